What follows belongs to an exercise in optimizing a design on an open flow for small area, a short achievable clock period and few clock cycles; a production flow would make more cautious choices. RTL that was checked went through simulation tests only; none was proved equivalent to the original. The runs stand in the order in which they began. Some may have run side by side, so a run need not build on the results above it, and the first need not be the original design. The series may have gaps, and a smaller design here may also do less where the tests do not look. Function not checked in run 2: the RTL went through the layout flow alone. No driver is modelled on the clock port, so clocking that relies on it looks cheaper here than on a real chip. Power and IR drop assume default switching activity.

==> design.v <==
`timescale 100ps / 100ps
`default_nettype none
module BESDPB #(
    parameter DATA_FILE = "",
    parameter ADDRESS_BITWIDTH = 16,
    parameter DATA_BITWIDTH = 32,
    parameter COLUMN_BITWIDTH = 8,
    parameter COLUMN_COUNT = DATA_BITWIDTH / COLUMN_BITWIDTH
) (
    input wire clk,
    input wire [COLUMN_COUNT-1:0] write_enable,
    input wire [ADDRESS_BITWIDTH-1:0] address,
    output wire [DATA_BITWIDTH-1:0] data_out,
    input wire [DATA_BITWIDTH-1:0] data_in
);
  reg [DATA_BITWIDTH-1:0] data[2**ADDRESS_BITWIDTH-1:0];
  assign data_out = data[address];
  always @(posedge clk) begin
    for (int i = 0; i < COLUMN_COUNT; i++) begin
      if (write_enable[i]) begin
        data[address][(i+1)*COLUMN_BITWIDTH-1-:COLUMN_BITWIDTH] <= data_in[(i+1)*COLUMN_BITWIDTH-1-:COLUMN_BITWIDTH];
      end
    end
  end
endmodule
`default_nettype wire
`timescale 100ps / 100ps
`default_nettype none
module Cache #(
    parameter LINE_IX_BITWIDTH = 4,
    parameter BURST_RAM_DEPTH_BITWIDTH = 21,
    parameter COMMAND_DELAY_INTERVAL = 13,
    parameter RAM_ADDRESSING = 3
) (
    input wire clk,
    input wire rst,
    input wire [31:0] address,
    output reg [31:0] data_out,
    output reg data_out_ready,
    input wire [31:0] data_in,
    input wire [3:0] write_enable,
    output wire busy,
    output reg br_cmd,   
    output reg br_cmd_en,   
    output reg [BURST_RAM_DEPTH_BITWIDTH-1:0] br_addr,   
    output reg [63:0] br_wr_data,   
    output reg [7:0] br_data_mask,   
    input wire [63:0] br_rd_data,   
    input wire br_rd_data_valid   
);
  localparam ZEROS_BITWIDTH = 2;   
  localparam COLUMN_IX_BITWIDTH = 3;   
  localparam COLUMN_COUNT = 2 ** COLUMN_IX_BITWIDTH;
  localparam LINE_COUNT = 2 ** LINE_IX_BITWIDTH;
  localparam TAG_BITWIDTH = 32 - LINE_IX_BITWIDTH - COLUMN_IX_BITWIDTH - ZEROS_BITWIDTH;
  localparam LINE_VALID_BIT = TAG_BITWIDTH;
  localparam LINE_DIRTY_BIT = TAG_BITWIDTH + 1;
  localparam LINE_TO_RAM_ADDRESS_LEFT_SHIFT = COLUMN_IX_BITWIDTH+ZEROS_BITWIDTH-RAM_ADDRESSING;
  wire [COLUMN_IX_BITWIDTH-1:0] column_ix = address[
    COLUMN_IX_BITWIDTH+ZEROS_BITWIDTH-1
    -:COLUMN_IX_BITWIDTH
  ];
  wire [LINE_IX_BITWIDTH-1:0] line_ix =  address[
    LINE_IX_BITWIDTH+COLUMN_IX_BITWIDTH+ZEROS_BITWIDTH-1
    -:LINE_IX_BITWIDTH
  ];
  wire [TAG_BITWIDTH-1:0] address_tag = address[
    TAG_BITWIDTH+LINE_IX_BITWIDTH+COLUMN_IX_BITWIDTH+ZEROS_BITWIDTH-1
    -:TAG_BITWIDTH
  ];
  wire [BURST_RAM_DEPTH_BITWIDTH-1:0] burst_line_address = {
    address[31:COLUMN_IX_BITWIDTH+ZEROS_BITWIDTH], {LINE_TO_RAM_ADDRESS_LEFT_SHIFT{1'b0}}
  };
  reg burst_is_reading;   
  reg [31:0] burst_data_in[COLUMN_COUNT];
  reg burst_is_writing;   
  reg [3:0] burst_tag_write_enable;
  reg [3:0] burst_write_enable[COLUMN_COUNT];
  wire [31:0] cached_tag_and_flags;
  reg [3:0] tag_write_enable;
  reg [31:0] tag_data_in;
  BESDPB #(
      .ADDRESS_BITWIDTH(LINE_IX_BITWIDTH)
  ) tag (
      .clk(clk),
      .write_enable(tag_write_enable),
      .address(line_ix),
      .data_in(tag_data_in),
      .data_out(cached_tag_and_flags)
  );
  reg [LINE_COUNT-1:0] lines_valid;
  reg [LINE_COUNT-1:0] lines_dirty;
  always_ff @(posedge clk) begin
    if (rst) begin
      lines_valid <= 0;
      lines_dirty <= 0;
    end else if (tag_write_enable[3]) begin
      lines_valid[line_ix] <= tag_data_in[LINE_VALID_BIT];
      lines_dirty[line_ix] <= tag_data_in[LINE_DIRTY_BIT];
    end
  end
  wire line_valid = lines_valid[line_ix];
  wire line_dirty = lines_dirty[line_ix];
  wire [TAG_BITWIDTH-1:0] cached_tag = cached_tag_and_flags[TAG_BITWIDTH-1:0];
  wire [BURST_RAM_DEPTH_BITWIDTH-1:0] cached_line_address = {
    {cached_tag,line_ix}, {LINE_TO_RAM_ADDRESS_LEFT_SHIFT{1'b0}}
  };
  wire cache_line_hit = line_valid && address_tag == cached_tag;
  reg [5:0] command_delay_interval_counter;
  assign busy = !cache_line_hit;
  reg [31:0] column_data_in[COLUMN_COUNT];
  reg [3:0] column_write_enable[COLUMN_COUNT];
  wire [31:0] column_data_out[COLUMN_COUNT];
  generate
    for (genvar i = 0; i < COLUMN_COUNT; i = i + 1) begin: column
      BESDPB #(
          .ADDRESS_BITWIDTH(LINE_IX_BITWIDTH)
      ) column (
          .clk(clk),
          .write_enable(column_write_enable[i]),
          .address(line_ix),
          .data_in(burst_is_reading ? burst_data_in[i] : column_data_in[i]),
          .data_out(column_data_out[i])
      );
    end
  endgenerate
  always_comb begin
    data_out = column_data_out[column_ix];
    data_out_ready = write_enable ? 0 : cache_line_hit;
    for (int i = 0; i < COLUMN_COUNT; i++) begin
      column_write_enable[i] = 0;
      column_data_in[i] = 0;
    end
    tag_write_enable = 0;
    tag_data_in = 0;
    if (burst_is_reading) begin
      for (int i = 0; i < COLUMN_COUNT; i++) begin
        column_write_enable[i] = burst_write_enable[i];
      end
      tag_write_enable = burst_tag_write_enable;
      tag_data_in = {1'b0, 1'b1, address_tag};
    end else if (burst_is_writing) begin
    end else if (write_enable) begin
      if (cache_line_hit) begin
        tag_write_enable = 4'b1111;
        tag_data_in = {1'b1, 1'b1, address_tag};
        column_write_enable[column_ix] = write_enable;
        column_data_in[column_ix] = data_in;
      end else begin   
      end
    end else begin
    end
  end
  reg [10:0] state;
  localparam STATE_IDLE = 11'b000_0000_0001;
  localparam STATE_READ_WAIT_FOR_DATA_READY = 11'b000_0000_0010;
  localparam STATE_READ_1 = 11'b000_0000_0100;
  localparam STATE_READ_2 = 11'b000_0000_1000;
  localparam STATE_READ_3 = 11'b000_0001_0000;
  localparam STATE_READ_UPDATE_TAG = 11'b000_0010_0000;
  localparam STATE_READ_FINISH = 11'b000_0100_0000;
  localparam STATE_WRITE_1 = 11'b000_1000_0000;
  localparam STATE_WRITE_2 = 11'b001_0000_0000;
  localparam STATE_WRITE_3 = 11'b010_0000_0000;
  localparam STATE_WRITE_FINISH = 11'b100_0000_0000;
  always_ff @(posedge clk) begin
    if (rst) begin
      burst_tag_write_enable <= 0;
      for (int i = 0; i < COLUMN_COUNT; i++) begin
        burst_write_enable[i] <= 0;
      end
      br_data_mask <= 4'b1111;
      br_cmd_en <= 0;
      burst_is_reading <= 0;
      burst_is_writing <= 0;
      command_delay_interval_counter <= 0;
      state <= STATE_IDLE;
    end else begin
      if (command_delay_interval_counter != 0) begin
        command_delay_interval_counter <= command_delay_interval_counter - 1;
      end
      case (state)
        STATE_IDLE: begin
          if (!cache_line_hit && command_delay_interval_counter == 0) begin
            if (line_dirty) begin
              br_cmd <= 1;   
              br_addr <= cached_line_address;
              br_wr_data[31:0] <= column_data_out[0];
              br_wr_data[63:32] <= column_data_out[1];
              br_cmd_en <= 1;
              command_delay_interval_counter <= COMMAND_DELAY_INTERVAL;
              burst_is_writing <= 1;
              state <= STATE_WRITE_1;
            end else begin   
              br_cmd <= 0;   
              br_addr <= burst_line_address;
              br_cmd_en <= 1;
              command_delay_interval_counter <= COMMAND_DELAY_INTERVAL;
              burst_is_reading <= 1;
              state <= STATE_READ_WAIT_FOR_DATA_READY;
            end
          end
        end
        STATE_READ_WAIT_FOR_DATA_READY: begin
          br_cmd_en <= 0;
          if (br_rd_data_valid) begin
            burst_write_enable[0] <= 4'b1111;
            burst_data_in[0] <= br_rd_data[31:0];
            burst_write_enable[1] <= 4'b1111;
            burst_data_in[1] <= br_rd_data[63:32];
            state <= STATE_READ_1;
          end
        end
        STATE_READ_1: begin
          burst_write_enable[0] <= 0;
          burst_write_enable[1] <= 0;
          burst_write_enable[2] <= 4'b1111;
          burst_data_in[2] <= br_rd_data[31:0];
          burst_write_enable[3] <= 4'b1111;
          burst_data_in[3] <= br_rd_data[63:32];
          state <= STATE_READ_2;
        end
        STATE_READ_2: begin
          burst_write_enable[2] <= 0;
          burst_write_enable[3] <= 0;
          burst_write_enable[4] <= 4'b1111;
          burst_data_in[4] <= br_rd_data[31:0];
          burst_write_enable[5] <= 4'b1111;
          burst_data_in[5] <= br_rd_data[63:32];
          state <= STATE_READ_3;
        end
        STATE_READ_3: begin
          burst_write_enable[4] <= 0;
          burst_write_enable[5] <= 0;
          burst_write_enable[6] <= 4'b1111;
          burst_data_in[6] <= br_rd_data[31:0];
          burst_write_enable[7] <= 4'b1111;
          burst_data_in[7] <= br_rd_data[63:32];
          state <= STATE_READ_UPDATE_TAG;
        end
        STATE_READ_UPDATE_TAG: begin
          burst_write_enable[6] <= 0;
          burst_write_enable[7] <= 0;
          burst_tag_write_enable <= 4'b1111;
          state <= STATE_READ_FINISH;
        end
        STATE_READ_FINISH: begin
          burst_is_reading <= 0;
          burst_tag_write_enable <= 0;
          state <= STATE_IDLE;
        end
        STATE_WRITE_1: begin
          br_cmd_en <= 0;
          br_wr_data[31:0] <= column_data_out[2];
          br_wr_data[63:32] <= column_data_out[3];
          state <= STATE_WRITE_2;
        end
        STATE_WRITE_2: begin
          br_wr_data[31:0] <= column_data_out[4];
          br_wr_data[63:32] <= column_data_out[5];
          state <= STATE_WRITE_3;
        end
        STATE_WRITE_3: begin
          br_wr_data[31:0] <= column_data_out[6];
          br_wr_data[63:32] <= column_data_out[7];
          state <= STATE_WRITE_FINISH;
        end
        STATE_WRITE_FINISH: begin
          if (command_delay_interval_counter == 0) begin
            br_cmd <= 0;   
            br_addr <= burst_line_address;
            br_cmd_en <= 1;
            command_delay_interval_counter <= COMMAND_DELAY_INTERVAL;
            burst_is_writing <= 0;
            burst_is_reading <= 1;
            state <= STATE_READ_WAIT_FOR_DATA_READY;
          end else begin
          end
        end
      endcase
    end
  end
endmodule
`default_nettype wire
==> run.sh <==
#!/bin/bash
# synth_recipe.tcl (not shown) runs the flow's synth.tcl, then flattens the netlist and writes it again
# the make line also repeats each setting of config.mk as NAME=value (left out here)
make -C /OpenROAD-flow-scripts/flow DESIGN_CONFIG=/design/flow/config.mk WORK_HOME=/design/flow/orfs CLKGATE_MAP_FILE= SYNTH_SCRIPT=/design/flow/synth_recipe.tcl finish
==> config.mk <==
export PLATFORM = sky130hd
export DESIGN_NAME = Cache
export DESIGN_NICKNAME = Cache
export VERILOG_FILES = /design/flow/design.v
export SDC_FILE = /design/flow/constraint.sdc
export NUM_CORES = 4
export LEC_CHECK = 0
export CAP_MARGIN = 20
export CORE_MARGIN = 2
export CORE_UTILIZATION = 45
export PLACE_DENSITY = 0.6
export SLEW_MARGIN = 20
==> constraint.sdc <==
create_clock -name core_clock -period 9.0 [get_ports {clk}]
set_input_delay 1.8000 -clock core_clock [delete_from_list [all_inputs] [get_ports {clk}]]
set_output_delay 1.8000 -clock core_clock [all_outputs]
set_load 0.01 [all_outputs]
==> results of run 1 <==
## final timing paths
| check | startpoint | cells past startpoint | slack (ns) | endpoint |
|---|---|---|---|---|
| worst max register to register | tag.data[13][14] | 11 | 3.69 | column[1].column.data[6][9] |
| worst max-delay path | address[5] | 8 | 0.99 | data_out[6] |
| worst min register to register | lines_valid[8] | 2 | 0.45 | lines_valid[8] |
| worst min-delay path | lines_valid[8] | 2 | 0.45 | lines_valid[8] |
## layout by cell type (no fill, tap or decap), types with 17 or more instances in the layout
cell type,netlist,layout
a21oi_1,59,58
a221o_1,47,47
a22o_1,306,306
a22oi_1,101,101
a31oi_1,18,17
and2_1,26,23
buf_12,0,36
buf_4,21,647
bufinv_16,0,55
clkbuf_1,373,102
clkbuf_16,0,490
clkdlybuf4s50_1,0,236
clkinv_1,0,106
clkinv_2,0,91
clkinvlp_4,0,24
dfxtp_1,57,56
diode_2,0,167
edfxtp_1,4804,4804
inv_1,41,38
mux2_2,51,51
mux2i_1,87,87
mux4_2,1353,1353
nand2_1,384,384
nor2_1,75,65
nor2b_1,49,34
nor3_1,29,26
o21ai_0,491,157
o21ai_1,60,393
o22ai_1,54,54
xnor2_1,18,18
## stage by stage
stage / cells / hold WS [ns]
2_1_floorplan: 8946 / 0.4204
3_3_place_gp: 14910 / 0.4292
3_5_place_dp: 14910 / 0.4435
4_1_cts: 15820 / 0.4542
5_1_grt: 15960 / 0.4697
6_report: 15980 / 0.4545
## state kept, by name, indices dropped and copies added (netlist names), 11 cells and up
register / cells
tag.data: 368
state: 11
burst_data_in: 256
br_addr: 19
lines_dirty: 16
br_wr_data: 64
lines_valid: 16
column.column.data: 4096
## power by group
part | switching [mW] | internal, mW
Combinational | 2.39 | 1.10
Clock | 8.55 | 11.5
Sequential | 0.0351 | 25.5
## cell type report
cell class	count	area (sq um)	share of cell area [%]
Sequential cell	4861	145400	65.91
Multi-Input combinational cell	3419	43760	19.84
Clock buffer	593	12660	5.738
Timing Repair Buffer	929	8033	3.641
Tap cell	5663	7086	3.212
Clock inverter	309	3103	1.406
Antenna cell	167	417.9	0.1894
Inverter	41	161.4	0.07316
## synthesized netlist by cell type (19+ instances only)
| cell type | count | area (sq um) |
|---|---|---|
| a21oi_1 | 59 | 295.3 |
| a221o_1 | 47 | 470.5 |
| a22o_1 | 306 | 2680 |
| a22oi_1 | 101 | 758.2 |
| and2_1 | 26 | 162.7 |
| buf_1 | 130 | 488.0 |
| buf_2 | 91 | 455.4 |
| buf_4 | 21 | 157.7 |
| clkbuf_1 | 373 | 1400 |
| dfxtp_1 | 57 | 1141 |
| edfxtp_1 | 4804 | 144300 |
| inv_1 | 41 | 153.9 |
| mux2_2 | 51 | 574.3 |
| mux2i_1 | 87 | 870.8 |
| mux4_2 | 1353 | 30470 |
| nand2_1 | 384 | 1441 |
| nand3_1 | 19 | 95.09 |
| nor2_1 | 75 | 281.5 |
| nor2b_1 | 49 | 306.5 |
| nor3_1 | 29 | 145.1 |
| o21ai_0 | 491 | 2457 |
| o21ai_1 | 60 | 300.3 |
| o22ai_1 | 54 | 337.8 |
## cells by family after synthesis
family / after synthesis / share of synthesized area, %
compound gates: 1223 / 4.266
xor+xnor: 28 / 0.1280
fa+ha+maj: 8 / 0.05225
buf+inv: 666 / 1.445
flops: 4861 / 75.89
mux: 1491 / 16.66
other cells: 2 / 0.003920
simple gates: 659 / 1.553
## worst max-delay path, stage by stage
cell             delay (ns)
buf_16                 0.50
buf_4                  0.54
buf_4                  0.58
mux4_2                 0.59
mux4_2                 0.54
mux4_2                 0.47
mux2_2                 0.30
clkdlybuf4s50_1        0.48
## per-layer routing
metal | up-vias | GRT usage [%] | part of all wire, % | wire length (um)
met5 | - | 0.03324 | 0.019 | 112
met2 | 5704 | 42.50 | 48 | 279600
li1 | 39750 | - | - | -
met3 | 1104 | 5.858 | 9.7 | 56660
met4 | 14 | 13.72 | 5.7 | 33320
met1 | 53590 | 34.47 | 37 | 213800
==> summary.md, run 1 <==
| Metric | Value |
|---|---|
| Synth Cell Area | around 190,000 sq um |
| Synth unique cells | between 70 and 80 |
| Fmax | around 0.12 GHz |
| Setup_tns | 0 ns |
| CP Data Arrival Time | between 6 and 7 ns |
| IO buf count | around 250 |
| Fin crit period | 8.008 ns |
| Antenna violations before repair | about 100 |
| Global-route wire length before repair | between 700,000 and 800,000 um |
| Final setup margin | a little under 1 ns |
| Worst-path fanout max | between 100 and 150 |
| P_leak | ~70 nW |
| Mapped Cells | 8,938 |
| FILL cells | around 33k |
| Number of global-route vias before repair | about 100k |
| Post-CTS Setup Inserts | 0 |
| # nets final | just under 10k |
| Yosys reg bits | between 4k and 5k |
| Synth Flop Type | edfxtp_1 |
| Worst EP required | between 7 and 8 ns |
| Status | complete, no violations |
| Worst-Margin Slew | ~1.3 ns |
| Synthesized area per cell | ~21 sq um |
| Routed WL | slightly below 600,000 um |
| Pre-antenna DRT Iters | 8 |
| Worst vdd ir | 0.1888 mV |
| Crit Path Class | in -> out |
| Post-synthesis sequential area ratio | 75.89% |
| I/O pins | between 200 and 300 |
| Final hold vios | 0 |
| Syn. warnings | 10 |
| RSZ-0062 raised after global routing | false |
| Cts hold-fix bufs | 0 |
| CTS tree | built |
| DRT antenna net count | 0 |
| GRT overflow | 0 |
| Dpl hpwl | between 400,000 and 500,000 um |
| Setup crit start kind | input port |
| Fin Clk Skew | around 0.065 ns |
| Drc violations | 0 |
| Number of enable flip-flop cells after synthesis | just under 5k |
| Post-synth ARST share | 0% |
| Root Driver | clkbuf_16 |
| Power per cell area | approximately 220 nW/um^2 |
| Die area | 431,000 sq um |
| Routed vias/inst | 6.267 |
| Worst skew pair latency | around 1.0 ns |
| Max cap viols | 0 |
| Core ar. | about 420,000 sq um |
| Finished Core Util | between 50 and 60% |
| Routability cong. | 0.9598 |
| Relative slew slack | roughly 14% |
| DR vias | about 100k |
| Hold WC Path Type | reg -> reg |
| Pin count of the biggest net entering global routing | ~140 |
| Final non-filler cell area | ~220,000 sq um |
| Cell row count | roughly 240 |
| Crit end category | output pin |
| H-tree Lvls | 5 |
| WL/cell | approximately 37 um |
| Proportion of layout cells with a drive suffix above 1 | 28.15% |
| Die Ht | roughly 660 um |
| DRT iter0 DRCs | between 10k and 15k |
| Clk pin slew, worst setup/hold paths | roughly 0.060 ns |
| Clock buffer depth | 4 |
| Total track usage | between 20% and 30% |
| Initial core utilization | between 40% and 50% |
| Setup WS pre-CTS | 1.027 ns |
| Post-CTS sizing | 0 |
| Final period util | 88.97% |
| Num Clock Sinks | approximately 5k |
| Area after DPL | approximately 200,000 sq um |
| Area growth syn-to-layout | 15.16% |
| Chip width | about 660 um |
| Setup violators final | 0 |
| Fin. max-slew vios | 0 |
| Total Power | 49.09 mW |
| Total CTS buffers | slightly below 500 |
Testbench counts, summed over its fixed seeds: cycles 393,976.
==> run 2, diff against run 1 <==
==> design.v (replaced) <==
`timescale 100ps / 100ps
`default_nettype none
module BESDPB #(
    parameter DATA_FILE = "",
    parameter ADDRESS_BITWIDTH = 16,
    parameter DATA_BITWIDTH = 32,
    parameter COLUMN_BITWIDTH = 8,
    parameter COLUMN_COUNT = DATA_BITWIDTH / COLUMN_BITWIDTH
) (
    input wire clk,
    input wire [COLUMN_COUNT-1:0] write_enable,
    input wire [ADDRESS_BITWIDTH-1:0] address,
    output wire [DATA_BITWIDTH-1:0] data_out,
    input wire [DATA_BITWIDTH-1:0] data_in
);
  reg [DATA_BITWIDTH-1:0] data[2**ADDRESS_BITWIDTH-1:0];
  assign data_out = data[address];
  always @(posedge clk) begin
    for (int i = 0; i < COLUMN_COUNT; i++) begin
      if (write_enable[i]) begin
        data[address][(i+1)*COLUMN_BITWIDTH-1-:COLUMN_BITWIDTH] <= data_in[(i+1)*COLUMN_BITWIDTH-1-:COLUMN_BITWIDTH];
      end
    end
  end
endmodule
`default_nettype wire
`timescale 100ps / 100ps
`default_nettype none
module Cache #(
    parameter LINE_IX_BITWIDTH = 4,
    parameter BURST_RAM_DEPTH_BITWIDTH = 21,
    parameter COMMAND_DELAY_INTERVAL = 14,
    parameter RAM_ADDRESSING = 3
) (
    input wire clk,
    input wire rst,
    input wire [31:0] address,
    output reg [31:0] data_out,
    output reg data_out_ready,
    input wire [31:0] data_in,
    input wire [3:0] write_enable,
    output reg busy,
    output reg br_cmd,   
    output reg br_cmd_en,
    output reg [BURST_RAM_DEPTH_BITWIDTH-1:0] br_addr,
    output reg [63:0] br_wr_data,
    output wire [7:0] br_data_mask,
    input wire [63:0] br_rd_data,
    input wire br_rd_data_valid
);
  localparam LINE_COUNT = 2 ** LINE_IX_BITWIDTH;
  localparam TAG_BITWIDTH = 32 - LINE_IX_BITWIDTH - 3 - 2 - 8;   
  assign br_data_mask = 8'h0F;
  reg [31:0] data[LINE_COUNT][8];
  reg [TAG_BITWIDTH-1:0] tags[LINE_COUNT];
  reg [LINE_COUNT-1:0] lines_valid;
  reg [LINE_COUNT-1:0] lines_dirty;
  wire [TAG_BITWIDTH-1:0] in_tag = address[23:9];
  wire [LINE_IX_BITWIDTH-1:0] in_idx = address[8:5];
  reg [TAG_BITWIDTH-1:0] a_tag;
  reg [LINE_IX_BITWIDTH-1:0] a_idx;
  reg [2:0] a_col;
  reg [3:0] a_we;
  reg [31:0] a_din;
  always_ff @(posedge clk) begin
    a_tag <= in_tag;
    a_idx <= in_idx;
    a_col <= address[4:2];
    a_we  <= write_enable;
    a_din <= data_in;
  end
  localparam S_REQ = 3'd0;
  localparam S_LOOK = 3'd1;
  localparam S_MISS = 3'd2;
  localparam S_WB = 3'd3;
  localparam S_FILL = 3'd4;
  localparam S_DONE = 3'd5;
  reg [2:0] state;
  reg hit_r;   
  reg dirty_r;   
  reg [TAG_BITWIDTH-1:0] old_tag;
  reg [3:0] cnt;   
  reg [1:0] beat;   
  wire [63:0] pair = {data[a_idx][{beat, 1'b1}], data[a_idx][{beat, 1'b0}]};
  wire in_hit = lines_valid[in_idx] && tags[in_idx] == in_tag;
  wire fill_beat = state == S_FILL && br_rd_data_valid;
  wire cpu_write = state == S_DONE && a_we != 0;
  reg [31:0] wdata[8];
  reg [3:0] wen[LINE_COUNT][8];
  always_comb begin
    for (int c = 0; c < 8; c++) begin
      wdata[c] = state == S_FILL ? (c % 2 ? br_rd_data[63:32] : br_rd_data[31:0]) : a_din;
      for (int l = 0; l < LINE_COUNT; l++) begin
        for (int b = 0; b < 4; b++) begin
          wen[l][c][b] = a_idx == l && ((fill_beat && beat == c / 2) ||
                                        (cpu_write && a_col == c && a_we[b]));
        end
      end
    end
  end
  always_ff @(posedge clk) begin
    for (int l = 0; l < LINE_COUNT; l++) begin
      for (int c = 0; c < 8; c++) begin
        for (int b = 0; b < 4; b++) begin
          if (wen[l][c][b]) data[l][c][8*b+:8] <= wdata[c][8*b+:8];
        end
      end
    end
  end
  always_ff @(posedge clk) begin
    if (fill_beat && beat == 3) tags[a_idx] <= a_tag;
  end
  always_ff @(posedge clk) begin
    if (rst) begin
      lines_valid <= 0;
      lines_dirty <= 0;
    end else if (fill_beat && beat == 3) begin
      lines_valid[a_idx] <= 1;
      lines_dirty[a_idx] <= 0;
    end else if (cpu_write) begin
      lines_dirty[a_idx] <= 1;
    end
  end
  always_ff @(posedge clk) begin
    if (rst) begin
      state <= S_REQ;
      busy <= 1;
      data_out_ready <= 0;
      br_cmd_en <= 0;
      cnt <= 0;
    end else begin
      br_cmd_en <= 0;
      if (cnt != 0) cnt <= cnt - 1;
      case (state)
        S_REQ: begin
          hit_r <= in_hit;
          dirty_r <= lines_valid[in_idx] && lines_dirty[in_idx];
          old_tag <= tags[in_idx];
          beat <= in_hit ? address[4:3] : 2'd0;
          state <= S_LOOK;
        end
        S_LOOK, S_MISS: begin
          if (state == S_LOOK && hit_r) begin
            data_out <= a_col[0] ? pair[63:32] : pair[31:0];
            busy <= 0;
            data_out_ready <= a_we == 0;
            state <= S_DONE;
          end else if (cnt == 0) begin
            cnt <= 4'(COMMAND_DELAY_INTERVAL - 1);
            br_cmd_en <= 1;
            if (dirty_r) begin
              br_cmd <= 1;
              br_addr <= {old_tag, a_idx, 2'b00};
              br_wr_data <= pair;
              dirty_r <= 0;
              beat <= 1;
              state <= S_WB;
            end else begin
              br_cmd <= 0;
              br_addr <= {a_tag, a_idx, 2'b00};
              beat <= 0;
              state <= S_FILL;
            end
          end else begin
            beat <= 0;
            state <= S_MISS;
          end
        end
        S_WB: begin
          br_wr_data <= pair;
          beat <= beat + 1;
          if (beat == 3) state <= S_MISS;
        end
        S_FILL: begin
          if (br_rd_data_valid) begin
            if (beat == a_col[2:1]) data_out <= a_col[0] ? br_rd_data[63:32] : br_rd_data[31:0];
            beat <= beat + 1;
            if (beat == 3) begin
              busy <= 0;
              data_out_ready <= a_we == 0;
              state <= S_DONE;
            end
          end
        end
        S_DONE: begin
          busy <= 1;
          data_out_ready <= 0;
          state <= S_REQ;
        end
        default: state <= S_REQ;
      endcase
    end
  end
endmodule
`default_nettype wire
--- a/config.mk
+++ b/config.mk
@@ -9,4 +9,7 @@
 export CORE_MARGIN = 2
 export CORE_UTILIZATION = 45
+export CTS_CLUSTER_DIAMETER = 60
+export CTS_CLUSTER_SIZE = 30
 export PLACE_DENSITY = 0.6
+export SETUP_SLACK_MARGIN = 5
 export SLEW_MARGIN = 20
==> run 2 against run 1 <==
Compared with the run above:
- still clean on timing, DRC and antenna
- first-iteration DRC count increased by 69%
- wire length increased by 23%
- synthesized area decreased by 13%
- flip-flop and latch count decreased by 290
- synthesized cell count increased by 2.6%
- sequential share of layout area increased by 2.6 points
- clock-buffer cell count decreased by 274
- clock power decreased by 22%
- sequential power about the same
- critical endpoint is now data_out[31]
- largest cell class unchanged
- largest power group unchanged
==> summary.md, run 2 <==
| Metric | Value |
|---|---|
| Status | complete, no violations |
| Total CTS buffers | 296 |
| Total track usage | 36.63% |
| Most area-consuming cells after synthesis | edfxtp_1, a22oi_1, a22o_1, a221oi_1, nor2_1 |
| Internal power | about 34 mW |
| Cell with the most instances after synthesis | edfxtp_1 |
| Worst path cell trace | buf_4 -> inv_2 -> ha_4 -> buf_12 -> nand2_2 -> nor2b_4 -> buf_12 -> a22o_1 -> a221oi_2 -> nand4_1 -> nor3_4 -> a31oi_4 -> mux4_2 |
| Drc violations | 0 |
| Clk pin slew, worst setup/hold paths | around 0.10 ns |
| Area growth syn-to-layout | 18.83% |
| Yosys reg bits | 4,571 |
| Power per cell area | between 200 and 250 nW/um^2 |
| Proportion of layout cells with a drive suffix above 1 | around 22% |
| Worst-path fanout max | 40 |
| DRT antenna net count | 0 |
| Final period util | between 40% and 50% |
| Top-area cell type share of the netlist area | about four fifths |
| P_leak | around 60 nW |
| Crit Path Class | reg -> reg |
| Sw Ratio | about 29% |
| Post-synthesis xor/xnor area fraction | less than 1% |
| Number of cells on the critical path | 13 |
| Die area | ~380,000 sq um |
| Max cap viols | 0 |
| Finished Layout Cells | between 15k and 20k |
| Routed vias/inst | 7.279 |
| Global-route wire length before repair | slightly above 900,000 um |
| Reg2reg end | data_out[31] |
| Cell row count | approximately 220 |
| Critical path origin | beat[0] |
| Most flops, register | data |
| Clock buffer depth | 4 |
| Worst Path Buf+Inv | 4 |
| Syn. warnings | 4 |
| Number of enable flip-flop cells after synthesis | between 4k and 5k |
| Setup WS pre-CTS | 3.042 ns |
| Largest family of logic cells by synthesized area | compound AO/OA/AOI/OAI gates |
| CP max stage delay | roughly 0.58 ns |
| Final hold slack | 0.4775 ns |
| I/O pins | approximately 260 |
| Initial core utilization | about 45% |
| Most common cell after layout, fill and taps aside | edfxtp_1 |
| Synth Area in Compound Gates | 10.66% |
| Most frequent cells in the layout | edfxtp_1, a22oi_1, buf_4, a22o_1, a221oi_1 |
| Post-synthesis mux area share | 1.665% |
| Synth top cells by count | edfxtp_1, a22oi_1, nor2_1, a22o_1, a221oi_1 |
| Mapped Cells | a little over 9k |
| Post-synthesis adder-cell area fraction | less than 1% |
| GRT overflow | 0 |
| Num Clock Sinks | 4,571 |
| Post-Synth Simple-Gate Area | between 4 and 5% |
| Max reg flops | around 4.1k |
| Routability cong. | roughly 0.95 |
| Total Power | between 40 and 50 mW |
| WL/cell | 46.86 um |
| Pin count of the biggest net entering global routing | 65 |
| Final hold vios | 0 |
| Comb power frac | between 10% and 20% |
| Chip width | 613.8 um |
| Setup violators final | 0 |
| Synth Cell Area | between 150,000 and 200,000 sq um |
| CP delay by family, top | compound AO/OA/AOI/OAI gates |
| Most frequent CP cell | buf_12 |
| Worst vdd ir | about 0.26 mV |
| Finished Core Util | approximately 54% |
| Core ar. | approximately 370,000 sq um |
| Clock power share | between 30% and 40% |
| IO buf count | between 200 and 250 |
| RSZ-0062 raised after global routing | true |
| Cells after DPL | 14.28k |
| Final setup margin | approximately 4.8 ns |
| Crit end category | flip-flop |
| Fin Clk Skew | approximately 0.07 ns |
| Final non-filler cell area | ~200,000 sq um |
| Slowest cell on crit path | mux4_2 |
| Post-synthesis sequential area ratio | 81.43% |
| # nets final | between 10k and 15k |
| Routed WL | 716,600 um |
| Antenna violations before repair | 74 |
| Yosys top cell by area | edfxtp_1 |
| Number of global-route vias before repair | approximately 100k |
| CP Data Arrival Time | roughly 5.0 ns |
| Setup crit start kind | flip-flop |
| Worst EP required | around 10 ns |
| Area after DPL | approximately 180,000 sq um |
| Worst skew pair latency | between 1 and 1.5 ns |
| Fin. max-slew vios | 0 |
| Synth unique cells | 71 |
| Root Driver | clkbuf_16 |
| DR vias | about 110k |
| Synth Flop Type | edfxtp_1 |
| Top Registers | data: 4096 flops, tags: 240 flops, br_wr_data: 64 flops |
| Sequential share of power | between 50% and 60% |
| Reg2reg start | beat[0] |
| DRT iter0 DRCs | approximately 25k |
| Post-synth ARST share | 0% |
| Pre-antenna DRT Iters | 9 |
| Die Ht | about 600 um |
| Setup_tns | 0 ns |
| Switch Pwr | 13.64 mW |
| Synthesized area per cell | ~18 sq um |
| H-tree Lvls | 5 |
| Fmax | between 0.2 and 0.25 GHz |
| Relative slew slack | between 10 and 15% |
| Flop-to-flop setup slack | between 4 and 5 ns |
| Dpl hpwl | 405,600 um |
| Setup crit end | data_out[31] |
| Hold WC Path Type | reg -> reg |
| Worst-Margin Slew | between 1 and 1.5 ns |
| Cells on worst reg2reg path | 13 |
| CTS tree | built |
| Fin crit period | ~4.2 ns |
==> run 2: cells by family after synthesis <==
family          count (synthesis)
xor+xnor                       24
mux                           145
compound gates               2222
flops                        4571
other cells                     2
buf+inv                       671
fa+ha+maj                      11
simple gates                 1524
==> run 2: layer usage <==
layer / GRT usage [%] / share of wire [%] / up-vias
li1: - / - / 40150
met1: 46.17 / 32 / 55980
met2: 51.54 / 41 / 12190
met3: 14.01 / 18 / 2923
met4: 26.65 / 9.3 / 48
met5: 0.4004 / 0.091 / -
==> run 2: layout make-up <==
| class | count | area [sq um] |
|---|---|---|
| inverters | 21 | 82.58 |
| fillers | 28300 | 170900 |
| clock buffers | 319 | 7726 |
| flip-flops and latches | 4571 | 136300 |
| multi-input cells | 3950 | 33340 |
| well taps | 4950 | 6193 |
| diodes | 140 | 350.3 |
| clock inverters | 225 | 3207 |
| repair buffers | 1115 | 11660 |
==> run 2: what timing repair did <==
| item | in CTS | in global routing |
|---|---|---|
| gates cloned | 34 | 19 |
| setup endpoints to repair | 3803 | 814 |
| pin swaps | 122 | 126 |
| gates resized for setup | 720 | 248 |
| buffers inserted | 156 | 118 |
| hold buffers | 0 | 0 |
==> run 2: power by group through the flow <==
stage	Clock [mW]	Combinational (mW)	Sequential, mW
after floorplan	0	2.33	25.8
after CTS	15.6	6.21	25.3
final	15.6	6.82	25.3
after detailed placement	0	5.49	25.8
after global placement	0	5.32	25.8
after global routing	16.3	6.80	25.3
==> run 2: worst min-delay path by stage <==
stage / slack (ns) / depth (start not counted) / to / start
after floorplan: 0.41 / 0 / br_addr[4] / a_idx[2]
after global placement: 0.44 / 2 / lines_valid[4] / lines_valid[4]
after detailed placement: 0.46 / 2 / lines_valid[2] / lines_valid[2]
after CTS: 0.48 / 2 / lines_valid[2] / lines_valid[2]
after global routing: 0.50 / 2 / lines_valid[12] / lines_valid[12]
final: 0.48 / 2 / lines_valid[2] / lines_valid[2]
==> run 2: worst register-to-register path, delay by kind of cell (launching register included) <==
family / cells / cell delay, ns
multiplexers: 1 / 0.61
AND/OR/NAND/NOR: 4 / 0.96
buffers and inverters: 4 / 0.56
flip-flops: 1 / 0.43
AO/OA/AOI/OAI: 3 / 1.21
adder cells (fa/ha/maj): 1 / 0.20
==> run 3, diff against run 2 <==
==> design.v (replaced) <==
`timescale 100ps / 100ps
`default_nettype none
module BESDPB #(
    parameter DATA_FILE = "",
    parameter ADDRESS_BITWIDTH = 16,
    parameter DATA_BITWIDTH = 32,
    parameter COLUMN_BITWIDTH = 8,
    parameter COLUMN_COUNT = DATA_BITWIDTH / COLUMN_BITWIDTH
) (
    input wire clk,
    input wire [COLUMN_COUNT-1:0] write_enable,
    input wire [ADDRESS_BITWIDTH-1:0] address,
    output wire [DATA_BITWIDTH-1:0] data_out,
    input wire [DATA_BITWIDTH-1:0] data_in
);
  reg [DATA_BITWIDTH-1:0] data[2**ADDRESS_BITWIDTH-1:0];
  assign data_out = data[address];
  always @(posedge clk) begin
    for (int i = 0; i < COLUMN_COUNT; i++) begin
      if (write_enable[i]) begin
        data[address][(i+1)*COLUMN_BITWIDTH-1-:COLUMN_BITWIDTH] <= data_in[(i+1)*COLUMN_BITWIDTH-1-:COLUMN_BITWIDTH];
      end
    end
  end
endmodule
`default_nettype wire
`timescale 100ps / 100ps
`default_nettype none
module Cache #(
    parameter LINE_IX_BITWIDTH = 4,
    parameter BURST_RAM_DEPTH_BITWIDTH = 21,
    parameter COMMAND_DELAY_INTERVAL = 14,
    parameter RAM_ADDRESSING = 3
) (
    input wire clk,
    input wire rst,
    input wire [31:0] address,
    output reg [31:0] data_out,
    output reg data_out_ready,
    input wire [31:0] data_in,
    input wire [3:0] write_enable,
    output reg busy,
    output reg br_cmd,   
    output reg br_cmd_en,
    output reg [BURST_RAM_DEPTH_BITWIDTH-1:0] br_addr,
    output reg [63:0] br_wr_data,
    output wire [7:0] br_data_mask,
    input wire [63:0] br_rd_data,
    input wire br_rd_data_valid
);
  localparam LINE_COUNT = 2 ** LINE_IX_BITWIDTH;
  localparam TAG_BITWIDTH = 32 - LINE_IX_BITWIDTH - 3 - 2 - 8;   
  assign br_data_mask = 8'h0F;
  reg [31:0] data[LINE_COUNT][8];
  reg [TAG_BITWIDTH-1:0] tags[LINE_COUNT];
  reg [LINE_COUNT-1:0] lines_valid;
  reg [LINE_COUNT-1:0] lines_dirty;
  wire [TAG_BITWIDTH-1:0] in_tag = address[23:9];
  wire [LINE_IX_BITWIDTH-1:0] in_idx = address[8:5];
  wire [2:0] in_col = address[4:2];
  wire in_write = write_enable != 0;
  wire [LINE_COUNT-1:0] match;
  for (genvar l = 0; l < LINE_COUNT; l++) begin : cmp
    assign match[l] = lines_valid[l] && tags[l] == in_tag;
  end
  wire in_hit = match[in_idx];
  wire in_dirty = lines_valid[in_idx] && lines_dirty[in_idx];
  reg st_req;   
  reg st_hit;   
  reg st_miss;   
  reg st_wb;   
  reg st_fill;   
  reg st_done;   
  reg wb_pending;   
  reg [3:0] cnt;   
  reg [1:0] beat;   
  reg [LINE_COUNT-1:0] lsel;   
  reg [3:0] psel;   
  reg [4*LINE_COUNT-1:0] rsel;   
  reg [3:0] fill_pair;   
  reg cpu_go;   
  reg [3:0] cpu_ce[8];   
  reg [3:0] from_ram[8];   
  reg fill_word;   
  reg [TAG_BITWIDTH-1:0] old_tag;
  always_comb begin
    old_tag = 0;
    for (int l = 0; l < LINE_COUNT; l++) old_tag = old_tag | {TAG_BITWIDTH{lsel[l]}} & tags[l];
  end
  reg [63:0] pair;
  always_comb begin
    pair = 0;
    for (int k = 0; k < 4 * LINE_COUNT; k++) begin
      pair = pair | ({64{rsel[k]}} & {data[k/4][2*(k%4)+1], data[k/4][2*(k%4)]});
    end
  end
  always_ff @(posedge clk) begin
    for (int l = 0; l < LINE_COUNT; l++) begin
      for (int c = 0; c < 8; c++) begin
        for (int b = 0; b < 4; b++) begin
          if (lsel[l] && (fill_pair[c/2] || cpu_go && cpu_ce[c][b])) begin
            data[l][c][8*b+:8] <= from_ram[c][b] ? br_rd_data[32*(c%2)+8*b+:8] : data_in[8*b+:8];
          end
        end
      end
    end
  end
  wire cnt_zero = cnt == 0;
  wire beat_in = st_fill && br_rd_data_valid;
  wire last_beat = beat_in && beat == 3;
  wire req_fill = st_req && !in_hit && cnt_zero && !in_dirty;   
  wire miss_cmd = st_miss && cnt_zero && (!wb_pending || psel[0]);
  wire st_req_n = st_done || last_beat && !busy;
  wire st_hit_n = st_req && in_hit && !in_write;
  wire st_miss_n = st_req && !in_hit && !req_fill || st_miss && !miss_cmd || st_wb && psel[3];
  wire st_wb_n = miss_cmd && wb_pending || st_wb && !psel[3];
  wire st_fill_n = req_fill || miss_cmd && !wb_pending || st_fill && !last_beat;
  wire st_done_n = st_req && in_hit && in_write || st_hit || last_beat && busy;
  wire cmd_n = req_fill || miss_cmd;   
  reg busy_n;
  always_comb begin
    busy_n = busy;
    if (st_req) busy_n = !(in_hit && in_write);
    if (st_hit) busy_n = 0;
    if (st_done) busy_n = 1;
    if (beat_in && beat == 2 && (in_write || in_col[2:1] != 3)) busy_n = 0;
    if (last_beat) busy_n = !busy;
  end
  wire [1:0] beat_n = st_req ? 2'd0 : beat_in ? beat + 2'd1 : beat;
  reg [3:0] psel_n;
  always_comb begin
    psel_n = 4'b0001 << in_col[2:1];
    if (st_miss) psel_n = wb_pending && miss_cmd ? 4'b0010 : 4'b0001;
    if (st_wb) psel_n = {psel[2:0], psel[3]};
  end
  wire filling_n = st_fill && !last_beat;
  always_ff @(posedge clk) begin
    lsel <= 0;
    lsel[in_idx] <= 1;
    psel <= psel_n;
    for (int k = 0; k < 4 * LINE_COUNT; k++) rsel[k] <= in_idx == k / 4 && psel_n[k%4];
    for (int p = 0; p < 4; p++) fill_pair[p] <= !rst && filling_n && beat_n == p;
    cpu_go <= !rst && !busy_n && in_write;
    for (int c = 0; c < 8; c++) begin
      for (int b = 0; b < 4; b++) begin
        cpu_ce[c][b] <= in_col == c && write_enable[b];
        from_ram[c][b] <= !(in_col == c && write_enable[b]);
      end
    end
    fill_word <= filling_n && beat_n == in_col[2:1];
  end
  always_ff @(posedge clk) begin
    for (int l = 0; l < LINE_COUNT; l++) begin
      if (lsel[l] && last_beat) tags[l] <= in_tag;
    end
  end
  always_ff @(posedge clk) begin
    if (rst) begin
      lines_valid <= 0;
      lines_dirty <= 0;
    end else begin
      for (int l = 0; l < LINE_COUNT; l++) begin
        if (lsel[l]) begin
          if (last_beat) begin
            lines_valid[l] <= 1;
            lines_dirty[l] <= cpu_go;
          end else if (cpu_go) begin
            lines_dirty[l] <= 1;
          end
        end
      end
    end
  end
  always_ff @(posedge clk) begin
    if (rst) begin
      st_req <= 1;
      st_hit <= 0;
      st_miss <= 0;
      st_wb <= 0;
      st_fill <= 0;
      st_done <= 0;
      busy <= 1;
      data_out_ready <= 0;
      br_cmd_en <= 0;
      cnt <= 0;
    end else begin
      st_req <= st_req_n;
      st_hit <= st_hit_n;
      st_miss <= st_miss_n;
      st_wb <= st_wb_n;
      st_fill <= st_fill_n;
      st_done <= st_done_n;
      busy <= busy_n;
      data_out_ready <= !busy_n && !in_write;
      br_cmd_en <= cmd_n;
      if (cmd_n) cnt <= 4'(COMMAND_DELAY_INTERVAL - 1);
      else if (cnt != 0) cnt <= cnt - 1;
    end
  end
  always_ff @(posedge clk) begin
    beat <= beat_n;
    if (st_req) wb_pending <= in_dirty;
    else if (cmd_n) wb_pending <= 0;
    br_cmd <= st_miss && wb_pending;
    br_addr <= {st_miss && wb_pending ? old_tag : in_tag, in_idx, 2'b00};
    br_wr_data <= pair;
    if (fill_word && br_rd_data_valid) data_out <= in_col[0] ? br_rd_data[63:32] : br_rd_data[31:0];
    else data_out <= in_col[0] ? pair[63:32] : pair[31:0];
  end
endmodule
`default_nettype wire
==> flow/run.sh (new file) <==
#!/bin/bash
set -euo pipefail
bash standard.sh SETUP_SLACK_MARGIN=5.8 PRE_CTS_TCL="$PWD/flow/near_pins.tcl" finish > standard.log 2>&1
==> flow/near_pins.tcl (new file) <==
# Before CTS: move each flip-flop that drives an output port's buffer next to
# that buffer, then legalize the placement again.
set block [ord::get_db_block]
set moved 0
foreach bterm [$block getBTerms] {
  if {[$bterm getIoType] != "OUTPUT"} { continue }
  set net [$bterm getNet]
  if {$net == "NULL"} { continue }
  set buf ""
  foreach it [$net getITerms] {
    if {[$it isOutputSignal]} { set buf [$it getInst] }
  }
  if {$buf == ""} { continue }
  set ff ""
  foreach bit [$buf getITerms] {
    if {![$bit isInputSignal]} { continue }
    set in_net [$bit getNet]
    if {$in_net == "NULL"} { continue }
    foreach it [$in_net getITerms] {
      if {[$it isOutputSignal]} { set ff [$it getInst] }
    }
  }
  if {$ff == ""} { continue }
  if {![string match "*df*" [[$ff getMaster] getName]]} { continue }
  set loc [$buf getLocation]
  $ff setLocation [lindex $loc 0] [lindex $loc 1]
  $ff setPlacementStatus PLACED
  incr moved
}
puts "near_pins: moved $moved flip-flops next to their output buffers"
detailed_placement
check_placement
==> standard.sh (new file) <==
#!/bin/bash
# synth_recipe.tcl (not shown) runs the flow's synth.tcl, then flattens the netlist and writes it again
# the make line also repeats each setting of config.mk as NAME=value (left out here)
make -C /OpenROAD-flow-scripts/flow DESIGN_CONFIG=/design/flow/config.mk WORK_HOME=/design/flow/orfs CLKGATE_MAP_FILE= SYNTH_SCRIPT=/design/flow/synth_recipe.tcl "${@:-finish}"
--- a/config.mk
+++ b/config.mk
@@ -6,5 +6,5 @@
 export NUM_CORES = 4
 export LEC_CHECK = 0
-export CAP_MARGIN = 20
+export CAP_MARGIN = 30
 export CORE_MARGIN = 2
 export CORE_UTILIZATION = 45
@@ -13,3 +13,3 @@
 export PLACE_DENSITY = 0.6
 export SETUP_SLACK_MARGIN = 5
-export SLEW_MARGIN = 20
+export SLEW_MARGIN = 45
removed: run.sh
==> run 3 against run 2 <==
Compared with the run above:
- combinational power down 52%
- die area up 3.9%
- largest cell class unchanged
- final cell count up 0.97%
- maximum frequency up 25%
- clock power up 13%
- largest power group unchanged
- first-iteration DRC count up 6.2%
- worst hold slack better by 0.030 ns
- critical path depth down 6
- still clean
- critical path type unchanged
- global-route usage up 2.6 points
==> summary.md, run 3 <==
| Metric | Value |
|---|---|
| Status | complete, no violations |
| Worst-Margin Slew | 0.9324 ns |
| Hold WC Path Type | reg -> reg |
| Max reg flops | approximately 4k |
| Cts hold-fix bufs | 0 |
| P_leak | ~63 nW |
| Post-synthesis sequential area ratio | around 80% |
| Die Ht | around 630 um |
| Worst vdd ir | about 0.24 mV |
| Final period util | a little under two fifths |
| Yosys reg bits | between 4k and 5k |
| Cell with the most instances after synthesis | edfxtp_1 |
| CTS tree | built |
| Synth Cell Area | ~170,000 sq um |
| Worst Path Buf+Inv | 2 |
| WL/cell | between 50 and 60 um |
| CP Data Arrival Time | approximately 4.2 ns |
| Mapped Cells | approximately 9.5k |
| Antenna violations before repair | about 90 |
| Dpl hpwl | between 400,000 and 500,000 um |
| Slowest cell on crit path | or4_4 |
| Worst path cell trace | buf_12 -> buf_12 -> a22o_1 -> a221oi_1 -> nand4_1 -> or4_4 -> mux4_2 |
| Clk pin slew, worst setup/hold paths | about 0.09 ns |
| Crit end category | flip-flop |
| Setup violators final | 0 |
| Post-synth ARST share | 0% |
| Cell row count | roughly 230 |
| Most frequent cells in the layout | edfxtp_1, a22o_1, a221oi_1, clkbuf_16, buf_4 |
| Relative slew slack | between 30% and 40% |
| Total track usage | about 40% |
| Worst EP required | 9.86 ns |
| Initial core utilization | 45.14% |
| Proportion of layout cells with a drive suffix above 1 | between 20 and 25% |
| # nets final | 10.10k |
| Num Clock Sinks | approximately 4.7k |
| Max cap viols | 0 |
| Drc violations | 0 |
| Syn. warnings | 5 |
| Worst-path fanout max | 29 |
| Power per cell area | roughly 220 nW/um^2 |
| Fin. max-slew vios | 0 |
| CP max stage delay | 0.67 ns |
| Fin Clk Skew | around 0.081 ns |
| Area of the multi-input gates | around 36,000 sq um |
| Number of enable flip-flop cells after synthesis | roughly 4.3k |
| FILL cells | around 30k |
| Routability cong. | 0.9601 |
| Most frequent CP cell | buf_12 |
| Most common cell after layout, fill and taps aside | edfxtp_1 |
| Worst skew pair latency | roughly 1.1 ns |
| Fmax | about 0.30 GHz |
| RSZ-0062 raised after global routing | true |
| Register area | around 140,000 sq um |
| Synth Flop Type | edfxtp_1 |
| Number of global-route vias before repair | 106.7k |
| DRT iter0 DRCs | between 20k and 30k |
| Top Registers | data: 4096 flops, tags: 240 flops |
| Total CTS buffers | about 350 |
| Most area-consuming cells after synthesis | edfxtp_1, a221oi_1, a22o_1, dfxtp_1, nor2b_1 |
| Synth unique cells | between 40 and 50 |
| DRT antenna net count | 0 |
| Chip width | between 600 and 700 um |
| Most flops, register | data |
| Pre-antenna DRT Iters | 9 |
| Setup crit start kind | flip-flop |
| Synth top cells by count | edfxtp_1, a221oi_1, a22o_1, nor2b_1, clkbuf_1 |
| DR vias | ~120k |
| CP delay by family, top | simple AND/OR/NAND/NOR gates |
| Final hold vios | 0 |
| IO buf count | between 200 and 250 |
| Routed vias/inst | around 7.7 |
| Routed WL | between 700,000 and 800,000 um |
| Finished Core Util | ~52% |
| Die area | approximately 400,000 sq um |
| Synthesized area per cell | ~18 sq um |
| Setup_tns | 0 ns |
| GRT overflow | 0 |
| Yosys top cell by area | edfxtp_1 |
| I/O pins | between 200 and 300 |
| Fin crit period | between 3 and 4 ns |
| Crit Path Class | reg -> reg |
| Core ar. | about 390,000 sq um |
| Pin count of the biggest net entering global routing | 50 |
| Global-route wire length before repair | 1,015,000 um |
| Top-area cell type share of the netlist area | between 70% and 80% |
| Area growth syn-to-layout | 16.27% |
==> run 3: cell types whose count changed in the layout (fill, tap and decap cells not counted), sizes merged, moves of 217 or more <==
cell,previous run,this run
a22o,492,1043
a221oi,482,1043
mux2,17,257
a22oi,933,104
nor2,634,156
nor2b,12,528
dfxtp,100,317
xor2,9,241
==> run 3: tightest hold or removal path, stage by stage (launching register included) <==
cell	delay, ns
dfxtp_1	0.35
nor2_1	0.05
nor2_1	0.07
==> run 3: kinds of logic after synthesis <==
kind of cell	Yosys count	synth area share [%]
DFF	4654	78.57
adders and majority gates	8	0.05759
other	2	0.004320
AOI/OAI and AO/OA	2285	11.27
buffers and inverters	738	2.498
and+or+nand+nor	1255	4.266
muxes	291	2.098
xor gates and xnor gates	245	1.234
==> run 3: area by class of cell <==
| type | count | share of cell area, % |
|---|---|---|
| repair buffers | 798 | 4.361 |
| clock buffers | 361 | 4.364 |
| diodes | 122 | 0.1511 |
| flip-flops and latches | 4654 | 67.78 |
| multi-input cells | 4094 | 17.98 |
| well taps | 5060 | 3.132 |
| clock inverters | 289 | 2.083 |
| inverters | 61 | 0.1449 |
==> run 3: through the flow <==
step / instances / instance area [sq um] / setup WS [ns] / hold WS (ns) / total power, mW
global route: 15370 / 201900 / 5.679 / 0.5266 / 45.68
floorplan: 9486 / 174200 / 5.582 / 0.4366 / 25.71
CTS: 15220 / 199800 / 5.668 / 0.5076 / 44.57
finish: 15440 / 202100 / 5.619 / 0.5072 / 45.09
global placement: 14480 / 182400 / 3.500 / 0.4639 / 27.36
detailed placement: 14510 / 185000 / 3.775 / 0.4777 / 27.47
==> run 3: metal layers <==
metal | share of wire (%) | GRT usage, % | up-vias
met4 | 8.4 | 26.50 | 66
met5 | 0.098 | 0.6544 | -
li1 | - | - | 40690
met1 | 32 | 48.53 | 59380
met2 | 41 | 54.28 | 14650
met3 | 19 | 18.70 | 3445
==> run 3: worst paths after layout <==
| kind | from | endpoint | slack [ns] | depth (start not counted) |
|---|---|---|---|---|
| worst max-delay path | rsel[4] | data_out[3] | 5.62 | 7 |
| worst min-delay path | lines_valid[0] | lines_valid[0] | 0.51 | 2 |
| worst max register to register | rsel[4] | data_out[3] | 5.62 | 7 |
| worst min register to register | lines_valid[0] | lines_valid[0] | 0.51 | 2 |
==> run 3: power by group <==
part	switching, mW	internal (mW)
Clock	9.46	8.23
Combinational	2.23	1.03
Sequential	0.201	23.9
==> run 3: timing repair <==
action | 4_1_cts | 5_1_grt
pin swaps | 44 | 46
buffers inserted | 48 | 80
gates cloned | 11 | 14
setup endpoints to repair | 400 | 244
gates resized for setup | 860 | 242
Testbench counts for the RTL of run 3, summed over its fixed seeds: cycles 391,830.
==> run 4, diff against run 3 <==
==> run.sh (new file) <==
#!/bin/bash
# synth_recipe.tcl (not shown) runs the flow's synth.tcl, then flattens the netlist and writes it again
# the make line also repeats each setting of config.mk as NAME=value (left out here)
make -C /OpenROAD-flow-scripts/flow DESIGN_CONFIG=/design/flow/config.mk WORK_HOME=/design/flow/orfs CLKGATE_MAP_FILE= SYNTH_SCRIPT=/design/flow/synth_recipe.tcl finish
removed: flow/run.sh
removed: flow/near_pins.tcl
removed: standard.sh
==> run 4 against run 3 <==
Compared with the run above:
- via count down 1.9%
- clock skew up 0.012 ns
- worst hold slack worse by 0.0092 ns
- clock-buffer cell count up 13
- global-route usage down 0.79 points
- total power down 0.26%
- sequential power about the same
- wire length down 3.4%
- non-clock buffer count down 147
- cell area down 1.9%
- highest routed layer unchanged
- largest power group unchanged
- critical path type unchanged
- sequential share of layout area up 1.3 points
- final cell count down 1.2%
==> summary.md, run 4 <==
| Metric | Value |
|---|---|
| Status | complete, no violations |
| Reg2reg start | rsel[17] |
| Die area | just under 400,000 sq um |
| Relative slew slack | between 30 and 40% |
| Worst-path fanout max | 32 |
| RSZ-0062 raised after global routing | false |
| Most area-consuming cells after synthesis | edfxtp_1, a221oi_1, a22o_1, dfxtp_1, nor2b_1 |
| Top Layer Used | met5 |
| Final hold vios | 0 |
| # nets final | 9,957 |
| CP max stage delay | approximately 0.75 ns |
| Met3 wire len | about 140,000 um |
| CP delay by family, top | simple AND/OR/NAND/NOR gates |
| Number of enable flip-flop cells after synthesis | 4,337 |
| Most flops, register | data |
| Fin Clk Skew | 0.09289 ns |
| Mapped Cells | 9,478 |
| CTS tree | built |
| Core ar. | 385,100 sq um |
| Synth top cells by count | edfxtp_1, a221oi_1, a22o_1, nor2b_1, clkbuf_1 |
| Post-CTS Setup Inserts | 0 |
| Max reg flops | 4,096 |
| Slowest cell on crit path | or4_4 |
| Most frequent cells in the layout | edfxtp_1, a22o_1, a221oi_1, clkbuf_16, buf_4 |
| Dpl hpwl | approximately 450,000 um |
| DR vias | between 100k and 150k |
| Drc violations | 0 |
| Area growth syn-to-layout | 14.02% |
| Critical path origin | rsel[17] |
| Worst Path Buf+Inv | 2 |
| Top Registers | data: 4096 flops, tags: 240 flops |
| Synth Flop Type | edfxtp_1 |
| Root Driver | clkbuf_16 |
| Pre-antenna DRT Iters | 10 |
| Total CTS buffers | ~350 |
| Fin. max-slew vios | 0 |
| GRT overflow | 0 |
| IO buf count | about 240 |
| Setup_tns | 0 ns |
| Power per cell area | 226.9 nW/um^2 |
| P_leak | 61.41 nW |
| Routed vias/inst | ~7.6 |
| Synth unique cells | 48 |
| H-tree Lvls | 5 |
| WL/cell | ~51 um |
| Worst-Margin Slew | 1.010 ns |
| Pin count of the biggest net entering global routing | 65 |
| Area after DPL | 184,800 sq um |
| Yosys top cell by area | edfxtp_1 |
| DRT iter0 DRCs | between 20k and 30k |
| Post-synthesis sequential area ratio | 78.57% |
| HP Start | st_done |
| Crit Path Class | reg -> reg |
| Setup crit start kind | flip-flop |
| Crit end category | flip-flop |
| Num Clock Sinks | 4,654 |
| Setup violators final | 0 |
| Total track usage | between 30% and 40% |
| WL met2 | 319,800 um |
| Final non-filler cell area | ~200,000 sq um |
| DRT antenna net count | 0 |
| Max cap viols | 0 |
| M1 wire length | approximately 250,000 um |
| Cell row count | roughly 230 |
| Routability cong. | ~0.95 |
| Post-synth ARST share | 0% |
| Worst vdd ir | approximately 0.18 mV |
| Top-area cell type share of the netlist area | 74.92% |
| CP Data Arrival Time | 4.95 ns |
| Antenna violations before repair | 63 |
| Fin crit period | ~4.0 ns |
| Worst path cell trace | buf_6 -> buf_4 -> a22o_1 -> a221oi_1 -> nand4_1 -> or4_4 -> mux4_2 |
| Worst EP required | approximately 9.9 ns |
| Chip width | around 630 um |
| Final period util | between 40% and 50% |
| Syn. warnings | 5 |
| Routed WL | just under 800,000 um |
| Proportion of layout cells with a drive suffix above 1 | a little under a fifth |
| Fmax | 0.2473 GHz |
| Synth Cell Area | ~170,000 sq um |
| Global-route wire length before repair | around 1,000,000 um |
| Clk pin slew, worst setup/hold paths | about 0.1 ns |
| Most common cell after layout, fill and taps aside | edfxtp_1 |
| Initial core utilization | between 40% and 50% |
| Die Ht | 625.5 um |
| Hold WC Path Type | reg -> reg |
| Cell with the most instances after synthesis | edfxtp_1 |
| I/O pins | approximately 260 |
| Yosys reg bits | approximately 4.7k |
| Number of global-route vias before repair | approximately 110k |
| Clock buffer depth | 4 |
| Synthesized area per cell | approximately 18 sq um |
| Worst skew pair latency | about 1.1 ns |
==> run 4: worst reg2reg max path, cell delays in order (launching register included) <==
cell,delay [ns]
dfxtp_4,0.51
buf_6,0.40
buf_4,0.57
a22o_1,0.32
a221oi_1,0.59
nand4_1,0.32
or4_4,0.75
mux4_2,0.51
==> run 4: kinds of logic after synthesis <==
family / Yosys count / share of synthesized area, %
buf+inv: 738 / 2.498
xor+xnor: 245 / 1.234
compound gates: 2285 / 11.27
fa+ha+maj: 8 / 0.05759
other cells: 2 / 0.004320
flops: 4654 / 78.57
mux: 291 / 2.098
simple gates: 1255 / 4.266
==> run 4: worst paths after layout <==
path / to / slack [ns] / cells after the start
setup / recovery: data_out[21] / 4.96 / 7
hold reg to reg: st_req / 0.50 / 2
hold / removal: st_req / 0.50 / 2
setup reg to reg: data_out[21] / 4.96 / 7
==> run 4: layout make-up <==
cell class / instances / area (sq um)
fillers: 30430 / 186900
flip-flops and latches: 4654 / 136900
multi-input cells: 4094 / 35540
clock buffers: 374 / 9135
well taps: 5060 / 6331
repair buffers: 651 / 5948
clock inverters: 285 / 3915
inverters: 61 / 229.0
diodes: 70 / 175.2
==> run 4: per-stage QoR <==
step                      instances  setup WS [ns]  hold slack, ns  util [%]  total power, mW
final                         15250          4.956          0.4980     51.46            44.97
after global routing          15200          5.015          0.5401     51.43            45.58
after CTS                     15170          5.040          0.4970     51.37            44.68
after detailed placement      14510          4.056          0.4769     47.98            27.46
after global placement        14480          3.735          0.4643     47.38            27.35
after floorplan                9486          5.455          0.4366         -            25.69
==> run 4: power breakdown <==
group	internal, mW	total [mW]	leakage (nW)	switching (mW)
registers	23.9	24.2	41.6	0.273
clock network	8.57	17.8	6.33	9.27
logic	0.927	2.94	13.4	2.01
total	33.4	45.0	61.4	11.6
==> run 4: metal layers <==
metal / GRT usage [%] / vias up
met1: 48.56 / 58750
met3: 16.86 / 3027
li1: - / 40300
met4: 23.75 / 63
met2: 54.19 / 13800
met5: 0.6544 / -
==> run 4: what timing repair did <==
item | 4_1_cts | 5_1_grt
setup endpoints to repair | 8 | 8
gates resized for setup | 8 | 3
hold buffers | 0 | 0
gates cloned | 0 | 0
pin swaps | 0 | 0
==> run 5, diff against run 4 <==
--- a/design.v
+++ b/design.v
@@ -82,5 +82,4 @@
   reg [3:0] cpu_ce[8];   
   reg [3:0] from_ram[8];   
-  reg fill_word;   
   reg [TAG_BITWIDTH-1:0] old_tag;
   always_comb begin
@@ -112,9 +111,10 @@
   wire miss_cmd = st_miss && cnt_zero && (!wb_pending || psel[0]);
   wire st_req_n = st_done || last_beat && !busy;
-  wire st_hit_n = st_req && in_hit && !in_write;
+  wire late_read = !in_write && in_col[2:1] == 3;
+  wire st_hit_n = st_req && in_hit && !in_write || last_beat && busy && late_read;
   wire st_miss_n = st_req && !in_hit && !req_fill || st_miss && !miss_cmd || st_wb && psel[3];
   wire st_wb_n = miss_cmd && wb_pending || st_wb && !psel[3];
   wire st_fill_n = req_fill || miss_cmd && !wb_pending || st_fill && !last_beat;
-  wire st_done_n = st_req && in_hit && in_write || st_hit || last_beat && busy;
+  wire st_done_n = st_req && in_hit && in_write || st_hit || last_beat && busy && !late_read;
   wire cmd_n = req_fill || miss_cmd;   
   reg busy_n;
@@ -124,6 +124,6 @@
     if (st_hit) busy_n = 0;
     if (st_done) busy_n = 1;
-    if (beat_in && beat == 2 && (in_write || in_col[2:1] != 3)) busy_n = 0;
-    if (last_beat) busy_n = !busy;
+    if (beat_in && beat == 2 && (in_write || in_col[2] == 0)) busy_n = 0;
+    if (last_beat) busy_n = !busy || late_read;
   end
   wire [1:0] beat_n = st_req ? 2'd0 : beat_in ? beat + 2'd1 : beat;
@@ -148,5 +148,4 @@
       end
     end
-    fill_word <= filling_n && beat_n == in_col[2:1];
   end
   always_ff @(posedge clk) begin
@@ -194,5 +193,5 @@
       data_out_ready <= !busy_n && !in_write;
       br_cmd_en <= cmd_n;
-      if (cmd_n) cnt <= 4'(COMMAND_DELAY_INTERVAL - 1);
+      if (br_cmd_en) cnt <= 4'(COMMAND_DELAY_INTERVAL - 2);
       else if (cnt != 0) cnt <= cnt - 1;
     end
@@ -205,6 +204,5 @@
     br_addr <= {st_miss && wb_pending ? old_tag : in_tag, in_idx, 2'b00};
     br_wr_data <= pair;
-    if (fill_word && br_rd_data_valid) data_out <= in_col[0] ? br_rd_data[63:32] : br_rd_data[31:0];
-    else data_out <= in_col[0] ? pair[63:32] : pair[31:0];
+    data_out <= in_col[0] ? pair[63:32] : pair[31:0];
   end
 endmodule
==> flow/run.sh (new file) <==
#!/bin/bash
set -euo pipefail
bash standard.sh SETUP_SLACK_MARGIN=5.8 PRE_CTS_TCL="$PWD/flow/near_pins.tcl" finish > standard.log 2>&1
==> flow/near_pins.tcl (new file) <==
# Before CTS: move each flip-flop that drives an output port's buffer next to
# that buffer, then legalize the placement again.
set block [ord::get_db_block]
set moved 0
foreach bterm [$block getBTerms] {
  if {[$bterm getIoType] != "OUTPUT"} { continue }
  set net [$bterm getNet]
  if {$net == "NULL"} { continue }
  set buf ""
  foreach it [$net getITerms] {
    if {[$it isOutputSignal]} { set buf [$it getInst] }
  }
  if {$buf == ""} { continue }
  set ff ""
  foreach bit [$buf getITerms] {
    if {![$bit isInputSignal]} { continue }
    set in_net [$bit getNet]
    if {$in_net == "NULL"} { continue }
    foreach it [$in_net getITerms] {
      if {[$it isOutputSignal]} { set ff [$it getInst] }
    }
  }
  if {$ff == ""} { continue }
  if {![string match "*df*" [[$ff getMaster] getName]]} { continue }
  set loc [$buf getLocation]
  $ff setLocation [lindex $loc 0] [lindex $loc 1]
  $ff setPlacementStatus PLACED
  incr moved
}
puts "near_pins: moved $moved flip-flops next to their output buffers"
detailed_placement
check_placement
==> standard.sh (new file) <==
#!/bin/bash
# synth_recipe.tcl (not shown) runs the flow's synth.tcl, then flattens the netlist and writes it again
# the make line also repeats each setting of config.mk as NAME=value (left out here)
make -C /OpenROAD-flow-scripts/flow DESIGN_CONFIG=/design/flow/config.mk WORK_HOME=/design/flow/orfs CLKGATE_MAP_FILE= SYNTH_SCRIPT=/design/flow/synth_recipe.tcl "${@:-finish}"
removed: run.sh
==> run 5 against run 4 <==
Compared with the run above:
- sequential power barely moved
- register-to-register slack improved by 0.65 ns
- sequential share of layout area fell by 0.93 points
- worst hold slack got worse by 0.014 ns
- setup slack improved by 0.55 ns
- maximum frequency rose by 16%
- first-iteration DRC count barely moved
- via count rose by 2.0%
- still clean
- die area fell by 0.85%
- clock power barely moved
- largest cell class unchanged
==> summary.md, run 5 <==
| Metric | Value |
|---|---|
| Num Clock Sinks | about 4.7k |
| Top-area cell type share of the netlist area | between 70 and 80% |
| Setup violators final | 0 |
| Synth unique cells | 54 |
| Routed WL | ~800,000 um |
| FILL cells | around 30k |
| Synthesized area per cell | approximately 18 sq um |
| Worst-path fanout max | 17 |
| Pin count of the biggest net entering global routing | 65 |
| Total CTS buffers | between 300 and 400 |
| Worst skew pair latency | roughly 1.1 ns |
| CP Data Arrival Time | roughly 4.3 ns |
| Cells on worst reg2reg path | 7 |
| Max cap viols | 0 |
| Most common cell after layout, fill and taps aside | edfxtp_1 |
| Register area | between 100,000 and 150,000 sq um |
| Area of the multi-input gates | between 30,000 and 40,000 sq um |
| Crit end category | flip-flop |
| Chip width | 622.9 um |
| Most frequent cells in the layout | edfxtp_1, a22o_1, a221oi_1, a22oi_1, clkbuf_16 |
| Post-synth ARST share | 0% |
| Number of global-route vias before repair | 108.4k |
| Routed vias/inst | ~7.6 |
| Fin crit period | about 3.5 ns |
| Area growth syn-to-layout | 16.66% |
| Initial core utilization | 45.15% |
| IO buf count | ~240 |
| Yosys reg bits | around 4.7k |
| GR Util met3 | approximately 17% |
| Total track usage | about 40% |
| DRT iter0 DRCs | 25.70k |
| Reg2reg start | rsel[21] |
| Mapped Cells | approximately 10k |
| Most area-consuming cells after synthesis | edfxtp_1, a221oi_1, a22o_1, dfxtp_1, a22oi_1 |
| Hold WC Path Type | reg -> reg |
| DRT antenna net count | 0 |
| Dpl hpwl | ~470,000 um |
| HP Start | psel[2] |
| Flop-to-flop setup slack | roughly 5.6 ns |
| Most used routing layer | met2 |
| Routability cong. | ~0.95 |
| Cell row count | about 230 |
| GRT overflow | 0 |
| Met2 GRT Util | a little under three fifths |
| Cts hold-fix bufs | 0 |
| RSZ-0062 raised after global routing | true |
| Worst vdd ir | 0.1752 mV |
| Setup_tns | 0 ns |
| Number of enable flip-flop cells after synthesis | around 4.3k |
| Final hold slack | 0.4838 ns |
| Proportion of layout cells with a drive suffix above 1 | a little over a fifth |
| Most flops, register | data |
| Worst EP required | about 9.8 ns |
| Core ar. | about 380,000 sq um |
| WHS Path Cells | 2 |
| Drc violations | 0 |
| Die Ht | just over 600 um |
| Final period util | between 30% and 40% |
| Global-route wire length before repair | 1,030,000 um |
| Crit Path Class | in -> reg |
| Critical path origin | address[14] |
| Power per cell area | ~230 nW/um^2 |
| Fmax | approximately 0.29 GHz |
| Synth top cells by count | edfxtp_1, a221oi_1, a22o_1, a22oi_1, nor2b_1 |
| Final hold vios | 0 |
| Synth Cell Area | about 170,000 sq um |
| Relative slew slack | between 30% and 40% |
| Worst-Margin Slew | ~0.97 ns |
| Status | complete, no violations |
| Synth Flop Type | edfxtp_1 |
| Max reg flops | roughly 4.1k |
| Clk pin slew, worst setup/hold paths | roughly 0.080 ns |
| Total Power | roughly 45 mW |
| Pre-antenna DRT Iters | 8 |
| Yosys top cell by area | edfxtp_1 |
| P_leak | ~62 nW |
| Fin. max-slew vios | 0 |
| Fin Clk Skew | approximately 0.088 ns |
| Cell with the most instances after synthesis | edfxtp_1 |
| I/O pins | around 260 |
| Top Registers | data: 4096 flops, tags: 240 flops |
| Setup crit start kind | input port |
| Post-synthesis sequential area ratio | 79.24% |
| CTS tree | built |
| Met1 global-route usage | 49.98% |
| Syn. warnings | 5 |
| WL/cell | between 50 and 60 um |
| Antenna violations before repair | between 70 and 80 |
| DR vias | roughly 120k |
| # nets final | around 10k |
| Die area | ~390,000 sq um |
-- run 5: final cells by class --
cell class,count,area share [%]
sequential,4653,68.15
clock buffer,382,4.605
tap,5038,3.135
inverter,63,0.1307
timing repair buffer,753,3.961
clock inverter,288,1.998
antenna,89,0.1108
multi-input combinational,4360,17.91
-- run 5: routing by layer --
metal  share of wire, %  routed length, um
met3                 18             144500
met2                 41             329900
met4                8.4              66690
met5              0.079                632
met1                 32             254500
-- run 5: worst max-delay path, stage by stage --
cell and delay (ns):
buf_6 0.23, buf_6 0.28, xor2_1 0.13, nor4_1 0.29, nand4_1 0.32, a21oi_2 0.29
nor4b_4 0.08, o311a_1 0.33, o41a_1 0.48
-- run 5: cell families (layout without fill, tap and decap cells) --
kind of cell / after synthesis / in the layout / synth area share, %
compound gates: 2326 / 2326 / 11.13
flops: 4653 / 4653 / 79.24
other cells: 2 / 99 / 0.004358
xor+xnor: 242 / 242 / 1.230
simple gates: 1517 / 1517 / 4.978
mux: 257 / 257 / 1.686
buf+inv: 743 / 1486 / 1.670
fa+ha+maj: 8 / 8 / 0.05808
-- run 5: through the flow --
| stage | instances | worst slack, ns | cell area, sq um | utilization [%] |
|---|---|---|---|---|
| floorplan | 9756 | 5.156 | 172700 | - |
| global placement | 14750 | 3.768 | 182700 | 47.87 |
| detailed placement | 14800 | 3.761 | 185500 | 48.60 |
| CTS | 15530 | 5.488 | 200000 | 52.38 |
| global route | 15570 | 5.519 | 200900 | 52.63 |
| finish | 15630 | 5.502 | 201000 | 52.67 |
-- run 5: where the power goes --
group	internal [mW]	switching (mW)	leakage, nW	total (mW)
registers	24.0	0.265	41.6	24.2
clock network	8.58	9.32	6.40	17.9
logic	1.00	2.33	14.4	3.33
total	33.5	11.9	62.5	45.4
-- run 5: final timing paths --
| kind | to |
|---|---|
| max | busy |
| min | psel[3] |
| max reg2reg | data_out[4] |
| min reg2reg | psel[3] |
-- run 5: repair_timing --
action,in CTS,in global routing
endpoints found under the hold margin,0,0
resized for setup,741,165
gates cloned,9,1
setup buffers,54,4
pin swaps,19,20
setup endpoints to repair,171,221
Testbench counts for the RTL of run 5, summed over its fixed seeds: cycles 395,707.
==> run 6, diff against run 5 <==
--- a/design.v
+++ b/design.v
@@ -82,4 +82,9 @@
   reg [3:0] cpu_ce[8];   
   reg [3:0] from_ram[8];   
+  reg fill_word;   
+  reg word_hi;   
+  wire take_ram = fill_word && br_rd_data_valid;
+  wire take_hi = !take_ram && word_hi;
+  wire take_lo = !take_ram && !word_hi;
   reg [TAG_BITWIDTH-1:0] old_tag;
   always_comb begin
@@ -111,10 +116,9 @@
   wire miss_cmd = st_miss && cnt_zero && (!wb_pending || psel[0]);
   wire st_req_n = st_done || last_beat && !busy;
-  wire late_read = !in_write && in_col[2:1] == 3;
-  wire st_hit_n = st_req && in_hit && !in_write || last_beat && busy && late_read;
+  wire st_hit_n = st_req && in_hit && !in_write;
   wire st_miss_n = st_req && !in_hit && !req_fill || st_miss && !miss_cmd || st_wb && psel[3];
   wire st_wb_n = miss_cmd && wb_pending || st_wb && !psel[3];
   wire st_fill_n = req_fill || miss_cmd && !wb_pending || st_fill && !last_beat;
-  wire st_done_n = st_req && in_hit && in_write || st_hit || last_beat && busy && !late_read;
+  wire st_done_n = st_req && in_hit && in_write || st_hit || last_beat && busy;
   wire cmd_n = req_fill || miss_cmd;   
   reg busy_n;
@@ -124,6 +128,6 @@
     if (st_hit) busy_n = 0;
     if (st_done) busy_n = 1;
-    if (beat_in && beat == 2 && (in_write || in_col[2] == 0)) busy_n = 0;
-    if (last_beat) busy_n = !busy || late_read;
+    if (beat_in && beat == 2 && (in_write || in_col[2:1] != 3)) busy_n = 0;
+    if (last_beat) busy_n = !busy;
   end
   wire [1:0] beat_n = st_req ? 2'd0 : beat_in ? beat + 2'd1 : beat;
@@ -148,4 +152,6 @@
       end
     end
+    fill_word <= filling_n && beat_n == in_col[2:1];
+    word_hi <= in_col[0];
   end
   always_ff @(posedge clk) begin
@@ -193,5 +199,5 @@
       data_out_ready <= !busy_n && !in_write;
       br_cmd_en <= cmd_n;
-      if (br_cmd_en) cnt <= 4'(COMMAND_DELAY_INTERVAL - 2);
+      if (cmd_n) cnt <= 4'(COMMAND_DELAY_INTERVAL - 1);
       else if (cnt != 0) cnt <= cnt - 1;
     end
@@ -204,5 +210,6 @@
     br_addr <= {st_miss && wb_pending ? old_tag : in_tag, in_idx, 2'b00};
     br_wr_data <= pair;
-    data_out <= in_col[0] ? pair[63:32] : pair[31:0];
+    data_out <= {32{take_hi}} & pair[63:32] | {32{take_lo}} & pair[31:0] |
+                {32{take_ram}} & (word_hi ? br_rd_data[63:32] : br_rd_data[31:0]);
   end
 endmodule
==> run 6 against run 5 <==
Compared with the run above:
- synthesized area increased by 0.89%
- largest power group unchanged
- critical path depth decreased by 3
- flip-flop and latch count increased by 2
==> summary.md, run 6 <==
| Metric | Value |
|---|---|
| Status | complete, no violations |
| Flop-to-flop setup slack | ~5.7 ns |
| Top Layer Used | met5 |
| CP Data Arrival Time | ~4.3 ns |
| Mapped Cells | 9,473 |
| Most frequent cells in the layout | edfxtp_1, a22o_1, a221oi_1, clkbuf_16, buf_4 |
| Final period util | 37.15% |
| Number of enable flip-flop cells after synthesis | ~4.3k |
| Met3 wire len | 138,700 um |
| Die Ht | around 630 um |
| Die area | 391,400 sq um |
| Global-route wire length before repair | 1,006,000 um |
| Total CTS buffers | 353 |
| Dpl hpwl | roughly 450,000 um |
| Most area-consuming cells after synthesis | edfxtp_1, a22o_1, a221oi_1, dfxtp_1, nor2b_1 |
| Worst path cell trace | buf_4 -> a22o_1 -> a221oi_1 -> nand4_1 -> or4_4 -> mux4_2 |
| Synthesized area per cell | between 15 and 20 sq um |
| Finished Core Util | 52.26% |
| Switch Pwr | between 10 and 15 mW |
| Fin crit period | 3.344 ns |
| Top Registers | data: 4096 flops, tags: 240 flops |
| DRT antenna net count | 0 |
| Worst vdd ir | between 0.15 and 0.2 mV |
| Routed vias/inst | about 7.6 |
| Internal power | between 30 and 40 mW |
| Yosys reg bits | 4,655 |
| Cells on worst reg2reg path | 6 |
| Routability cong. | approximately 0.96 |
| DR vias | between 100k and 150k |
| Routed WL | 780,100 um |
| Sw Ratio | about a quarter |
| Crit Path Class | reg -> reg |
| Setup crit end | data_out[24] |
| WL met2 | around 320,000 um |
| Slowest cell on crit path | a221oi_1 |
| Post-synth ARST share | 0% |
| M1 wire length | ~250,000 um |
| Clk pin slew, worst setup/hold paths | around 0.10 ns |
| Synth unique cells | just over 50 |
| Reg2reg end | data_out[24] |
| Fin Clk Skew | roughly 0.098 ns |
| CTS tree | built |
| Total track usage | 38.71% |
| RSZ-0062 raised after global routing | true |
| CP delay by family, top | compound AO/OA/AOI/OAI gates |
| WL/cell | a little over 50 um |
| Chip width | roughly 630 um |
| IO buf count | 243 |
| Drc violations | 0 |
| Worst-path fanout max | 21 |
| Cell with the most instances after synthesis | edfxtp_1 |
| Relative slew slack | between 30% and 40% |
| Number of global-route vias before repair | about 110k |
| Fmax | between 0.2 and 0.3 GHz |
| DRT iter0 DRCs | between 20k and 25k |
| Sequential share of power | between 50% and 60% |
| Proportion of layout cells with a drive suffix above 1 | 22.40% |
| Num Clock Sinks | 4,655 |
| P_leak | roughly 63 nW |
| Comb power frac | 7.1% |
| Critical path origin | rsel[13] |
| Antenna violations before repair | 80 |
| Reg2reg start | rsel[13] |
| Yosys top cell by area | edfxtp_1 |
| Synth top cells by count | edfxtp_1, a22o_1, a221oi_1, nor2b_1, dfxtp_1 |
| Post-synthesis sequential area ratio | between 70% and 80% |
| Cell row count | 228 |
| Worst EP required | about 9.9 ns |
| Core ar. | 385,100 sq um |
| # nets final | slightly above 10k |
| Setup crit start kind | flip-flop |
| I/O pins | 264 |
| Initial core utilization | ~45% |
| GRT overflow | 0 |
| Max reg flops | between 4k and 5k |
| Setup violators final | 0 |
| Max cap viols | 0 |
| Most flops, register | data |
| Clock power share | about two fifths |
| Worst skew pair latency | 1.05 ns |
| FILL cells | about 30k |
| Final hold slack | just over 0.5 ns |
| Worst-Margin Slew | a little under 1 ns |
| CP max stage delay | approximately 0.7 ns |
| Hold WC Path Type | reg -> reg |
| Synth Cell Area | about 170,000 sq um |
| Number of cells on the critical path | 6 |
| Syn. warnings | 5 |
| Pin count of the biggest net entering global routing | 57 |
| Fin. max-slew vios | 0 |
| Pre-antenna DRT Iters | 9 |
| Area growth syn-to-layout | 15.76% |
| Final hold vios | 0 |
| Synth Flop Type | edfxtp_1 |
| Setup_tns | 0 ns |
| Power per cell area | 223.5 nW/um^2 |
| Most common cell after layout, fill and taps aside | edfxtp_1 |
| Top-area cell type share of the netlist area | 74.90% |
| Worst Path Buf+Inv | 1 |
| Crit end category | flip-flop |
## run 6: changes by cell type in the layout (fill, tap and decap cells not counted), moves of 28 or more
cell	delta
nor4_1	-71
a22oi_1	-559
diode_2	-28
a221oi_2	+31
or4_4	+34
a22o_1	+280
a221oi_1	+245
mux4_2	+34
nand3_1	-101
nand2_1	-30
## run 6: kinds of logic after synthesis
group | share of synthesized area [%]
other | 0.004319
XOR/XNOR | 1.234
buffers and inverters | 2.507
flip-flops | 78.57
adder cells (fa/ha/maj) | 0.05757
multiplexers | 2.124
AND/OR/NAND/NOR | 4.254
AO/OA/AOI/OAI | 11.25
## run 6: timing repair
item,4_1_cts,5_1_grt
pin swaps,41,47
setup endpoints to repair,413,190
cloned,16,4
resized for setup,864,183
setup buffers,61,37
hold buffers,0,0
## run 6: worst min path at each step
stage	startpoint	end	slack, ns	depth (start not counted)
floorplan	lines_valid[12]	lines_valid[12]	0.45	2
global placement	lines_dirty[12]	lines_dirty[12]	0.48	2
detailed placement	lines_dirty[1]	lines_dirty[1]	0.48	2
CTS	lines_dirty[1]	lines_dirty[1]	0.50	2
global route	lines_dirty[1]	lines_dirty[1]	0.53	2
finish	lines_dirty[1]	lines_dirty[1]	0.50	2
## run 6: per-stage QoR
stage / total power [mW] / cell area, sq um / setup WS, ns / cells
5_1_grt: 45.59 / 201100 / 5.680 / 15320
3_5_place_dp: 27.46 / 185000 / 4.005 / 14530
4_1_cts: 44.54 / 200100 / 5.671 / 15270
3_3_place_gp: 27.35 / 182600 / 3.910 / 14490
2_1_floorplan: 25.73 / 174300 / 5.574 / 9481
6_report: 44.98 / 201300 / 5.656 / 15370
## run 6: layout make-up
class / instances / area (sq um) / share of cell area, %
Inverter: 61 / 289.0 / 0.1436
Multi-Input combinational cell: 4088 / 35990 / 17.88
Sequential cell: 4655 / 137000 / 68.08
Antenna cell: 61 / 152.6 / 0.07584
Clock buffer: 376 / 9154 / 4.548
Timing Repair Buffer: 787 / 8508 / 4.227
Tap cell: 5060 / 6331 / 3.145
Clock inverter: 286 / 3825 / 1.900
## run 6: per-layer routing
layer / vias to the layer above / GRT usage [%]
li1: 40560 / -
met1: 58940 / 48.50
met2: 13660 / 54.94
met3: 3338 / 15.85
met4: 59 / 26.00
met5: - / 0
## run 6: tightest hold or removal path, cell delays in order (launching register included)
cell and delay (ns):
dfxtp_1 0.33, a22oi_1 0.06, nor2_1 0.07
## run 6: power by group through the flow
stage                     Combinational [mW]  Clock, mW  Sequential [mW]
after CTS                               2.94       17.4             24.2
after detailed placement                2.82          0             24.6
after global placement                  2.68          0             24.7
after global routing                    3.17       18.2             24.2
after floorplan                         1.14          0             24.6
final                                   3.18       17.6             24.2
Testbench counts for the RTL of run 6, summed over its fixed seeds: cycles 391,830.
==> run 7, diff against run 6 <==
--- a/config.mk
+++ b/config.mk
@@ -6,5 +6,5 @@
 export NUM_CORES = 4
 export LEC_CHECK = 0
-export CAP_MARGIN = 30
+export CAP_MARGIN = 25
 export CORE_MARGIN = 2
 export CORE_UTILIZATION = 45
@@ -13,3 +13,3 @@
 export PLACE_DENSITY = 0.6
 export SETUP_SLACK_MARGIN = 5
-export SLEW_MARGIN = 45
+export SLEW_MARGIN = 30
==> run 7 against run 6 <==
Compared with the run above:
- worst hold slack improved by 0.0054 ns
- maximum frequency down 1.9%
- global-route usage increased by 0.60 points
- clock skew is 0.012 ns lower
- sequential power about the same
- register-to-register slack lost 0.06 ns
- core utilization shrank 0.21 points
- setup slack worse by 0.064 ns
- total power grew 0.11%
- non-clock buffer count shrank 16
- combinational power hardly changed
- clock-buffer cell count shrank 9
- critical path type unchanged
- largest power group unchanged
==> summary.md, run 7 <==
| Metric | Value |
|---|---|
| Status | complete, no violations |
| Routed vias/inst | approximately 7.7 |
| Most flops, register | data |
| GRT overflow | 0 |
| Total CTS buffers | approximately 360 |
| Post-synth ARST share | 0% |
| WL/cell | 51.59 um |
| CP delay by family, top | simple AND/OR/NAND/NOR gates |
| Die Ht | between 600 and 700 um |
| Hold Path End | lines_dirty[11] |
| DRT iter0 DRCs | 25.94k |
| Worst path cell trace | buf_4 -> a221oi_1 -> nand4_1 -> or4_4 -> mux4_2 |
| Most common cell after layout, fill and taps aside | edfxtp_1 |
| Top Layer Used | met5 |
| DRT antenna net count | 0 |
| Worst vdd ir | 0.2008 mV |
| Mapped Cells | around 9.5k |
| Max cap viols | 0 |
| CP max stage delay | approximately 0.8 ns |
| Worst Path Buf+Inv | 1 |
| Worst-path fanout max | 21 |
| Reg2reg start | rsel[19] |
| Sw Ratio | around 26% |
| Pre-antenna DRT Iters | 9 |
| Number of enable flip-flop cells after synthesis | 4,337 |
| RSZ-0062 raised after global routing | true |
| Max reg flops | 4,096 |
| Final non-filler cell area | roughly 200,000 sq um |
| IO buf count | between 200 and 250 |
| Syn. warnings | 5 |
| Power per cell area | between 200 and 250 nW/um^2 |
| WHS Path Cells | 2 |
| Crit end category | flip-flop |
| Setup crit start kind | flip-flop |
| Final hold vios | 0 |
| Fin crit period | roughly 3.4 ns |
| Synth Flop Type | edfxtp_1 |
| P_leak | between 60 and 70 nW |
| Worst skew pair latency | roughly 1.1 ns |
| Fmax | 0.2934 GHz |
| Synthesized area per cell | around 18 sq um |
| Comb power frac | around 7.0% |
| M1 wire length | around 250,000 um |
| Area after DPL | roughly 180,000 sq um |
| Cell with the most instances after synthesis | edfxtp_1 |
| Initial core utilization | between 40% and 50% |
| Yosys top cell by area | edfxtp_1 |
| Global-route wire length before repair | between 1,000,000 and 1,500,000 um |
| DR vias | 118.6k |
| WL met2 | approximately 330,000 um |
| Hold WC Path Type | reg -> reg |
| Core ar. | between 300,000 and 400,000 sq um |
| Clock power share | between 30% and 40% |
| Routed WL | around 790,000 um |
| Fin. max-slew vios | 0 |
| Total track usage | between 30% and 40% |
| Yosys reg bits | ~4.7k |
| Final period util | 37.87% |
| Cells on worst reg2reg path | 5 |
| Synth unique cells | 51 |
| Top Registers | data: 4096 flops, tags: 240 flops |
| Switch Pwr | roughly 12 mW |
| Drc violations | 0 |
| Synth top cells by count | edfxtp_1, a22o_1, a221oi_1, nor2b_1, dfxtp_1 |
| Pin count of the biggest net entering global routing | between 50 and 60 |
| Flop-to-flop setup slack | around 5.6 ns |
| Sequential share of power | 53.7% |
| Routability cong. | 0.9552 |
| Setup_tns | 0 ns |
| Number of global-route vias before repair | roughly 110k |
| Antenna violations before repair | 89 |
| Fin Clk Skew | roughly 0.086 ns |
| HP Start | lines_dirty[11] |
| Relative slew slack | between 10% and 20% |
| Cts hold-fix bufs | 0 |
| Worst-Margin Slew | approximately 1.3 ns |
| Most frequent cells in the layout | edfxtp_1, a22o_1, a221oi_1, clkbuf_16, buf_4 |
| Area growth syn-to-layout | 15.29% |
| Num Clock Sinks | 4,655 |
| Top-area cell type share of the netlist area | about three quarters |
| Dpl hpwl | 448,900 um |
| Setup violators final | 0 |
| Reg2reg end | data_out[24] |
| Met3 wire len | ~150,000 um |
| Slowest cell on crit path | or4_4 |
| Most area-consuming cells after synthesis | edfxtp_1, a22o_1, a221oi_1, dfxtp_1, nor2b_1 |
| Die area | about 390,000 sq um |
| Crit Path Class | reg -> reg |
| Proportion of layout cells with a drive suffix above 1 | between 20% and 30% |
| Internal power | roughly 33 mW |
| Post-synthesis sequential area ratio | approximately four fifths |
| I/O pins | 264 |
| CP Data Arrival Time | 4.29 ns |
| Synth Cell Area | 173,900 sq um |
| Cell row count | between 200 and 250 |
| Chip width | between 600 and 700 um |
| Finished Core Util | 52.05% |
| Worst EP required | 9.88 ns |
| Clk pin slew, worst setup/hold paths | 0.09 ns |
| # nets final | slightly above 10k |
| CTS tree | built |
run 7: changes by cell type in the layout (fill, tap and decap cells not counted), moves of 10 or more:
cell,delta
buf_16,+12
inv_16,+11
buf_6,-23
nor2b_1,+14
nor2b_4,-148
dfxtp_1,+10
buf_12,-24
nor2b_2,+134
inv_8,+23
diode_2,+43
dfxtp_2,-10
run 7: final cells by class:
type                            instances  area (sq um)
Fill cell                           30230        184700
Sequential cell                      4655        137000
Multi-Input combinational cell       4088         35150
Clock buffer                          367          9056
Timing Repair Buffer                  771          8454
Tap cell                             5060          6331
Clock inverter                        300          3901
Inverter                               61         289.0
Antenna cell                          104         260.3
run 7: worst max path at each step:
stage	startpoint	to	slack, ns	cells after the start
after floorplan	address[21]	busy	5.57	10
after global placement	address[15]	busy	3.91	10
after detailed placement	address[17]	busy	3.89	10
after CTS	busy	busy	5.62	1
after global routing	busy	busy	5.64	1
final	rsel[19]	data_out[24]	5.59	5
run 7: tightest hold or removal path, delay by kind of cell, from the launching register on:
family             cells  cell delay [ns]
DFF                    1             0.33
and+or+nand+nor        1             0.08
AOI/OAI and AO/OA      1             0.07
run 7: per-layer routing:
layer	track usage (%)	vias up
li1	-	40660
met1	48.48	59690
met2	55.23	14550
met5	0.09878	-
met4	26.96	69
met3	17.61	3627
run 7: power by group through the flow:
stage               logic [mW]  clock network [mW]  registers (mW)
CTS                       2.89                17.5            24.1
floorplan                 1.14                   0            24.6
global route              3.14                18.3            24.2
finish                    3.16                17.7            24.2
detailed placement        2.75                   0            24.7
global placement          2.68                   0            24.7
run 7: metrics by stage:
| step | setup WS (ns) | cells | hold WS [ns] | power, mW |
|---|---|---|---|---|
| CTS | 5.620 | 15250 | 0.5088 | 44.54 |
| detailed placement | 3.886 | 14510 | 0.4874 | 27.41 |
| global route | 5.637 | 15310 | 0.5376 | 45.62 |
| finish | 5.592 | 15410 | 0.5080 | 45.03 |
| floorplan | 5.574 | 9481 | 0.4549 | 25.73 |
| global placement | 3.910 | 14490 | 0.4821 | 27.35 |
run 7: repair_timing:
item	4_1_cts	5_1_grt
pin swaps	35	37
buffers inserted	59	39
gates resized for setup	862	184
endpoints found under the setup margin	320	231
cloned	19	8
run 7: cells by family after synthesis:
family,synth area share [%]
simple gates,4.254
other cells,0.004319
xor+xnor,1.234
buf+inv,2.507
mux,2.124
fa+ha+maj,0.05757
flops,78.57
compound gates,11.25

[static timing again, ports no longer ideal]
In the flow no input, the clock included, has a driving cell. The finished layouts below were timed again as built, in two steps. Step 1 (the two cells are an assumption about what drives the block):
set clk [get_ports {clk}]
set_driving_cell -lib_cell sky130_fd_sc_hd__clkbuf_16 $clk
set_driving_cell -lib_cell sky130_fd_sc_hd__buf_2 [delete_from_list [all_inputs] $clk]
Step 2 moves the port delays by t, midway between the first and last clock arrival at a register: inputs arrive t later, outputs are due t later. That takes back most of the time a late clock gives input paths. Slacks: no drivers / after step 1 / after step 2; pairs: no drivers / after step 1.
run	t (ns)	setup WS [ns]	latest minus earliest clock arrival (ns)	worst register clock-pin slew, ns
run 1	1.111	0.992 / 0.904 / 0.904	0.093 / 0.093	0.07 / 0.07
run 2	1.103	4.775 / 4.728 / 4.046	0.088 / 0.089	0.11 / 0.11
run 3	1.169	5.619 / 5.568 / 4.648	0.101 / 0.101	0.12 / 0.12
run 4	1.106	4.956 / 4.922 / 4.068	0.102 / 0.103	0.11 / 0.11
run 5	1.129	5.502 / 5.573 / 4.447	0.100 / 0.100	0.11 / 0.11
run 6	1.123	5.656 / 5.575 / 4.653	0.106 / 0.105	0.10 / 0.10
run 7	1.157	5.592 / 5.534 / 4.712	0.110 / 0.109	0.11 / 0.11
After both steps setup and hold are still met in every run listed. The setup slack of run 5, which loses most, moves by +0.071 ns with the drivers and by -1.055 ns with both steps.
